This is an optimization exercise on Yosys and OpenROAD, whose aim is small area, not a production implementation.
Function was checked by simulation only, so behaviour that the tests miss may differ from the original.
Order is by start time. A run may have started before the one above it ended, and the first run may already hold edits.
Some runs may be left out. An edit can pass the tests and still lose a function that they never use.
Power and IR drop assume default switching activity.

==> flow/design.v <==
module alu_unit (
  input clk,
  input [2:0] funct,
  input [31:0] x,
  input [31:0] y,
  input alt,
  output reg [31:0] out
);
  wire [31:0] sra = $signed(x) >>> y[4:0];
  always @(posedge clk) begin
    case (funct) 
      3'b000: begin   
        out <= alt ? (x - y) : (x + y);
      end
      3'b001: begin   
        out <= x << y[4:0];
      end
      3'b010: begin   
        out <= {31'b0, $signed(x) < $signed(y)};
      end
      3'b011: begin   
        out <= {31'b0, x < y};
      end
      3'b100: begin   
        out <= x ^ y;
      end
      3'b101: begin   
        out <= alt ? sra : (x >> y[4:0]);
      end
      3'b110: begin   
        out <= x | y;
      end
      3'b111: begin   
        out <= x & y;
      end
    endcase
  end
endmodule
==> flow/run.sh <==
#!/bin/bash
# synth_recipe.tcl (not shown) runs the flow's synth.tcl, then flattens the netlist and writes it again
# the make line also repeats each setting of config.mk as NAME=value (left out here)
make -C /OpenROAD-flow-scripts/flow DESIGN_CONFIG=/design/flow/config.mk WORK_HOME=/design/flow/orfs CLKGATE_MAP_FILE= SYNTH_SCRIPT=/design/flow/synth_recipe.tcl finish
==> flow/config.mk <==
export PLATFORM = sky130hd
export DESIGN_NAME = alu_unit
export DESIGN_NICKNAME = alu_unit
export VERILOG_FILES = /design/flow/design.v
export SDC_FILE = /design/flow/constraint.sdc
export NUM_CORES = 4
export LEC_CHECK = 0
export CAP_MARGIN = 20
export CORE_MARGIN = 2
export CORE_UTILIZATION = 40
export SLEW_MARGIN = 20
==> flow/constraint.sdc <==
create_clock -name core_clock -period 5.0 [get_ports {clk}]
set_input_delay 1.0000 -clock core_clock [delete_from_list [all_inputs] [get_ports {clk}]]
set_output_delay 1.0000 -clock core_clock [all_outputs]
set_load 0.01 [all_outputs]
==> results of run 1 <==
## layout make-up
class,instances,area (um2),area share
multi-input cells,1066,7600,0.731
repair buffers,130,1200,0.115
flip-flops and latches,32,641,0.0616
inverters,117,439,0.0422
well taps,285,357,0.0343
clock buffers,5,125,0.0120
clock inverters,3,42.5,0.00409
## metrics by stage
stage | area, um2 | hold slack, ns | worst slack (ns)
floorplan | 9130 | 1.25 | 0.750
global placement | 10200 | 1.68 | 0.481
detailed placement | 10200 | 1.71 | 0.498
CTS | 10400 | 1.40 | 0.802
global route | 10400 | 1.43 | 0.468
finish | 10400 | 1.39 | 0.670
## cells by family (layout without fill, tap and decap cells)
| logic type | count (synthesis) | count (layout) |
|---|---|---|
| AOI/OAI and AO/OA | 483 | 483 |
| and+or+nand+nor | 337 | 337 |
| buffers and inverters | 221 | 255 |
| muxes | 118 | 118 |
| adders and majority gates | 99 | 99 |
| DFF | 32 | 32 |
| xor gates and xnor gates | 29 | 29 |
## cells in the mapped netlist, drive strengths merged, types with 5 or more instances
cell | number | area (um2)
ha | 97 | 1210
mux2i | 88 | 881
nand4 | 6 | 37.5
nand2 | 85 | 319
inv | 115 | 432
a22oi | 11 | 82.6
a211o | 8 | 70.1
nor4 | 8 | 65.1
nand3 | 13 | 65.1
or3 | 12 | 75.1
xnor2 | 25 | 219
a222oi | 9 | 90.1
a21o | 9 | 67.6
o2111ai | 5 | 43.8
nand2b | 21 | 131
and2 | 5 | 31.3
o22ai | 12 | 81.3
a31oi | 14 | 87.6
o21ai | 150 | 754
o211ai | 28 | 215
nor2 | 129 | 492
o311a | 5 | 50.1
a22o | 7 | 61.3
and3 | 9 | 56.3
dfxtp | 32 | 641
nor2b | 7 | 43.8
buf | 45 | 225
clkbuf | 59 | 221
o221ai | 13 | 114
mux4 | 21 | 473
nor3 | 21 | 105
a221oi | 13 | 120
o21bai | 11 | 82.6
o21a | 5 | 37.5
or2 | 5 | 31.3
a21oi | 134 | 671
a211oi | 14 | 105
mux2 | 9 | 101
## per-layer routing
layer	part of all wire	GRT usage	up-vias
met5	0	0	-
met4	0.034	0.101	0
met3	0.11	0.0574	95
met2	0.43	0.490	704
met1	0.43	0.467	5023
li1	-	-	4874
## critical path, stage by stage
cell,delay [ns]
clkdlybuf4s50_1,0.59
inv_1,0.07
ha_1,0.44
or4_4,0.61
nor2_4,0.12
o211ai_2,0.12
a31oi_1,0.37
nor2_1,0.17
o41ai_2,0.47
a21oi_1,0.19
o21ai_1,0.23
o211ai_1,0.12
## report_power, final
part           internal (uW)  switching, uW
clock                    235            145
sequential               291           17.5
combinational            466            749
## worst paths after layout
check / to / depth (start not counted)
min: out[1] / 5
max: out[0] / 12
==> flow_summary_export.csv, run 1 <==
group,metric,value,unit
finish,stdcell_count,1638,
worst_hold_path,hp-class,"primary input to register",
finish,layout_common_cells,"a21oi_1 (134), nor2_1 (127), inv_1 (103)",
floorplan,start_util,0.406,
sta,setup_viol,0,
logic_synthesis,synth-seq-area-share,0.0702,
setup_path,crit_start,"x[9]",
finish,nFillCells,2329,
clock_network,cts-root-buf,"clkbuf_16",
clock_network,cts.clk_slew.worst_paths,0.06,ns
sta,setup_tns,0,ns
detailed_routing,ant_nets,0,
detailed_routing,drc,0,
logic_synthesis,synth.distinct_cells,86,
pwr,power.total,1900,uW
logic_synthesis,async_flop_share,0,
outcome,outcome,"complete, no violations",
finish,layout_commonest_cell,"a21oi_1",
sta,drv_slew,0,
finish,final_nets,1520,
grt,grt_pass1_vias,9770,
placed_design,dp_cells,1630,
sta,rsz0062_at_grt,"false",
floorplan,die-area,24000,um2
sta,tightest_slew,0.943,ns
detailed_routing,wl_per_cell,24.6,um
logic_synthesis,synthSimpleGateAreaFrac,0.174,
pwr,power_density,183,nW/um2
sta,period_minus_slack,4.33,ns
clock_network,post_cts_buffers,0,
detailed_routing,routed_wirelength,40200,um
logic_synthesis,synth_fa_ha_area_frac,0.137,
setup_path,worst-path-max-fanout,11,
grt,grt_pass1_wl,60300,um
logic_synthesis,syn_inst,1319,
floorplan,core_area,22500,um2
logic_synthesis,synth_area,9130,um2
grt,grt-ovfl-total,0,
setup_path,worstPathArrival,4.49,ns
detailed_routing,dr.pass1.iters,7,
logic_synthesis,syn_avg_cell_area,6.92,um2
sta,maxSlewHeadroom,0.365,
clock_network,cts_tree,"done",
pwr,p_leak,0.00443,uW
detailed_routing,viasPerCell,6.53,
finish,n_antenna_cell,0,
finish,drive_gt1_frac,0.0724,
sta,hold_viol_final,0,
sta,finalCritPeriodShare,0.866,
floorplan,chipWidth,155,um
placed_design,gp_congestion,0.985,
detailed_routing,drt_iter0_drc,1788,
clock_network,ctsResizeCount,0,
grt,groute.usage.overall,0.324,
finish,syn_to_final_growth,14.0,%
detailed_routing,vias,10700,
floorplan,dieHeight,155,um
floorplan,num_rows,55,
setup_path,cp-start-kind,"primary input",
logic_synthesis,synth_top_family_by_area,"compound AO/OA/AOI/OAI gates",
setup_path,endpoint_kind,"register",
job,max_cap_viol_count,0,
pwr,irDropWorstVdd,0.000125,V
finish,regMostFlops,"out",
logic_synthesis,synth-edff-count,0,
grt,antenna_found_initial,0,
clock_network,cts_sinks,32,
logic_synthesis,synth_nets,1487,
logic_synthesis,synth_xor_area_frac,0.0278,
clock_network,htreeDepth,2,
clock_network,cts-buffers-inserted,5,
sta,max_freq,231,MHz
logic_synthesis,synth_mux_area_frac,0.159,
placed_design,port_buffers,100,
finish,final_core_util,0.462,
worst_hold_path,hold_start,"y[1]",
floorplan,ios,101,
placed_design,hpwl,31400,um
setup_path,path_class,"primary input to register",
clock_network,ctsLongestPathBuffers,2,
logic_synthesis,yosys_warnings,1,
logic_synthesis,synth-main-ff-cell,"dfxtp_1",
finish,largest_reg_flops,32,
setup_path,crit_required,5.16,ns
logic_synthesis,synth_compound_area_frac,0.335,
grt,grt_max_degree,70,
finish,reg.largest.list,"out: 32 flops",
logic_synthesis,ys_ff_latch,32,
clock_network,ctsHoldBuffers,0,
==> run 2: changes to the inputs <==
==> flow/design.v (replaced) <==
module alu_unit (
  input clk,
  input [2:0] funct,
  input [31:0] x,
  input [31:0] y,
  input alt,
  output reg [31:0] out
);
  wire sub = ~funct[2] & (funct[1] | (~funct[0] & alt));
  wire [31:0] yb = y ^ {32{sub}};
  wire [31:0] p = x ^ yb;
  wire [31:0] g = x & yb;
  wire [32:0] c;
  wire [8:0] bc;
  assign bc[0] = sub;
  genvar i, b;
  generate
    for (b = 0; b < 8; b = b + 1) begin : blk
      wire [3:0] pp = p[4*b+3:4*b];
      wire [3:0] gg = g[4*b+3:4*b];
      wire G = gg[3] | (pp[3] & (gg[2] | (pp[2] & (gg[1] | (pp[1] & gg[0])))));
      wire P = &pp;
      assign bc[b+1] = G | (P & bc[b]);
      assign c[4*b] = bc[b];
      assign c[4*b+1] = gg[0] | (pp[0] & bc[b]);
      assign c[4*b+2] = gg[1] | (pp[1] & c[4*b+1]);
      assign c[4*b+3] = gg[2] | (pp[2] & c[4*b+2]);
    end
  endgenerate
  assign c[32] = bc[8];
  wire [31:0] sum = p ^ c[31:0];
  wire sltu = ~c[32];
  wire setbit = sltu ^ (~funct[0] & (x[31] ^ y[31]));
  wire left = (funct == 3'b001);
  wire [4:0] sh = y[4:0];
  wire [31:0] xr;
  generate
    for (i = 0; i < 32; i = i + 1) begin : rev
      assign xr[i] = left ? x[31-i] : x[i];
    end
  endgenerate
  wire fill = alt & x[31] & funct[2];
  wire [31:0] s0 = sh[0] ? {fill, xr[31:1]} : xr;
  wire [31:0] s1 = sh[1] ? {{2{fill}}, s0[31:2]} : s0;
  wire [31:0] s2 = sh[2] ? {{4{fill}}, s1[31:4]} : s1;
  wire [31:0] s3 = sh[3] ? {{8{fill}}, s2[31:8]} : s2;
  wire [31:0] s4 = sh[4] ? {{16{fill}}, s3[31:16]} : s3;
  wire [31:0] sl;
  generate
    for (i = 0; i < 32; i = i + 1) begin : rev2
      assign sl[i] = s4[31-i];
    end
  endgenerate
  reg [31:0] r;
  always @(*) begin
    case (funct)
      3'b000: r = sum;
      3'b001: r = sl;
      3'b010, 3'b011: r = {31'b0, setbit};
      3'b100: r = p;
      3'b101: r = s4;
      3'b110: r = p | g;
      default: r = g;
    endcase
  end
  always @(posedge clk) out <= r;
endmodule
--- a/flow/config.mk
+++ b/flow/config.mk
@@ -6,4 +6,5 @@
 export NUM_CORES = 4
 export LEC_CHECK = 0
+export ABC_AREA = 1
 export CAP_MARGIN = 20
 export CORE_MARGIN = 2
==> flow_summary_export.csv, run 2 <==
group,metric,value,unit
setup_path,slowest_delay,0.47,ns
grt,antenna_found_initial,0,
finish,syn_to_final_growth,38.8,%
placed_design,port_buffers,100,
finish,layout_common_cells,"nand2_1 (227), inv_1 (129), buf_4 (119)",
floorplan,num_rows,45,
finish,nFillCells,1561,
logic_synthesis,synth_area,6230,um2
logic_synthesis,async_flop_share,0,
pwr,p_int,998,uW
sta,setup_viol,0,
pwr,clock_power_share,0.189,
finish,n_antenna_cell,0,
setup_path,worst-path-max-fanout,8,
worst_hold_path,hp-class,"primary input to register",
detailed_routing,viasPerCell,5.43,
sta,finalCritPeriodShare,0.953,
setup_path,crit_required,5.19,ns
logic_synthesis,synthTopCellsByArea,"nand2_1 (14%), ha_1 (13%), dfxtp_1 (10%)",
finish,layout_commonest_cell,"nand2_1",
logic_synthesis,synth-main-ff-cell,"dfxtp_1",
pwr,comb_power_share,0.632,
clock_network,cts_tree,"done",
sta,maxSlewHeadroom,0.515,
clock_network,cts_sinks,32,
logic_synthesis,synthTopCellsByCount,"nand2_1 (233), inv_1 (133), o21ai_1 (107)",
setup_path,critPathMostFrequentCell,"nand2_2",
grt,groute.usage.overall,0.293,
logic_synthesis,synth_most_common_cell,"nand2_1",
logic_synthesis,synth.distinct_cells,46,
placed_design,pre_cts_slack,-0.675,ns
finish,stdcell_count,1363,
sta,rsz0062_at_grt,"false",
sta,fin_ws,0.237,ns
detailed_routing,routed_wirelength,24200,um
placed_design,gp_congestion,1.00,
setup_path,slowest_stage,"fa_1",
floorplan,chipWidth,129,um
setup_path,worstPathArrival,4.96,ns
detailed_routing,vias,7395,
logic_synthesis,synth_nets,1154,
detailed_routing,drt_iter0_drc,633,
finish,regMostFlops,"out",
sta,tightest_slew,0.727,ns
detailed_routing,drc,0,
floorplan,dieHeight,129,um
logic_synthesis,synth-edff-count,0,
logic_synthesis,yosysTopAreaCellShare,0.140,
setup_path,path_class,"primary input to register",
placed_design,dp_cells,1341,
pwr,switching_share,0.421,
logic_synthesis,syn_inst,998,
finish,regArea,641,um2
grt,grt_pass1_vias,6997,
clock_network,cts-root-buf,"clkbuf_16",
logic_synthesis,synth_top_area_cell,"nand2_1",
detailed_routing,ant_nets,0,
sta,max_freq,210,MHz
floorplan,die-area,16600,um2
sta,whs,1.24,ns
sta,hold_viol_final,0,
pwr,irDropWorstVdd,0.000116,V
pwr,seqPwrFrac,0.179,
outcome,outcome,"complete, no violations",
logic_synthesis,synth-seq-area-share,0.103,
job,max_cap_viol_count,0,
finish,reg.largest.list,"out: 32 flops",
floorplan,ios,101,
sta,setup_tns,0,ns
logic_synthesis,syn_avg_cell_area,6.24,um2
logic_synthesis,ys_ff_latch,32,
finish,largest_reg_flops,32,
clock_network,cts.clk_slew.worst_paths,0.05,ns
sta,period_minus_slack,4.76,ns
setup_path,cp-start-kind,"primary input",
detailed_routing,wl_per_cell,17.7,um
clock_network,htreeDepth,2,
setup_path,cp_top_family,"adder cells",
setup_path,critPathBufInv,7,
finish,multiInputGateArea,5120,um2
finish,drive_gt1_frac,0.186,
worst_hold_path,hold_start,"funct[1]",
sta,drv_slew,0,
clock_network,ctsLongestPathBuffers,2,
clock_network,ctsHoldBuffers,0,
logic_synthesis,yosys_warnings,1,
placed_design,hpwl,18600,um
floorplan,start_util,0.410,
setup_path,endpoint_kind,"register",
pwr,p_leak,0.00428,uW
worst_hold_path,hold_end,"out[0]",
clock_network,cts-buffers-inserted,5,
detailed_routing,dr.pass1.iters,6,
floorplan,core_area,15200,um2
finish,final_nets,1330,
grt,grt_pass1_wl,37400,um
pwr,power_density,199,nW/um2
pwr,switching_power,725,uW
grt,grt_max_degree,42,
worst_hold_path,hold-path-cell-count,6,
grt,grt-ovfl-total,0,
pwr,power.total,1720,uW
-- run 2: cell types whose count changed after synthesis, moves of 17 or more --
| cell | before | now |
|---|---|---|
| inv_1 | 103 | 133 |
| o211ai_1 | 27 | 10 |
| o21ai_0 | 76 | 39 |
| ha_1 | 97 | 64 |
| nand2_1 | 85 | 233 |
| mux2i_1 | 88 | 15 |
| a21oi_1 | 134 | 48 |
| nand3_1 | 13 | 67 |
| fa_1 | 2 | 23 |
| o21ai_1 | 73 | 107 |
| nand2b_1 | 21 | 0 |
| nor2_1 | 128 | 38 |
| mux4_2 | 21 | 0 |
| clkbuf_1 | 59 | 31 |
-- run 2: through the flow --
stage	utilization	cell area, um2
after floorplan	-	6240
after global placement	0.531	8070
after detailed placement	0.531	8070
after CTS	0.554	8420
after global routing	0.569	8650
final	0.569	8650
-- run 2: worst max-delay path by stage --
stage,to,from,cells past startpoint
after global routing,out[30],y[4],28
after global placement,out[30],alt,31
after CTS,out[30],funct[0],32
after floorplan,out[30],funct[2],30
after detailed placement,out[30],funct[0],33
final,out[30],funct[2],28
-- run 2: cell families (layout without fill, tap and decap cells) --
| group | count (synthesis) | count (layout) | synth area share |
|---|---|---|---|
| compound gates | 260 | 260 | 0.240 |
| xor+xnor | 34 | 34 | 0.0478 |
| fa+ha+maj | 87 | 87 | 0.202 |
| buf+inv | 198 | 375 | 0.128 |
| flops | 32 | 32 | 0.103 |
| mux | 15 | 15 | 0.0241 |
| simple gates | 372 | 372 | 0.255 |
-- run 2: tightest hold or removal path, delay by kind of cell --
kind / cells / cell delay [ns]
AO/OA/AOI/OAI: 1 / 0.04
buffers and inverters: 3 / 0.32
AND/OR/NAND/NOR: 2 / 0.12
-- run 2: power by group through the flow --
stage	registers [uW]	clock network [uW]	logic [uW]
detailed placement	313	0	1000
global route	311	341	1200
finish	308	326	1090
CTS	309	338	1040
global placement	313	0	1000
floorplan	336	0	539
-- run 2: what timing repair did --
action	4_1_cts	5_1_grt
gates resized for setup	28	48
setup endpoints to repair	6	9
pin swaps	16	17
buffers inserted	13	1
gates cloned	0	0
-- run 2: cell type report --
cell class | instances | share of cell area
flip-flops and latches | 32 | 0.0740
well taps | 188 | 0.0272
clock inverters | 2 | 0.00116
inverters | 143 | 0.0623
repair buffers | 224 | 0.228
multi-input cells | 768 | 0.592
clock buffers | 6 | 0.0160
-- run 2: layer usage --
metal  routed length [um]  track usage  share of wire  vias up
li1                     -            -              -     3637
met1                10100        0.375           0.42     3350
met2                10900        0.465           0.45      329
met3                 1630       0.0445          0.067       79
met4                 1460        0.175          0.061        0
met5                    0            0              0        -
==> run 3: changes to the inputs <==
==> flow/flow/run.sh (new file) <==
#!/bin/bash
# Own layout flow: the standard ORFS flow, except that synthesis maps the
# combinational logic with an area-oriented ABC script (flow/abc_area.script)
# and does not pre-map full/half adders (ADDER_MAP_FILE empty).
# Registers are mapped exactly as in the standard synthesis (dfflibmap runs
# before ABC), so their names and cell types are unchanged.
set -euo pipefail
WORK=$(pwd)
rm -rf "$WORK/scripts_area"
cp -r "$FLOW_HOME/scripts" "$WORK/scripts_area"
cp "$WORK/flow/abc_area.script" "$WORK/scripts_area/abc_area.script"
VARS=(SCRIPTS_DIR="$WORK/scripts_area" ABC_AREA=1 ADDER_MAP_FILE=)
bash standard.sh "${VARS[@]}" synth > "$WORK/synth.log" 2>&1
bash standard.sh "${VARS[@]}" > "$WORK/layout.log" 2>&1
test -f "$WORK/out/final.def"
==> flow/flow/abc_area.script (new file) <==
strash
dch -f
amap
mfs2
strash
dch -f
amap
topo
stime -c
==> flow/standard.sh (new file) <==
#!/bin/bash
# synth_recipe.tcl (not shown) runs the flow's synth.tcl, then flattens the netlist and writes it again
# the make line also repeats each setting of config.mk as NAME=value (left out here)
make -C /OpenROAD-flow-scripts/flow DESIGN_CONFIG=/design/flow/config.mk WORK_HOME=/design/flow/orfs CLKGATE_MAP_FILE= SYNTH_SCRIPT=/design/flow/synth_recipe.tcl "${@:-finish}"
removed: flow/run.sh
==> flow_summary_export.csv, run 3 <==
group,metric,value,unit
outcome,outcome,"failed layout checks",
outcome,failed_checks,"setup timing",
clock_network,cts_tree,"done",
sta,hold_viol_final,0,
detailed_routing,drt_iter0_drc,829,
finish,drive_gt1_frac,0.258,
sta,drv_slew,0,
logic_synthesis,syn_avg_cell_area,6.16,um2
sta,tightest_slew,1.03,ns
setup_path,worst-path-max-fanout,19,
logic_synthesis,synth-seq-area-share,0.145,
logic_synthesis,synth-main-ff-cell,"dfxtp_1",
clock_network,cts_sinks,32,
finish,regMostFlops,"out",
logic_synthesis,yosysTopAreaCellShare,0.162,
detailed_routing,ant_nets,0,
placed_design,port_buffers,100,
sta,setup_viol,11,
placed_design,hpwl,15300,um
setup_path,worstPathArrival,7.70,ns
detailed_routing,wl_per_cell,20.1,um
floorplan,num_rows,38,
floorplan,core_area,10800,um2
setup_path,slowest_stage,"a311oi_2",
clock_network,cts.clk_slew.worst_paths,0.08,ns
worst_hold_path,hold_start,"funct[2]",
logic_synthesis,syn_inst,719,
pwr,power.total,1570,uW
finish,nFillCells,929,
grt,grt_pass1_vias,7103,
grt,groute.usage.overall,0.377,
grt,grt-ovfl-total,0,
clock_network,cts-buffers-inserted,5,
floorplan,chipWidth,109,um
setup_path,cp-start-kind,"primary input",
sta,max_freq,133,MHz
grt,grt_max_degree,35,
sta,fin_ws,-2.51,ns
logic_synthesis,synth_most_common_cell,"nor2_1",
pwr,irDropWorstVdd,0.000132,V
floorplan,die-area,11900,um2
logic_synthesis,synth_top_area_cell,"nor2_1",
detailed_routing,drc,0,
logic_synthesis,async_flop_share,0,
floorplan,dieHeight,109,um
pwr,p_leak,0.00312,uW
sta,maxSlewHeadroom,0.309,
grt,antenna_found_initial,0,
logic_synthesis,synth_area,4430,um2
pwr,power_density,208,nW/um2
logic_synthesis,yosys_warnings,1,
clock_network,htreeDepth,2,
worst_hold_path,hold_end,"out[0]",
clock_network,ctsLongestPathBuffers,2,
sta,period_minus_slack,7.51,ns
logic_synthesis,synth_nets,788,
worst_hold_path,hold-path-cell-count,7,
sta,whs,1.24,ns
detailed_routing,viasPerCell,6.40,
setup_path,endpoint_kind,"register",
finish,reg.largest.list,"out: 32 flops",
detailed_routing,dr.pass1.iters,8,
clock_network,cts-root-buf,"clkbuf_8",
logic_synthesis,synthTopCellsByArea,"nor2_1 (16%), o22ai_1 (16%), dfxtp_1 (14%)",
logic_synthesis,synthTopCellsByCount,"nor2_1 (191), o22ai_1 (114), a21oi_1 (70)",
finish,layout_common_cells,"buf_4 (181), nor2_1 (159), o22ai_1 (109)",
finish,final_nets,1096,
sta,rsz0062_at_grt,"true",
logic_synthesis,ys_ff_latch,32,
setup_path,slowest_delay,0.31,ns
setup_path,critPathMostFrequentCell,"nor2_2",
finish,layout_commonest_cell,"buf_4",
placed_design,dp_cells,1087,
detailed_routing,vias,7471,
logic_synthesis,synth.distinct_cells,34,
floorplan,start_util,0.408,
job,max_cap_viol_count,0,
worst_hold_path,hp-class,"primary input to register",
placed_design,gp_congestion,0.968,
floorplan,ios,101,
sta,setup_tns,-15.78,ns
finish,syn_to_final_growth,70.2,%
finish,largest_reg_flops,32,
finish,n_antenna_cell,0,
setup_path,path_class,"primary input to register",
detailed_routing,routed_wirelength,23500,um
grt,grt_pass1_wl,35200,um
finish,stdcell_count,1168,
logic_synthesis,synth-edff-count,0,
setup_path,crit_required,5.19,ns
sta,finalCritPeriodShare,1.50,
-- run 3: cell count changes in the layout (fill, tap and decap cells not counted), moves of 26 or more --
cell | previous run | this run
clkinv_1 | 2 | 35
nor2_2 | 0 | 27
o22ai_1 | 12 | 109
inv_1 | 129 | 0
ha_1 | 54 | 0
nand2_1 | 227 | 36
buf_4 | 119 | 181
o21ai_1 | 108 | 2
a21oi_1 | 41 | 67
o22a_1 | 0 | 45
nor2b_1 | 0 | 28
nor2_1 | 38 | 159
nand3_1 | 67 | 0
-- run 3: repair_timing --
| item | in CTS | in global routing |
|---|---|---|
| resized for setup | 66 | 45 |
| pin swaps | 47 | 49 |
| setup endpoints to repair | 16 | 13 |
| buffers inserted | 81 | 18 |
| hold buffers | 0 | 0 |
-- run 3: cell type report --
| type | count | area, um2 | share of cell area |
|---|---|---|---|
| Clock buffer | 8 | 90.1 | 0.0120 |
| Tap cell | 140 | 175 | 0.0233 |
| Sequential cell | 32 | 641 | 0.0851 |
| Timing Repair Buffer | 301 | 2590 | 0.345 |
| Multi-Input combinational cell | 647 | 3870 | 0.514 |
| Inverter | 40 | 161 | 0.0214 |
-- run 3: metal layers --
layer | share of wire | vias to the layer above | track usage | wire length [um]
li1 | - | 3432 | - | -
met1 | 0.40 | 3408 | 0.452 | 9330
met2 | 0.46 | 498 | 0.643 | 10800
met3 | 0.089 | 133 | 0.0837 | 2090
met4 | 0.053 | 0 | 0.169 | 1240
met5 | 0 | - | 0 | 0
-- run 3: worst max-delay path by stage --
stage / from / endpoint / cells past startpoint
after floorplan: alt / out[0] / 52
after CTS: funct[1] / out[0] / 54
after detailed placement: funct[0] / out[0] / 56
final: funct[1] / out[0] / 53
after global placement: funct[0] / out[0] / 56
after global routing: funct[1] / out[0] / 54
-- run 3: kinds of logic after synthesis --
kind of cell,count (synthesis),synth area share
compound gates,356,0.540
buf+inv,40,0.0339
flops,32,0.145
simple gates,291,0.281
-- run 3: power breakdown --
| group | switching, uW | internal [uW] |
|---|---|---|
| Combinational | 517 | 511 |
| Clock | 125 | 113 |
| Sequential | 10.3 | 293 |
-- run 3: worst max-delay path: cells and delay by family --
kind	cells	cell delay, ns
AOI/OAI and AO/OA	15	2.39
buffers and inverters	4	0.60
and+or+nand+nor	34	3.70
-- run 3: stage by stage --
| stage | instance area [um2] | setup WS (ns) | util |
|---|---|---|---|
| global placement | 6590 | -3.29 | 0.608 |
| CTS | 7440 | -2.60 | 0.687 |
| global route | 7530 | -2.87 | 0.695 |
| detailed placement | 6590 | -3.76 | 0.608 |
| finish | 7530 | -2.51 | 0.695 |
| floorplan | 4440 | -4.27 | - |
==> run 4: changes to the inputs <==
--- a/flow/design.v
+++ b/flow/design.v
@@ -7,26 +7,27 @@
   output reg [31:0] out
 );
+  genvar i, l;
   wire sub = ~funct[2] & (funct[1] | (~funct[0] & alt));
   wire [31:0] yb = y ^ {32{sub}};
   wire [31:0] p = x ^ yb;
   wire [31:0] g = x & yb;
-  wire [32:0] c;
-  wire [8:0] bc;
-  assign bc[0] = sub;
-  genvar i, b;
-  generate
-    for (b = 0; b < 8; b = b + 1) begin : blk
-      wire [3:0] pp = p[4*b+3:4*b];
-      wire [3:0] gg = g[4*b+3:4*b];
-      wire G = gg[3] | (pp[3] & (gg[2] | (pp[2] & (gg[1] | (pp[1] & gg[0])))));
-      wire P = &pp;
-      assign bc[b+1] = G | (P & bc[b]);
-      assign c[4*b] = bc[b];
-      assign c[4*b+1] = gg[0] | (pp[0] & bc[b]);
-      assign c[4*b+2] = gg[1] | (pp[1] & c[4*b+1]);
-      assign c[4*b+3] = gg[2] | (pp[2] & c[4*b+2]);
-    end
-  endgenerate
-  assign c[32] = bc[8];
+  reg [31:0] G, P;
+  integer d, k;
+  always @(*) begin
+    G = g;
+    P = p;
+    G[0] = g[0] | (p[0] & sub);    
+    for (d = 1; d < 32; d = d * 2)
+      for (k = 2 * d - 1; k < 32; k = k + 2 * d) begin
+        G[k] = G[k] | (P[k] & G[k - d]);
+        P[k] = P[k] & P[k - d];
+      end
+    for (d = 8; d >= 1; d = d / 2)
+      for (k = 3 * d - 1; k < 32; k = k + 2 * d) begin
+        G[k] = G[k] | (P[k] & G[k - d]);
+        P[k] = P[k] & P[k - d];
+      end
+  end
+  wire [32:0] c = {G, sub};
   wire [31:0] sum = p ^ c[31:0];
   wire sltu = ~c[32];
==> flow/flow/run.sh (replaced) <==
#!/bin/bash
# Own layout flow: the standard ORFS flow (standard.sh), except that
#  - synthesis maps the combinational logic with an area-oriented ABC script
#    (flow/abc_area.script: structural hashing + amap, which keeps the
#    RTL's adder structure) and does not pre-map full/half adders;
#  - port buffers are sky130_fd_sc_hd__buf_1 cells.
# Registers are mapped exactly as in the standard synthesis (dfflibmap runs
# before ABC), so their names and cell types are unchanged.
set -euo pipefail
WORK=$(pwd)
rm -rf "$WORK/scripts_area"
cp -r "$FLOW_HOME/scripts" "$WORK/scripts_area"
cp "$WORK/flow/abc_area.script" "$WORK/scripts_area/abc_area.script"
VARS=(SCRIPTS_DIR="$WORK/scripts_area" ABC_AREA=1 ADDER_MAP_FILE=
      "BUFFER_PORTS_ARGS=-buffer_cell sky130_fd_sc_hd__buf_1")
bash standard.sh "${VARS[@]}" synth > "$WORK/synth.log" 2>&1
bash standard.sh "${VARS[@]}" > "$WORK/layout.log" 2>&1
test -f "$WORK/out/final.def"
==> flow/flow/abc_area.script (replaced) <==
strash
amap
topo
stime -c
--- a/flow/config.mk
+++ b/flow/config.mk
@@ -10,3 +10,4 @@
 export CORE_MARGIN = 2
 export CORE_UTILIZATION = 40
+export GPL_TIMING_DRIVEN = 0
 export SLEW_MARGIN = 20
==> flow_summary_export.csv, run 4 <==
group,metric,value,unit
finish,layout_common_cells,"o22a_1 (117), nor2_1 (103), nand2_1 (93), o21ai_0 (93), buf_1 (92)",
setup_path,endpoint_kind,"register",
detailed_routing,dr.pass1.iters,5,
finish,drive_gt1_frac,0.0679,
floorplan,core_area,11900,um2
finish,final_core_util,0.498,
setup_path,worstPathArrival,4.89,ns
floorplan,die-area,13000,um2
sta,rsz0062_at_grt,"false",
logic_synthesis,yosysTopAreaCellShare,0.211,
finish,layout_commonest_cell,"o22a_1",
finish,n_antenna_cell,0,
detailed_routing,drt_iter0_drc,664,
clock_network,htreeDepth,2,
sta,hold_viol_final,0,
logic_synthesis,synth-seq-area-share,0.132,
logic_synthesis,syn_inst,773,
setup_path,cp.depth,16,
sta,finalCritPeriodShare,0.940,
sta,tightest_slew,1.03,ns
setup_path,critPathBufInv,4,
detailed_routing,vias,6564,
setup_path,crit_chain,"clkbuf_2 > o21ai_4 > buf_4 > buf_4 > clkinv_4 > o21ai_0 > or2_0 > nand2_1 > or4_1 > or2_0 > o41ai_1 > nand2_1 > o21ai_0 > o32a_1 > nand3_1 > a22o_1",
placed_design,port_buffers,100,
clock_network,ctsHoldBuffers,0,
finish,final_nets,967,
finish,syn_to_final_growth,22.5,%
logic_synthesis,ys_ff_latch,32,
pwr,irDropWorstVdd,0.000111,V
finish,fin_area,5940,um2
sta,max_freq,213,MHz
logic_synthesis,async_flop_share,0,
floorplan,ios,101,
clock_network,cts_tree,"done",
sta,maxSlewHeadroom,0.311,
setup_path,crit_required,5.18,ns
placed_design,hpwl,13200,um
grt,groute.usage.overall,0.292,
clock_network,cts-buffers-inserted,5,
logic_synthesis,synthTopCellsByArea,"o22a_1 (21%), dfxtp_1 (13%), o22ai_1 (11%)",
grt,antenna_found_initial,0,
logic_synthesis,synth.distinct_cells,33,
job,max_cap_viol_count,0,
grt,grt_pass1_wl,30300,um
logic_synthesis,synth_area,4850,um2
sta,whs,1.00,ns
setup_path,slowest_stage,"o41ai_1",
logic_synthesis,synth_nets,842,
logic_synthesis,yosys_warnings,1,
logic_synthesis,synth_top_area_cell,"o22a_1",
detailed_routing,viasPerCell,6.28,
logic_synthesis,synth_most_common_cell,"o22a_1",
pwr,p_leak,0.00202,uW
logic_synthesis,synth-edff-count,0,
floorplan,chipWidth,114,um
detailed_routing,wl_per_cell,18.4,um
clock_network,ctsLongestPathBuffers,2,
worst_hold_path,hp-class,"primary input to register",
detailed_routing,drc,0,
floorplan,num_rows,40,
detailed_routing,routed_wirelength,19200,um
clock_network,cts_sinks,32,
setup_path,slowest_delay,0.68,ns
placed_design,gp_congestion,0.903,
grt,grt-ovfl-total,0,
floorplan,start_util,0.407,
sta,period_minus_slack,4.70,ns
logic_synthesis,synthTopCellsByCount,"o22a_1 (117), nor2_1 (104), o21ai_0 (95)",
worst_hold_path,hold-path-cell-count,3,
floorplan,dieHeight,114,um
grt,grt_max_degree,64,
clock_network,cts-root-buf,"clkbuf_16",
outcome,outcome,"complete, no violations",
pwr,power_density,235,nW/um2
clock_network,cts.clk_slew.worst_paths,0.06,ns
setup_path,crit_start,"funct[1]",
worst_hold_path,hold_start,"x[5]",
setup_path,path_class,"primary input to register",
setup_path,worst-path-max-fanout,29,
detailed_routing,ant_nets,0,
finish,reg.largest.list,"out: 32 flops",
grt,grt_pass1_vias,5813,
setup_path,cp-start-kind,"primary input",
sta,drv_slew,0,
placed_design,postPlaceCellArea,5500,um2
finish,nFillCells,1315,
sta,setup_viol,0,
finish,largest_reg_flops,32,
logic_synthesis,syn_avg_cell_area,6.27,um2
setup_path,cp_top_family,"compound AO/OA/AOI/OAI gates",
finish,regMostFlops,"out",
logic_synthesis,synth-main-ff-cell,"dfxtp_1",
==> run 4: cell types whose count changed in the layout (fill, tap and decap cells not counted), moves of 28 or more <==
cell	before	now
buf_4	181	13
clkdlybuf4s50_1	94	0
buf_1	0	92
o22a_1	45	117
nand2_1	36	93
o21ai_0	36	93
nor2_1	159	103
o22ai_1	109	81
==> run 4: per-layer routing <==
metal,track usage,up-vias,part of all wire,routed length [um]
met3,0.0323,25,0.078,1500
li1,-,3301,-,-
met1,0.422,2939,0.46,8780
met5,0,-,0,0
met4,0.104,0,0.021,399
met2,0.449,299,0.44,8550
==> run 4: kinds of logic (layout without fill, tap and decap cells) <==
| family | count (synthesis) | after routing | share of synthesized area |
|---|---|---|---|
| DFF | 32 | 32 | 0.132 |
| and+or+nand+nor | 240 | 240 | 0.205 |
| AOI/OAI and AO/OA | 429 | 429 | 0.604 |
| xor gates and xnor gates | 3 | 3 | 0.00542 |
| buffers and inverters | 69 | 194 | 0.0534 |
==> run 4: through the flow <==
stage | cells | setup slack [ns] | total power [uW] | TNS (ns)
floorplan | 773 | -0.0987 | 794 | -0.140
global placement | 1020 | -2.48 | 998 | -56.80
detailed placement | 1023 | -1.83 | 1010 | -28.59
CTS | 1036 | 0.00323 | 1360 | 0
global route | 1045 | 0.00421 | 1490 | 0
finish | 1045 | 0.298 | 1400 | 0
==> run 4: final cells by class <==
class	instances	area (um2)	area share
repair buffers	116	546	0.0919
well taps	147	184	0.0310
flip-flops and latches	32	641	0.108
clock buffers	7	153	0.0257
inverters	69	298	0.0502
repair inverters	2	13.8	0.00232
multi-input cells	672	4100	0.691
==> run 4: worst paths after layout <==
kind / end / slack (ns)
min: out[5] / 1.00
max: out[0] / 0.30
==> run 4: timing repair <==
item,4_1_cts,5_1_grt
gates resized for setup,22,21
endpoints found under the setup margin,29,26
cloned,2,0
setup buffers,4,8
pin swaps,2,3
==> run 4: report_power, final <==
group | internal [uW] | switching (uW)
Combinational | 278 | 477
Clock | 209 | 126
Sequential | 298 | 9.78
==> run 5: changes to the inputs <==
==> flow/design.v (replaced) <==
module alu_nmux32 (
  input s,
  input [31:0] a,
  input [31:0] b,
  output [31:0] y
);
  assign y = ~(s ? a : b);
endmodule
module alu_unit (
  input clk,
  input [2:0] funct,
  input [31:0] x,
  input [31:0] y,
  input alt,
  output reg [31:0] out
);
  genvar i;
  wire sub    = ~funct[2] & (funct[1] | (~funct[0] & alt));  
  wire isadd  = ~funct[2] & ~funct[1] & ~funct[0];          
  wire islog  = funct[2] & funct[1];                         
  wire en_p   = (funct[2] & ~funct[0]) | isadd;                
  wire isshift = ~funct[1] & funct[0];                       
  wire isslt  = ~funct[2] & funct[1];
  wire [31:0] yb = y ^ {32{sub}};
  wire [31:0] p = x ^ yb;
  wire [31:0] g = x & yb;
  reg [31:0] G, P;
  integer d, k;
  always @(*) begin
    G = g;
    P = p;
    G[0] = g[0] | (p[0] & sub);
    for (d = 1; d < 32; d = d * 2)
      for (k = 2 * d - 1; k < 32; k = k + 2 * d) begin
        G[k] = G[k] | (P[k] & G[k - d]);
        P[k] = P[k] & P[k - d];
      end
    for (d = 8; d >= 1; d = d / 2)
      for (k = 3 * d - 1; k < 32; k = k + 2 * d) begin
        G[k] = G[k] | (P[k] & G[k - d]);
        P[k] = P[k] & P[k - d];
      end
  end
  wire [32:0] c = {G, sub};
  wire [31:0] u = p & {32{en_p}};
  wire [31:0] v = (c[31:0] & {32{isadd}}) | (g & {32{islog}});
  wire [31:0] a = u ^ v;
  wire sltu = ~c[32];
  wire setbit = isslt & (sltu ^ (~funct[0] & (x[31] ^ y[31])));
  wire left = ~funct[2];
  wire fill = alt & x[31] & funct[2];
  wire nfill = ~fill;
  wire [31:0] xrev;
  generate
    for (i = 0; i < 32; i = i + 1) begin : rev
      assign xrev[i] = x[31-i];
    end
  endgenerate
  wire [31:0] xr, s0, s1, s2, s3, s4, sres;
  alu_nmux32 m0 (.s(left),  .a(xrev),                   .b(x),  .y(xr));   
  alu_nmux32 m1 (.s(y[0]),  .a({nfill, xr[31:1]}),      .b(xr), .y(s0));   
  alu_nmux32 m2 (.s(y[1]),  .a({{2{fill}}, s0[31:2]}),  .b(s0), .y(s1));   
  alu_nmux32 m3 (.s(y[2]),  .a({{4{nfill}}, s1[31:4]}), .b(s1), .y(s2));   
  alu_nmux32 m4 (.s(y[3]),  .a({{8{fill}}, s2[31:8]}),  .b(s2), .y(s3));   
  alu_nmux32 m5 (.s(y[4]),  .a({{16{nfill}}, s3[31:16]}), .b(s3), .y(s4));  
  wire [31:0] s4rev;
  generate
    for (i = 0; i < 32; i = i + 1) begin : rev2
      assign s4rev[i] = s4[31-i];
    end
  endgenerate
  alu_nmux32 m6 (.s(left), .a(s4rev), .b(s4), .y(sres));   
  wire [31:0] r = a | (~sres & {32{isshift}}) | {31'b0, setbit};
  always @(posedge clk) out <= r;
endmodule
--- a/flow/config.mk
+++ b/flow/config.mk
@@ -9,5 +9,8 @@
 export CAP_MARGIN = 20
 export CORE_MARGIN = 2
-export CORE_UTILIZATION = 40
+export CORE_UTILIZATION = 60
+export CTS_BUF_LIST = sky130_fd_sc_hd__clkbuf_4
 export GPL_TIMING_DRIVEN = 0
 export SLEW_MARGIN = 20
+export SYNTH_HIERARCHICAL = 1
+export SYNTH_MINIMUM_KEEP_SIZE = 0
==> flow_summary_export.csv, run 5 <==
group,metric,value,unit
outcome,outcome,"complete, no violations",
setup_path,endpoint_kind,"register",
pwr,p_leak,0.00139,uW
floorplan,die-area,7460,um2
setup_path,cp-start-kind,"primary input",
grt,busiest_layer,"met2",
detailed_routing,viasPerCell,7.60,
sta,finalCritPeriodShare,0.957,
placed_design,gp_congestion,1.06,
finish,largest_reg_flops,32,
job,max_cap_viol_count,0,
sta,drv_slew,0,
logic_synthesis,yosysTopAreaCellShare,0.390,
clock_network,cts-root-buf,"clkbuf_4",
finish,reg.largest.list,"out: 32 flops",
logic_synthesis,synth-main-ff-cell,"dfxtp_1",
grt,grt-ovfl-total,0,
clock_network,ctsLongestPathBuffers,2,
finish,layout_commonest_cell,"o22ai_1",
clock_network,ctsHoldBuffers,0,
logic_synthesis,yosys_warnings,7,
grt,groute.usage.overall,0.423,
placed_design,postPlaceCellArea,4580,um2
grt,grt_use_met2,0.699,
sta,max_freq,209,MHz
setup_path,crit_chain,"buf_1 > nor2_1 > o21ai_4 > clkinv_4 > nor2_1 > a21oi_1 > nand2_1 > o21ai_0 > or2_0 > nor3_1 > clkinv_1 > o21ai_0 > a31oi_4 > clkinv_1 > a21boi_1 > o21a_1 > o31a_1 > o21a_1 > o22ai_1 > o221ai_1",
detailed_routing,drt_iter0_drc,856,
pwr,switching_share,0.475,
detailed_routing,vias,6231,
clock_network,cts.clk_slew.worst_paths,0.11,ns
clock_network,cts-buffers-inserted,5,
logic_synthesis,async_flop_share,0,
floorplan,core_area,6680,um2
pwr,clock_power_share,0.150,
detailed_routing,routed_wirelength,16400,um
placed_design,port_buffers,100,
finish,n_antenna_cell,0,
logic_synthesis,synth_nets,697,
sta,tightest_slew,0.953,ns
clock_network,cts_sinks,32,
logic_synthesis,syn_inst,628,
detailed_routing,ant_nets,0,
logic_synthesis,synth.distinct_cells,27,
setup_path,worstPathArrival,4.99,ns
setup_path,crit_required,5.21,ns
grt,antenna_found_initial,0,
logic_synthesis,synth-seq-area-share,0.157,
logic_synthesis,synthTopCellsByArea,"o22ai_1 (39%), dfxtp_1 (16%), o221ai_1 (6.9%)",
pwr,p_int,584,uW
placed_design,dp_cells,809,
logic_synthesis,synth_most_common_cell,"o22ai_1",
placed_design,hpwl,11400,um
detailed_routing,dr.pass1.iters,10,
floorplan,dieHeight,86.4,um
logic_synthesis,synthTopCellsByCount,"o22ai_1 (254), nand2_1 (71), nor2_1 (50)",
finish,fin_area,4710,um2
grt,grtUsageMet3,0.0581,
finish,nFillCells,589,
floorplan,num_rows,30,
pwr,irDropWorstVdd,0.000203,V
pwr,power_density,236,nW/um2
logic_synthesis,synth_area,4070,um2
grt,grt_max_degree,71,
setup_path,path_class,"primary input to register",
logic_synthesis,synth-edff-count,0,
logic_synthesis,synth_top_area_cell,"o22ai_1",
finish,final_nets,808,
sta,period_minus_slack,4.78,ns
finish,regArea,641,um2
setup_path,slowest_delay,0.45,ns
pwr,seqPwrFrac,0.274,
grt,grt.met1_usage,0.543,
finish,regMostFlops,"out",
pwr,comb_power_share,0.576,
detailed_routing,drc,0,
sta,hold_viol_final,0,
pwr,switching_power,529,uW
clock_network,htreeDepth,2,
floorplan,ios,101,
setup_path,slowest_stage,"nor3_1",
grt,grt_pass1_wl,25500,um
setup_path,worst-path-max-fanout,16,
worst_hold_path,hp-class,"primary input to register",
sta,setup_viol,0,
finish,drive_gt1_frac,0.0351,
logic_synthesis,syn_avg_cell_area,6.49,um2
finish,multiInputGateArea,3380,um2
floorplan,chipWidth,86.4,um
finish,layout_common_cells,"o22ai_1 (254), buf_1 (95), nand2_1 (70)",
floorplan,start_util,0.610,
sta,maxSlewHeadroom,0.361,
logic_synthesis,ys_ff_latch,32,
finish,stdcell_count,820,
sta,rsz0062_at_grt,"false",
clock_network,cts_tree,"done",
finish,syn_to_final_growth,15.8,%
detailed_routing,wl_per_cell,20.1,um
grt,grt_pass1_vias,5306,
[run 5: cell types whose count changed after synthesis, sizes merged, moves of 7 or more]
cell,delta
or2,+8
nor2,-54
a2111oi,-20
clkinv,-42
o21ai,-61
a211oi,-10
o21a,+7
o22a,-114
a22oi,-12
o22ai,+168
nand2,-22
o221ai,+32
a21oi,-15
[run 5: layout make-up]
cell class                      instances  area share
Inverter                               27      0.0281
Timing Repair Buffer                  102      0.0841
Clock buffer                            7      0.0111
Tap cell                               80      0.0212
Sequential cell                        32       0.136
Timing Repair inverter                  2     0.00212
Multi-Input combinational cell        569       0.717
Clock inverter                          1    0.000796
[run 5: cells by family after synthesis]
| kind of cell | Yosys count | share of synthesized area |
|---|---|---|
| buffers and inverters | 27 | 0.0249 |
| AO/OA/AOI/OAI | 395 | 0.621 |
| XOR/XNOR | 10 | 0.0215 |
| flip-flops | 32 | 0.157 |
| AND/OR/NAND/NOR | 164 | 0.176 |
[run 5: worst max-delay path: cells and delay by family]
family | cells | cell delay [ns]
AO/OA/AOI/OAI | 11 | 2.15
AND/OR/NAND/NOR | 5 | 1.08
buffers and inverters | 4 | 0.74
[run 5: path summary, 6_finish.rpt]
kind	start	end	slack, ns	depth (start not counted)
worst min-delay path	funct[1]	out[0]	1.04	3
worst max-delay path	funct[0]	out[31]	0.22	20
[run 5: power groups by stage]
stage	Combinational [uW]	Clock (uW)	Sequential (uW)
4_1_cts	611	171	305
2_1_floorplan	386	0	334
6_report	641	167	305
3_3_place_gp	579	0	310
5_1_grt	689	184	309
3_5_place_dp	597	0	311
[run 5: repair_timing]
action | 4_1_cts | 5_1_grt
gates cloned | 2 | 0
buffers inserted | 1 | 0
setup endpoints to repair | 15 | 5
gates resized for setup | 7 | 2
pin swaps | 1 | 0
[run 5: layer usage]
metal	wire length [um]	vias to the layer above
li1	-	2880
met3	1990	95
met4	829	0
met1	6060	2759
met2	7570	497
met5	0	-
[run 5: stage by stage]
stage / hold slack, ns / setup slack [ns] / total power, uW / TNS, ns / util
floorplan: 1.18 / 0.311 / 720 / 0 / -
global placement: 1.35 / -1.21 / 889 / -16.39 / 0.682
detailed placement: 1.34 / -1.45 / 908 / -14.76 / 0.685
CTS: 1.02 / 0.0727 / 1090 / 0 / 0.702
global route: 1.06 / 0.0810 / 1180 / 0 / 0.706
finish: 1.04 / 0.216 / 1110 / 0 / 0.706
[run 5: Yosys stat by module, one instance, submodules excluded]
module | area (um2) | times used | flip-flops and latches | cells
alu_nmux32 | 204 | 7 | 0 | 33
alu_unit | 2650 | 1 | 32 | 397
==> run 6: changes to the inputs <==
--- a/flow/design.v
+++ b/flow/design.v
@@ -25,22 +25,46 @@
   wire [31:0] p = x ^ yb;
   wire [31:0] g = x & yb;
-  reg [31:0] G, P;
+  wire [7:0] gg, gp;
+  genvar j;
+  generate
+    for (j = 0; j < 8; j = j + 1) begin : grp
+      wire [3:0] pj = p[4*j+3:4*j];
+      wire [3:0] gj = g[4*j+3:4*j];
+      if (j == 0) begin : first
+        wire g0 = gj[0] | (pj[0] & sub);
+        assign gg[j] = gj[3] | (pj[3] & (gj[2] | (pj[2] & (gj[1] | (pj[1] & g0)))));
+        assign gp[j] = 1'b0;
+      end else begin : rest
+        assign gg[j] = gj[3] | (pj[3] & (gj[2] | (pj[2] & (gj[1] | (pj[1] & gj[0])))));
+        assign gp[j] = &pj;
+      end
+    end
+  endgenerate
+  reg [7:0] GG, GP;
   integer d, k;
   always @(*) begin
-    G = g;
-    P = p;
-    G[0] = g[0] | (p[0] & sub);
-    for (d = 1; d < 32; d = d * 2)
-      for (k = 2 * d - 1; k < 32; k = k + 2 * d) begin
-        G[k] = G[k] | (P[k] & G[k - d]);
-        P[k] = P[k] & P[k - d];
+    GG = gg;
+    GP = gp;
+    for (d = 1; d < 8; d = d * 2)
+      for (k = 2 * d - 1; k < 8; k = k + 2 * d) begin
+        GG[k] = GG[k] | (GP[k] & GG[k - d]);
+        GP[k] = GP[k] & GP[k - d];
       end
-    for (d = 8; d >= 1; d = d / 2)
-      for (k = 3 * d - 1; k < 32; k = k + 2 * d) begin
-        G[k] = G[k] | (P[k] & G[k - d]);
-        P[k] = P[k] & P[k - d];
+    for (d = 2; d >= 1; d = d / 2)
+      for (k = 3 * d - 1; k < 8; k = k + 2 * d) begin
+        GG[k] = GG[k] | (GP[k] & GG[k - d]);
+        GP[k] = GP[k] & GP[k - d];
       end
   end
-  wire [32:0] c = {G, sub};
+  wire [32:0] c;
+  assign c[0] = sub;
+  generate
+    for (j = 0; j < 8; j = j + 1) begin : gc
+      assign c[4*j+1] = g[4*j]   | (p[4*j]   & c[4*j]);
+      assign c[4*j+2] = g[4*j+1] | (p[4*j+1] & c[4*j+1]);
+      assign c[4*j+3] = g[4*j+2] | (p[4*j+2] & c[4*j+2]);
+      assign c[4*j+4] = GG[j];
+    end
+  endgenerate
   wire [31:0] u = p & {32{en_p}};
   wire [31:0] v = (c[31:0] & {32{isadd}}) | (g & {32{islog}});
--- a/flow/config.mk
+++ b/flow/config.mk
@@ -9,5 +9,5 @@
 export CAP_MARGIN = 20
 export CORE_MARGIN = 2
-export CORE_UTILIZATION = 60
+export CORE_UTILIZATION = 65
 export CTS_BUF_LIST = sky130_fd_sc_hd__clkbuf_4
 export GPL_TIMING_DRIVEN = 0
==> flow_summary_export.csv, run 6 <==
group,metric,value,unit
finish,layout_commonest_cell,"o22ai_1",
sta,hold_viol_final,0,
clock_network,cts_tree,"done",
detailed_routing,vias,6115,
worst_hold_path,hold_start,"funct[1]",
sta,fin_ws,0.334,ns
sta,setup_viol,0,
floorplan,num_rows,28,
setup_path,slowest_delay,0.57,ns
logic_synthesis,synth_nets,670,
grt,grt_max_degree,71,
setup_path,crit_start,"funct[2]",
finish,largest_reg_flops,32,
grt,grt_pass1_vias,5020,
pwr,power.total,1090,uW
pwr,power_density,234,nW/um2
setup_path,cp-start-kind,"primary input",
setup_path,crit_chain,"buf_1 > bufinv_16 > o21ai_4 > clkinv_4 > nor2_1 > a21oi_1 > nand2_1 > o21ai_0 > or4_1 > o221ai_2 > a31oi_2 > clkinv_1 > a21boi_0 > o21a_1 > o21a_1 > o21a_1 > o21a_1 > o22ai_1 > o221ai_1",
setup_path,critPathMostFrequentCell,"o21a_1",
logic_synthesis,ys_ff_latch,32,
logic_synthesis,synthTopCellsByCount,"o22ai_1 (253), nand2_1 (64), o21a_1 (44)",
setup_path,endpoint_kind,"register",
finish,n_antenna_cell,0,
finish,layout_common_cells,"o22ai_1 (253), buf_1 (95), nand2_1 (63)",
logic_synthesis,async_flop_share,0,
finish,reg.largest.list,"out: 32 flops",
setup_path,crit_end,"out[31]",
sta,max_freq,214,MHz
sta,maxSlewHeadroom,0.201,
finish,drive_gt1_frac,0.0337,
floorplan,ios,101,
logic_synthesis,synth_top_area_cell,"o22ai_1",
setup_path,crit_required,5.22,ns
clock_network,htreeDepth,2,
logic_synthesis,synth.distinct_cells,27,
setup_path,worstPathArrival,4.88,ns
floorplan,die-area,6850,um2
floorplan,start_util,0.677,
placed_design,gp_congestion,1.06,
clock_network,cts-root-buf,"clkbuf_4",
detailed_routing,ant_nets,0,
sta,drv_slew,0,
worst_hold_path,hp-class,"primary input to register",
grt,groute.usage.overall,0.439,
logic_synthesis,syn_avg_cell_area,6.71,um2
logic_synthesis,yosysTopAreaCellShare,0.392,
logic_synthesis,synth-main-ff-cell,"dfxtp_1",
logic_synthesis,syn_inst,601,
clock_network,cts_sinks,32,
logic_synthesis,synth_area,4030,um2
placed_design,pre_cts_slack,-0.863,ns
sta,finalCritPeriodShare,0.933,
pwr,irDropWorstVdd,0.000196,V
grt,grt-ovfl-total,0,
floorplan,dieHeight,82.8,um
placed_design,dp_cells,776,
logic_synthesis,synth-seq-area-share,0.159,
placed_design,postPlaceCellArea,4530,um2
grt,grt_pass1_wl,23400,um
pwr,p_leak,0.00135,uW
finish,syn_to_final_growth,15.5,%
finish,regMostFlops,"out",
setup_path,slowest_stage,"or4_1",
detailed_routing,drc,0,
setup_path,worst-path-max-fanout,70,
detailed_routing,dr.pass1.iters,14,
sta,tightest_slew,1.20,ns
detailed_routing,drt_iter0_drc,986,
placed_design,port_buffers,100,
clock_network,cts-buffers-inserted,5,
sta,period_minus_slack,4.67,ns
finish,stdcell_count,787,
logic_synthesis,synth-edff-count,0,
clock_network,ctsHoldBuffers,0,
detailed_routing,routed_wirelength,15500,um
grt,antenna_found_initial,0,
finish,final_nets,780,
floorplan,core_area,5960,um2
logic_synthesis,synth_most_common_cell,"o22ai_1",
logic_synthesis,synthTopCellsByArea,"o22ai_1 (39%), dfxtp_1 (16%), o21a_1 (8.2%)",
floorplan,chipWidth,82.8,um
clock_network,ctsLongestPathBuffers,2,
detailed_routing,viasPerCell,7.77,
finish,fin_area,4660,um2
placed_design,hpwl,10600,um
clock_network,cts.clk_slew.worst_paths,0.12,ns
setup_path,path_class,"primary input to register",
sta,rsz0062_at_grt,"false",
job,max_cap_viol_count,0,
finish,final_core_util,0.782,
outcome,outcome,"complete, no violations",
logic_synthesis,yosys_warnings,7,
detailed_routing,wl_per_cell,19.7,um
[run 6: repair_timing]
item,in CTS,in global routing
pin swaps,0,1
buffers inserted,0,1
gates cloned,2,0
resized for setup,3,5
endpoints found under the setup margin,9,6
[run 6: worst min-delay path by stage]
stage                        end  slack [ns]  cells past startpoint
final                     out[0]        1.04                      3
after global routing      out[0]        1.07                      3
after CTS                 out[0]        0.99                      3
after detailed placement  out[0]        1.36                      3
after global placement    out[0]        1.35                      3
after floorplan           out[0]        1.19                      2
[run 6: cells by family (layout without fill, tap and decap cells)]
family                 Yosys count  after routing  synth area share
AO/OA/AOI/OAI                  399            399             0.645
XOR/XNOR                        10             10            0.0217
AND/OR/NAND/NOR                142            142             0.157
flip-flops                      32             32             0.159
buffers and inverters           18            129            0.0167
[run 6: cell type report]
class                           instances  area [um2]
Inverter                               18        98.8
Timing Repair Buffer                  101         402
Timing Repair inverter                  2        12.5
Multi-Input combinational cell        551        3360
Tap cell                               75        93.8
Clock inverter                          3        13.8
Fill cell                             479        1300
Sequential cell                        32         641
Clock buffer                            5        37.5
[run 6: report_power, final]
| part | switching, uW | total, uW | internal (uW) |
|---|---|---|---|
| Clock | 106 | 158 | 51.6 |
| Combinational | 403 | 629 | 226 |
| Sequential | 9.78 | 305 | 296 |
| Total | 519 | 1090 | 573 |
[run 6: critical path: cells and delay by family]
| kind | cells | cell delay, ns |
|---|---|---|
| AND/OR/NAND/NOR | 3 | 0.86 |
| buffers and inverters | 4 | 0.74 |
| AO/OA/AOI/OAI | 12 | 2.28 |
[run 6: per-module statistics from Yosys (local to each module, per instance)]
module | times used | cell area [um2] | cells
alu_nmux32 | 7 | 204 | 33
alu_unit | 1 | 2610 | 370
[run 6: metal layers]
layer | GRT usage | up-vias | share of wire
li1 | - | 2799 | -
met1 | 0.541 | 2661 | 0.36
met5 | 0 | - | 0
met3 | 0.113 | 116 | 0.16
met2 | 0.727 | 539 | 0.44
met4 | 0.180 | 0 | 0.040
[run 6: metrics by stage]
stage          hold slack, ns  setup TNS [ns]
3_5_place_dp             1.36           -7.22
2_1_floorplan            1.19               0
6_report                 1.04               0
5_1_grt                  1.07               0
4_1_cts                 0.994               0
3_3_place_gp             1.35          -13.37
==> run 7: changes to the inputs <==
--- a/flow/design.v
+++ b/flow/design.v
@@ -6,4 +6,11 @@
 );
   assign y = ~(s ? a : b);
+endmodule
+module alu_xor32 (
+  input [31:0] a,
+  input [31:0] b,
+  output [31:0] y
+);
+  assign y = a ^ b;
 endmodule
 module alu_unit (
@@ -22,6 +29,7 @@
   wire isshift = ~funct[1] & funct[0];                       
   wire isslt  = ~funct[2] & funct[1];
-  wire [31:0] yb = y ^ {32{sub}};
-  wire [31:0] p = x ^ yb;
+  wire [31:0] yb, p;
+  alu_xor32 xy (.a(y), .b({32{sub}}), .y(yb));
+  assign p = x ^ yb;
   wire [31:0] g = x & yb;
   wire [7:0] gg, gp;
@@ -69,5 +77,6 @@
   wire [31:0] u = p & {32{en_p}};
   wire [31:0] v = (c[31:0] & {32{isadd}}) | (g & {32{islog}});
-  wire [31:0] a = u ^ v;
+  wire [31:0] a;
+  assign a = u ^ v;
   wire sltu = ~c[32];
   wire setbit = isslt & (sltu ^ (~funct[0] & (x[31] ^ y[31])));
--- a/flow/config.mk
+++ b/flow/config.mk
@@ -10,5 +10,5 @@
 export CORE_MARGIN = 2
 export CORE_UTILIZATION = 65
-export CTS_BUF_LIST = sky130_fd_sc_hd__clkbuf_4
+export CTS_BUF_LIST = sky130_fd_sc_hd__clkbuf_8
 export GPL_TIMING_DRIVEN = 0
 export SLEW_MARGIN = 20
==> flow_summary_export.csv, run 7 <==
group,metric,value,unit
outcome,outcome,"complete, no violations",
setup_path,crit_required,5.13,ns
finish,regMostFlops,"out",
placed_design,port_buffers,100,
finish,final_nets,751,
setup_path,crit_start,"funct[0]",
clock_network,cts.clk_slew.worst_paths,0.07,ns
detailed_routing,wl_per_cell,21.4,um
floorplan,chipWidth,82.4,um
logic_synthesis,synth-seq-area-share,0.160,
sta,whs,1.19,ns
logic_synthesis,syn_inst,570,
sta,fin_ws,0.175,ns
sta,max_freq,207,MHz
placed_design,hpwl,10600,um
grt,grt-ovfl-total,0,
floorplan,die-area,6790,um2
logic_synthesis,synth_most_common_cell,"o22ai_1",
logic_synthesis,async_flop_share,0,
detailed_routing,routed_wirelength,16200,um
setup_path,path_class,"primary input to register",
sta,finalCritPeriodShare,0.965,
detailed_routing,vias,6035,
finish,largest_reg_flops,32,
clock_network,cts-root-buf,"clkbuf_8",
finish,n_antenna_cell,0,
grt,grt_max_degree,36,
placed_design,postPlaceCellArea,4490,um2
finish,fin_area,4700,um2
logic_synthesis,synth_area,4000,um2
pwr,power_density,256,nW/um2
floorplan,core_area,5920,um2
grt,grt_pass1_wl,24200,um
grt,grt_pass1_vias,5038,
grt,grt.met1_usage,0.590,
logic_synthesis,syn_avg_cell_area,7.01,um2
logic_synthesis,yosys_warnings,7,
logic_synthesis,synth-main-ff-cell,"dfxtp_1",
logic_synthesis,synthTopCellsByCount,"o22ai_1 (231), nand2_1 (64), o21a_1 (45)",
detailed_routing,dr.pass1.iters,9,
sta,maxSlewHeadroom,0.394,
floorplan,ios,101,
placed_design,gp_congestion,1.06,
grt,grt_use_met2,0.721,
worst_hold_path,hp-class,"primary input to register",
finish,syn_to_final_growth,17.7,%
detailed_routing,viasPerCell,7.96,
floorplan,dieHeight,82.4,um
clock_network,cts_sinks,32,
grt,grtUsageMet3,0.110,
logic_synthesis,synth_nets,639,
finish,drive_gt1_frac,0.0454,
sta,setup_viol,0,
logic_synthesis,yosysTopAreaCellShare,0.362,
clock_network,cts-buffers-inserted,5,
sta,period_minus_slack,4.82,ns
job,max_cap_viol_count,0,
sta,hold_viol_final,0,
setup_path,worstPathArrival,4.96,ns
logic_synthesis,synthTopCellsByArea,"o22ai_1 (36%), dfxtp_1 (16%), o21a_1 (8.5%)",
grt,antenna_found_initial,0,
clock_network,ctsLongestPathBuffers,2,
finish,reg.largest.list,"out: 32 flops",
floorplan,start_util,0.675,
placed_design,pre_cts_slack,-1.31,ns
sta,rsz0062_at_grt,"false",
floorplan,num_rows,28,
detailed_routing,drc,0,
pwr,p_leak,0.00146,uW
grt,groute.usage.overall,0.460,
setup_path,worst-path-max-fanout,5,
logic_synthesis,synth.distinct_cells,23,
sta,drv_slew,0,
sta,tightest_slew,0.904,ns
finish,layout_commonest_cell,"o22ai_1",
setup_path,endpoint_kind,"register",
clock_network,htreeDepth,2,
logic_synthesis,synth_top_area_cell,"o22ai_1",
finish,layout_common_cells,"o22ai_1 (231), buf_1 (94), nand2_1 (63)",
grt,busiest_layer,"met2",
clock_network,ctsHoldBuffers,0,
detailed_routing,ant_nets,0,
setup_path,cp-start-kind,"primary input",
logic_synthesis,synth-edff-count,0,
logic_synthesis,ys_ff_latch,32,
detailed_routing,drt_iter0_drc,1102,
clock_network,cts_tree,"done",
pwr,irDropWorstVdd,0.000194,V
setup_path,crit_end,"out[31]",
run 7: Yosys stat by module, one instance, submodules excluded:
module,flops+latches,copies in the design,cells inside,area [um2]
alu_nmux32,0,7,33,204
alu_unit,32,1,307,2290
alu_xor32,0,1,32,280
run 7: layout make-up:
cell class | count | area (um2)
Timing Repair Buffer | 103 | 405
Inverter | 15 | 73.8
Tap cell | 75 | 93.8
Multi-Input combinational cell | 523 | 3380
Clock inverter | 2 | 7.51
Clock buffer | 6 | 82.6
Sequential cell | 32 | 641
Fill cell | 443 | 1220
Timing Repair inverter | 2 | 17.5
run 7: worst min-delay path by stage:
stage / start / endpoint / slack [ns] / depth (start not counted)
floorplan: funct[1] / out[0] / 1.15 / 1
global placement: funct[1] / out[0] / 1.34 / 2
detailed placement: funct[1] / out[0] / 1.36 / 2
CTS: funct[1] / out[0] / 1.10 / 2
global route: funct[1] / out[0] / 1.21 / 2
finish: funct[1] / out[0] / 1.19 / 2
run 7: what timing repair did:
action                     in CTS  in global routing
setup endpoints to repair      20                  6
gates resized for setup         8                  7
pin swaps                       0                  1
gates cloned                    2                  0
buffers inserted                2                  1
run 7: kinds of logic after synthesis:
kind of cell           Yosys count  synth area share
AO/OA/AOI/OAI                  377             0.635
buffers and inverters           15            0.0141
flip-flops                      32             0.160
XOR/XNOR                        34            0.0745
AND/OR/NAND/NOR                112             0.116
run 7: critical path, cell delays in order:
cell	delay, ns
buf_1	0.23
nor2_1	0.13
o21ai_4	0.22
clkinv_4	0.10
xor2_2	0.21
xnor2_2	0.22
o21a_1	0.23
o21a_1	0.21
o21a_1	0.25
o21a_1	0.28
o221ai_4	0.30
a31oi_4	0.17
clkinv_1	0.14
a21boi_2	0.10
o21a_1	0.20
o21a_1	0.20
o21a_1	0.20
o21a_1	0.18
o22a_1	0.20
nand2_1	0.07
o221ai_1	0.11
run 7: metal layers:
metal / vias to the layer above / part of all wire
met3: 114 / 0.15
met5: - / 0
met4: 0 / 0.058
met1: 2648 / 0.37
li1: 2693 / -
met2: 580 / 0.43
run 7: power by group:
group          switching (uW)  internal, uW  total, uW
Sequential               11.4           298        309
Clock                     110           109        219
Combinational             435           241        676
run 7: metrics by stage:
stage / utilization / total power [uW] / setup TNS, ns / instances
6_report: 0.794 / 1200 / 0 / 758
2_1_floorplan: - / 743 / 0 / 570
3_5_place_dp: 0.758 / 929 / -16.37 / 745
5_1_grt: 0.794 / 1260 / 0 / 758
4_1_cts: 0.783 / 1160 / 0 / 757
3_3_place_gp: 0.756 / 906 / -16.32 / 745
==> run 8: changes to the inputs <==
--- a/flow/design.v
+++ b/flow/design.v
@@ -6,11 +6,4 @@
 );
   assign y = ~(s ? a : b);
-endmodule
-module alu_xor32 (
-  input [31:0] a,
-  input [31:0] b,
-  output [31:0] y
-);
-  assign y = a ^ b;
 endmodule
 module alu_unit (
@@ -29,7 +22,6 @@
   wire isshift = ~funct[1] & funct[0];                       
   wire isslt  = ~funct[2] & funct[1];
-  wire [31:0] yb, p;
-  alu_xor32 xy (.a(y), .b({32{sub}}), .y(yb));
-  assign p = x ^ yb;
+  wire [31:0] yb = y ^ {32{sub}};
+  wire [31:0] p = x ^ yb;
   wire [31:0] g = x & yb;
   wire [7:0] gg, gp;
@@ -77,6 +69,5 @@
   wire [31:0] u = p & {32{en_p}};
   wire [31:0] v = (c[31:0] & {32{isadd}}) | (g & {32{islog}});
-  wire [31:0] a;
-  assign a = u ^ v;
+  wire [31:0] a = u ^ v;
   wire sltu = ~c[32];
   wire setbit = isslt & (sltu ^ (~funct[0] & (x[31] ^ y[31])));
--- a/flow/config.mk
+++ b/flow/config.mk
@@ -9,6 +9,6 @@
 export CAP_MARGIN = 20
 export CORE_MARGIN = 2
-export CORE_UTILIZATION = 65
-export CTS_BUF_LIST = sky130_fd_sc_hd__clkbuf_8
+export CORE_UTILIZATION = 70
+export CTS_BUF_LIST = sky130_fd_sc_hd__clkbuf_4
 export GPL_TIMING_DRIVEN = 0
 export SLEW_MARGIN = 20
==> flow_summary_export.csv, run 8 <==
group,metric,value,unit
placed_design,port_buffers,100,
finish,regMostFlops,"out",
pwr,switching_power,519,uW
placed_design,hpwl,10700,um
logic_synthesis,synth-edff-count,0,
sta,maxSlewHeadroom,0.316,
logic_synthesis,synthTopCellsByCount,"o22ai_1 (253), nand2_1 (64), o21a_1 (44)",
clock_network,cts_sinks,32,
job,max_cap_viol_count,0,
grt,groute.usage.overall,0.478,
floorplan,dieHeight,79.9,um
pwr,comb_power_share,0.577,
setup_path,endpoint_kind,"register",
sta,hold_viol_final,0,
finish,layout_commonest_cell,"o22ai_1",
pwr,clock_power_share,0.146,
finish,largest_reg_flops,32,
clock_network,ctsLongestPathBuffers,2,
sta,drv_slew,0,
finish,regArea,641,um2
setup_path,crit_required,5.20,ns
grt,grt_pass1_wl,24700,um
sta,setup_viol,0,
logic_synthesis,yosys_warnings,7,
floorplan,num_rows,27,
pwr,p_leak,0.00135,uW
floorplan,die-area,6390,um2
pwr,switching_share,0.469,
setup_path,slowest_delay,0.57,ns
setup_path,slowest_stage,"or4_1",
setup_path,worst-path-max-fanout,70,
logic_synthesis,synth_area,4030,um2
detailed_routing,vias,6339,
finish,nFillCells,387,
detailed_routing,ant_nets,0,
logic_synthesis,syn_avg_cell_area,6.71,um2
sta,setup_tns,0,ns
placed_design,gp_congestion,1.22,
pwr,p_int,589,uW
grt,grt_pass1_vias,5486,
logic_synthesis,synth-main-ff-cell,"dfxtp_1",
detailed_routing,routed_wirelength,15600,um
sta,finalCritPeriodShare,0.949,
detailed_routing,wl_per_cell,20.0,um
setup_path,crit_chain,"buf_1 > bufinv_16 > o21ai_2 > clkinv_2 > nor2_1 > a21oi_1 > nand2_1 > o21ai_0 > or4_1 > o221a_1 > a21boi_2 > o21a_1 > o21a_1 > o21a_1 > o21a_1 > o22ai_1 > o221ai_1",
sta,tightest_slew,1.03,ns
sta,max_freq,211,MHz
pwr,seqPwrFrac,0.277,
logic_synthesis,synth.distinct_cells,27,
setup_path,critPathBufInv,3,
floorplan,chipWidth,79.9,um
detailed_routing,drc,0,
outcome,outcome,"complete, no violations",
logic_synthesis,synth_top_area_cell,"o22ai_1",
setup_path,path_class,"primary input to register",
floorplan,ios,101,
clock_network,htreeDepth,2,
sta,rsz0062_at_grt,"false",
logic_synthesis,synthTopCellsByArea,"o22ai_1 (39%), dfxtp_1 (16%), o21a_1 (8.2%)",
finish,drive_gt1_frac,0.0352,
worst_hold_path,hp-class,"primary input to register",
finish,n_antenna_cell,0,
grt,grt-ovfl-total,0,
pwr,power_density,237,nW/um2
logic_synthesis,synth_most_common_cell,"o22ai_1",
finish,reg.largest.list,"out: 32 flops",
logic_synthesis,synth_nets,670,
clock_network,post_cts_buffers,0,
finish,syn_to_final_growth,15.6,%
detailed_routing,dr.pass1.iters,15,
detailed_routing,viasPerCell,8.11,
finish,final_nets,778,
logic_synthesis,ys_ff_latch,32,
clock_network,cts_tree,"done",
floorplan,core_area,5540,um2
pwr,irDropWorstVdd,0.000164,V
sta,period_minus_slack,4.74,ns
finish,multiInputGateArea,3380,um2
pwr,power.total,1110,uW
setup_path,worstPathArrival,4.94,ns
clock_network,cts-buffers-inserted,5,
setup_path,critPathMostFrequentCell,"o21a_1",
grt,grt_max_degree,71,
finish,layout_common_cells,"o22ai_1 (253), buf_1 (95), nand2_1 (63)",
floorplan,start_util,0.728,
grt,antenna_found_initial,0,
logic_synthesis,syn_inst,601,
clock_network,cts-root-buf,"clkbuf_4",
setup_path,cp_top_family,"compound AO/OA/AOI/OAI gates",
logic_synthesis,synth-seq-area-share,0.159,
logic_synthesis,yosysTopAreaCellShare,0.392,
setup_path,cp-start-kind,"primary input",
clock_network,cts.clk_slew.worst_paths,0.10,ns
detailed_routing,drt_iter0_drc,1593,
logic_synthesis,async_flop_share,0,
## run 8: per-layer routing
metal  part of all wire  up-vias  GRT usage
met3               0.16      192      0.150
met5                  0        -          0
met4              0.077        0      0.256
met2               0.43      695      0.766
li1                   -     2802          -
met1               0.34     2650      0.565
## run 8: path summary, 6_finish.rpt
path,startpoint,end,cells after the start
worst max-delay path,funct[2],out[31],17
worst min-delay path,funct[1],out[0],3
## run 8: area by class of cell
type,count,area share
multi-input combinational,551,0.725
sequential,32,0.137
timing repair buffer,100,0.0818
inverter,18,0.0231
tap,72,0.0193
clock buffer,7,0.0113
timing repair inverter,1,0.00107
clock inverter,1,0.000805
## run 8: kinds of logic (layout without fill, tap and decap cells)
logic type | after synthesis | count (layout) | synth area share
XOR/XNOR | 10 | 10 | 0.0217
AND/OR/NAND/NOR | 142 | 142 | 0.157
AO/OA/AOI/OAI | 399 | 399 | 0.645
flip-flops | 32 | 32 | 0.159
buffers and inverters | 18 | 127 | 0.0167
## run 8: power by group through the flow
stage          registers, uW  logic [uW]  clock network, uW
2_1_floorplan            334         383                  0
3_3_place_gp             310         558                  0
3_5_place_dp             312         584                  0
4_1_cts                  306         593                161
5_1_grt                  310         678                175
6_report                 307         639                162
## run 8: per-module statistics from Yosys (local to each module, per instance)
module / cells inside / flip-flops and latches / times used / area [um2]
alu_nmux32: 33 / 0 / 7 / 204
alu_unit: 370 / 32 / 1 / 2610
## run 8: repair_timing
item                       CTS  global route
cloned                       1             0
hold buffers                 0             0
setup endpoints to repair   10             7
resized for setup            5             7
## run 8: stage by stage
stage / instances / area (um2) / setup slack, ns / hold slack, ns / utilization
CTS: 782 / 4610 / 0.0718 / 1.01 / 0.832
global route: 782 / 4660 / 0.0356 / 1.05 / 0.842
detailed placement: 773 / 4520 / -0.936 / 1.36 / 0.816
floorplan: 601 / 4040 / 0.317 / 1.19 / -
finish: 782 / 4660 / 0.256 / 1.05 / 0.842
global placement: 773 / 4510 / -0.830 / 1.36 / 0.814

-- what the ideal ports hide --
The flow's constraints put no driver on any port. The routed layouts listed below were extracted and timed again, unchanged, in two steps.
Step 1, drivers: a clkbuf_16 drives clk and a buf_2 each remaining input, both assumed.
Step 2, shift: input delay + t, output delay - t, t = (earliest + latest rising clock arrival at the registers) / 2. This alone moves slack from input paths to output paths.
Slacks: ideal / step 1 / step 2; pairs: ideal / step 1.
run	t (ns)	setup WS [ns]	hold WS [ns]	latest minus earliest clock arrival (ns)
run 1	0.350	0.670 / 0.689 / 0.340	1.393 / 1.373 / 1.723	0.018 / 0.017
run 2	0.335	0.237 / 0.252 / -0.083	1.237 / 1.220 / 1.555	0.004 / 0.004
run 3	0.351	-2.511 / -2.526 / -2.878	1.243 / 1.226 / 1.578	0.009 / 0.009
run 4	0.330	0.298 / 0.314 / -0.016	1.003 / 0.985 / 1.315	0.004 / 0.004
run 5	0.384	0.216 / 0.228 / -0.156	1.044 / 1.031 / 1.415	0.010 / 0.010
run 6	0.384	0.334 / 0.340 / -0.044	1.036 / 1.030 / 1.414	0.012 / 0.012
run 7	0.325	0.175 / 0.186 / -0.139	1.186 / 1.175 / 1.406	0.009 / 0.009
run 8	0.371	0.256 / 0.266 / -0.106	1.048 / 1.040 / 1.412	0.007 / 0.007
Met with ideal ports but missed after step 2: setup timing in 6 of these runs. For run 6, which loses most, drivers alone change the setup slack by +0.006 ns; drivers and shift together by -0.378 ns.
